This is an optimization exercise on Yosys and OpenROAD, whose aim is small area, not a production implementation. Function was checked by simulation only, so behaviour that the tests miss may differ from the original. Order is by start time. A run may have started before the one above it ended, and the first run may already hold edits. The series may have gaps, and a smaller design here may also do less where the tests do not look. Power is estimated from default activity; no workload was simulated.

## flow/config.mk

```make
export PLATFORM = sky130hd
export DESIGN_NAME = ctrl_microondas
export DESIGN_NICKNAME = ctrl_microondas
export VERILOG_FILES = /design/flow/design.v
export SDC_FILE = /design/flow/constraint.sdc
export NUM_CORES = 4
export LEC_CHECK = 0
export CAP_MARGIN = 20
export CORE_MARGIN = 2
export CORE_UTILIZATION = 40
export SLEW_MARGIN = 20
```

## flow/constraint.sdc

```tcl
create_clock -name core_clock -period 10.0 [get_ports {clock}]
set_input_delay 2.0000 -clock core_clock [delete_from_list [all_inputs] [get_ports {clock}]]
set_output_delay 2.0000 -clock core_clock [all_outputs]
set_load 0.01 [all_outputs]
```

## flow/design.v

```verilog
 module edge_detector
(
  input clock, reset, din,
  output reg rising
);
  reg [16:0] contador;
  reg [1:0] EA;
  always @(posedge clock or posedge reset)
  begin
    if (reset == 1'b1) begin
	  EA <= 2'd0;
      rising <= 1'b0;
	  contador <= 17'd0;
    end
    else begin
      case (EA)
        2'd0 : begin
          if (din == 1'b1) begin
            contador <= 17'd0;
			EA <= 2'd1;
			rising <= 1'b1;
          end
        end
        2'd1 : begin
	      EA <= 2'd2;
	      rising <= 1'b0;
        end	
        default : begin
          if (din == 1'b0 && contador > 130) begin  
            EA <= 2'd0;
		  end
		  else begin
		    contador <= contador + 1;
          end
        end
      endcase
    end
  end
endmodule
module edge_detector_no_count
(
  input clock, reset, din,
  output rising
);
  reg din_reg;
  assign rising = (din_reg == 1'b0 && din == 1'b1) ? 1'b1 : 1'b0;
  always @(posedge clock or posedge reset)
  begin
    if (reset == 1'b1) begin
      din_reg <= 1'b0;
    end
    else begin
      din_reg <= din;
    end
  end
endmodule
module dspl_drv_NexysA7 
#(parameter HALF_MS_COUNT = 50)  
(
  input clock, reset,
  input [5:0] d1, d2, d3, d4, d5, d6, d7, d8,
  output reg [7:0] an, dec_cat
);
  reg ck_1KHz;
  reg [2:0] dig_selection;
  reg [4:0] selected_dig;
  reg [31:0] count_50K;
  wire ck_1KHz_rise = (count_50K == HALF_MS_COUNT-1) && !ck_1KHz;  
  always @(posedge clock or posedge reset)
  begin
    if (reset == 1'b1) begin
      ck_1KHz   <= 1'b0;
      count_50K <= 32'd0;
    end
    else begin
      if (count_50K == HALF_MS_COUNT-1) begin
        ck_1KHz   <= ~ck_1KHz;
        count_50K <= 32'd0;
      end
      else begin
        count_50K <= count_50K + 1;
      end
    end
  end
  always @(posedge clock or posedge reset)
  begin
    if (reset == 1'b1) begin
      dig_selection <= 3'd0;
      selected_dig  <= 5'd0;
      an            <= 8'b11111111;  
    end
    else if (ck_1KHz_rise) begin
      if (dig_selection == 3'b111) begin
        dig_selection <= 3'd0;
      end
      else begin
        dig_selection <= dig_selection + 1;
      end
      case (dig_selection)
        3'd0 : begin
          selected_dig <= d1[4:0];
          an <= {7'b1111111, ~d1[5]};
        end
        3'd1 : begin
          selected_dig <= d2[4:0];
          an <= {6'b111111, ~d2[5], 1'b1};
        end
        3'd2 : begin
          selected_dig <= d3[4:0];
          an <= {5'b11111, ~d3[5], 2'b11};
        end
        3'd3 : begin
          selected_dig <= d4[4:0];
          an <= {4'b1111, ~d4[5], 3'b111};
        end
        3'd4 : begin
          selected_dig <= d5[4:0];
          an <= {3'b111, ~d5[5], 4'b1111};
        end
        3'd5 : begin
          selected_dig <= d6[4:0];
          an <= {2'b11, ~d6[5], 5'b11111};
        end
        3'd6 : begin
          selected_dig <= d7[4:0];
          an <= {1'b1, ~d7[5], 6'b111111};
        end
        default : begin
          selected_dig <= d8[4:0];
          an <= {~d8[5], 7'b1111111};
        end
      endcase
    end
  end
  always @*
  begin
    case (selected_dig[4:1])
      4'h0 : dec_cat[7:1] = 7'b0000001;
      4'h1 : dec_cat[7:1] = 7'b1001111;
      4'h2 : dec_cat[7:1] = 7'b0010010;
      4'h3 : dec_cat[7:1] = 7'b0000110;
      4'h4 : dec_cat[7:1] = 7'b1001100;
      4'h5 : dec_cat[7:1] = 7'b0100100;
      4'h6 : dec_cat[7:1] = 7'b0100000;
      4'h7 : dec_cat[7:1] = 7'b0001111;
      4'h8 : dec_cat[7:1] = 7'b0000000;
      4'h9 : dec_cat[7:1] = 7'b0000100;
      4'hA : dec_cat[7:1] = 7'b0001000;
      4'hB : dec_cat[7:1] = 7'b1100000;
      4'hC : dec_cat[7:1] = 7'b0110001;
      4'hD : dec_cat[7:1] = 7'b1000010;
      4'hE : dec_cat[7:1] = 7'b0110000;
      default : dec_cat[7:1] = 7'b0111000;
    endcase
    dec_cat[0] = ~selected_dig[0];
  end
endmodule
module timer
(
    input start, stop, pause, clock, reset,
    input [6:0] min, sec,
    output done,
    output [7:0] an, dec_cat
);
    parameter HALF_MS_COUNT = 50_000;  
    parameter LIMITESEC = 7'd60;
    parameter LIMITEMIN = 7'd100;
    reg [1:0] EA, PE;
    wire [3:0] sec_u, sec_d, min_u, min_d;
    reg [6:0] count_sec;
    reg [6:0] count_min;
    reg [26:0] clock_count;
    reg ck1seg, done_int;
    wire ck1seg_rise = (clock_count == HALF_MS_COUNT) && !ck1seg;  
    wire  stop_int, pause_int, start_int;
    edge_detector stop_left     (.clock(clock), .reset(reset), .din(stop), .rising(stop_int));
    edge_detector pause_center  (.clock(clock), .reset(reset), .din(pause), .rising(pause_int));
    edge_detector start_right   (.clock(clock), .reset(reset), .din(start), .rising(start_int));                        
    always @(posedge clock or posedge reset)
    begin
        if(reset) begin
            ck1seg <= 0;
            clock_count <= 0;
        end
        else begin
            if (clock_count == HALF_MS_COUNT) begin
                clock_count <= 'd0;
                ck1seg <= ~ck1seg;
            end else begin
                clock_count <= clock_count + 'd1;
            end
        end
    end
    always @(posedge clock or posedge reset)
    begin
        if(reset) begin
            EA <= 'd0;
            done_int<= 'd0;
        end else begin
            case (EA)
                'd0: begin  
                    if(start_int == 'b1) begin
                        EA <= 'd1;
                    end
                end
                'd1: begin  
                    done_int <= 'd0;
                    if(pause_int == 'b1) begin
                        EA <= 'd2;
                    end
                    else if(stop_int == 'b1 || (count_sec == 'd0 && count_min == 'd0)) begin
                        EA <= 'd0;
                        done_int<= 'd1;
                    end 
                end
                'd2: begin  
                    if(pause_int == 'b1 || start_int == 'b1) begin
                        EA <= 'd1;
                    end
                    else if (stop_int == 'b1) begin
                        EA <= 'd0;
                        done_int<= 'd1;
                    end
                end
            endcase
        end
    end
    always @(posedge clock or posedge reset)
    begin
        if(reset) begin
            count_sec <= 'd0;
            count_min <= 'd0;    
        end else if (ck1seg_rise) begin
            if(EA == 'd0) begin
                count_sec <= sec;
                count_min <= min;
                if(min >= LIMITEMIN) begin
                    count_min <= 'd99;
                end else begin
                    count_min <= min;
                end
                if(sec >= LIMITESEC) begin
                    count_sec <= LIMITESEC;
                end 
            end
            if (EA == 'd1) begin
                if(count_sec == 'd0 && count_min >= 'd1) begin
                    count_sec <= 'd59;
                    count_min <= count_min - 'd1;
                end else  begin
                    count_sec <= count_sec - 'd1;
                end
            end
        end
    end
    assign  done = done_int;
    dspl_drv_NexysA7 display(.clock(clock), .reset(reset), .an(an), .dec_cat(dec_cat),  
                             .d1({1'b1, sec_u[3:0], 1'b0}), 
                             .d2({1'b1, sec_d[3:0], 1'b0}), 
                             .d3({1'b1, min_u[3:0], 1'b0}), 
                             .d4({1'b1, min_d[3:0], 1'b0}), 
                             .d5(6'b0), 
                             .d6({1'b1, 5'b0}), 
                             .d7(6'b0), 
                             .d8(6'b0));
    assign sec_u = count_sec % 10;
    assign sec_d = count_sec / 10;
    assign min_u = count_min % 10;
    assign min_d = count_min / 10;
endmodule
module ctrl_microondas
( 
  input clock, reset,
  input start, stop, pause, porta, mais, menos, potencia, sec_mod,
  input [1:0] min_mod,
  input [2:0] presets,
  output [2:0] potencia_rgb,
  output[7:0] an, dec_cat
);
  reg [1:0] EA, potencia_int;
  reg [6:0] min_int, sec_int,potencia_out;
  reg [2:0] potencia_rgb_int;
  integer incremento;
  wire [7:0] dec_cat_timer, pot_cat;
  wire start_int, stop_int, pause_int, mais_int, menos_int, done_int, done_timer, pause_timer, preset_neg, preset_edge;
  assign done = done_int;
  assign potencia_rgb = potencia_rgb_int;
  assign preset_neg = (presets == 'd0) ? 'b1 : 'b0;
  assign dec_cat = (an[5] =='b0)? pot_cat:
                    dec_cat_timer;
  assign pot_cat = (potencia_int == 'd1) ? 8'b11101111 :
                   (potencia_int == 'd2) ? 8'b11111101 :
                   (potencia_int == 'd3) ? 8'b01111111 :
                   'b11111111;
  assign pause_timer = (pause_int && EA == 'd1) || (porta == 'd1 && (EA  == 'd1))||(pause_int && porta =='d0 && EA == 'd2);
  always@(posedge clock or posedge reset) begin 
    if(reset)begin 
        potencia_rgb_int<= 'b000;
    end else begin
        if(potencia_int == 'd1 && EA == 'd1)begin 
          potencia_rgb_int <= 'b001;
        end
        if(potencia_int == 'd2 && EA == 'd1)begin 
          potencia_rgb_int <= 'b010;
        end
        if(potencia_int == 'd3 && EA == 'd1)begin 
          potencia_rgb_int <= 'b100;
        end
        if(EA == 'd0 || EA == 'd2)begin 
          potencia_rgb_int <= 'b000;
        end
    end
  end
  edge_detector stop_left     (.clock(clock), .reset(reset), .din(stop),  .rising(stop_int));
  edge_detector pause_center  (.clock(clock), .reset(reset), .din(pause), .rising(pause_int));
  edge_detector start_right   (.clock(clock), .reset(reset), .din(start), .rising(start_int));                        
  edge_detector mais_up       (.clock(clock), .reset(reset), .din(mais),  .rising(mais_int));                        
  edge_detector menos_down    (.clock(clock), .reset(reset), .din(menos), .rising(menos_int));
  edge_detector_no_count timer_done    (.clock(clock), .reset(reset), .din(done_timer), .rising(done_int));
  edge_detector_no_count preset_detect    (.clock(clock), .reset(reset), .din(preset_neg), .rising(preset_edge));
  timer timer_int (.clock(clock), .reset(reset), .start(start_int && porta == 'd0), .stop(stop_int), .pause(pause_timer ),
                   .min(min_int), .sec(sec_int), .done(done_timer), .an(an), .dec_cat(dec_cat_timer));
  always@(posedge clock or posedge reset) begin
      if(reset) begin
          EA <= 'd0;
      end else begin
          case(EA)
            'd0: begin   
                if(start_int == 'd1 && porta == 'd0) begin
                  EA <= 'd1;
                end
                if(preset_edge == 'd1) begin
                  EA <= 'd3;
                end
            end
            'd1: begin   
                if(pause_int == 'd1 || porta== 'd1) begin
                  EA <= 'd2;
                end
                if(stop_int ==  'd1) begin
                  EA <= 'd3;
                end
                if(done_int == 'd1) begin 
                  EA <= 'd3;
                end
                if(sec_int == 'd0 && min_int == 'd0) begin
                  EA <= 'd0;
                end
            end
            'd2: begin   
                if((pause_int == 'd1 || start_int == 'd1) && porta == 'd0) begin
                  EA <= 'd1;
                end
                if(stop_int == 'd1)begin 
                EA <= 'd3;
                end
            end
            'd3: begin
                EA <= 'd0;
            end
          endcase
      end
  end
    always@(posedge clock or posedge reset) begin
      if(reset)begin
          incremento <= 0;
        end else begin
          if((sec_mod == 'd0 && min_mod == 'd0)||(min_mod == 'd1)) begin
            incremento <= 1;
          end else if((sec_mod == 'd1 && min_mod == 'd0)||(min_mod >='d2)) begin
            incremento <= 10;
          end
        end
    end
    always@(posedge clock or posedge reset) begin
        if(reset)begin
          min_int <= 0;
          sec_int <= 0;
          potencia_int <= 2;
        end else begin
          if(EA == 'd0)begin  
            case(presets)
                'd0:begin  
                  if(potencia == 'd0)begin  
                   if(min_int > 99) begin 
                        min_int <= 'd99;
                      end 
                    if(min_mod == 'd0) begin  
                       if(mais_int == 'd1) begin
                         sec_int <= sec_int + incremento;
                         if(sec_int == 'd59 && incremento == 'd1)begin
                            sec_int <= 'd0;
                            min_int <= min_int + 'd1;
                         end
                         if(sec_int >= 'd50 && incremento == 'd10)begin
                            sec_int <= sec_int % 50;
                            min_int <= min_int + 'd1;
                         end
                       end
                       if(menos_int == 'd1)begin 
                         sec_int <= sec_int - incremento;
                          if(sec_int =='d0 && incremento == 'd1 && min_int == 'd0) begin
                              sec_int <= 'd0;
                          end
                          if(sec_int == 'd0 && incremento == 'd1 && min_int >= 'd1) begin 
                              sec_int <= 'd59;
                              min_int <= min_int - 1;
                          end
                          if(sec_int <= 9 && incremento == 'd10 && min_int >= 'd1 )begin 
                            min_int <= min_int - 1;
                            sec_int <= 'd50 + sec_int;
                          end else if(sec_int <= 10 && incremento == 'd10 && min_int == 0)begin 
                            sec_int <= 'd0;
                          end
                        end
                    end
                    if(min_mod == 'd1 || min_mod == 'd2 || min_mod == 'd3)begin
                      if(mais_int == 'd1) begin
                          min_int <= min_int + incremento;
                      end
                      if(menos_int == 'd1)begin 
                          min_int <= min_int - incremento;
                            if(min_int <= 'd10 && incremento == 'd10)begin 
                              min_int <= 'd0;
                            end else if( min_int <= 'd1 && incremento == 'd1)begin 
                              min_int <= 'd0;
                            end
                      end
                    end    
                  end else if(potencia == 'd1) begin  
                    if(mais_int == 'd1 && potencia_int <= 2)begin
                      potencia_int <= potencia_int + 'd1;
                    end
                    if (menos_int == 'd1 && potencia_int >= 2) begin
                      potencia_int <= potencia_int - 'd1;
                    end
                  end
                end  
                'd1: begin  
                  min_int <= 'd99;
                  sec_int <= 'd30;
                  potencia_int <= 'd1;
                end
                'd2: begin  
                  min_int <= 'd3;
                  sec_int <= 'd30;
                  potencia_int <= 'd2;
                end
                'd4: begin  
                  min_int <= 'd1;
                  sec_int <= 'd15;
                  potencia_int <= 'd3;
                end
            endcase
          end
          if(EA == 'd1)begin  
              if(done_int=='d1)begin 
                sec_int <= 0;
                min_int <= 0;
              end
          end
          if(EA == 'd2)begin  
          end
          if(EA == 'd3) begin
                sec_int <= 0;
                min_int <= 0;
          end
        end
    end
endmodule
```

## flow/run.sh

```bash
#!/bin/bash
# synth_recipe.tcl (not shown) runs the flow's synth.tcl, then flattens the netlist and writes it again
# the make line also repeats each setting of config.mk as NAME=value (left out here)
make -C /OpenROAD-flow-scripts/flow DESIGN_CONFIG=/design/flow/config.mk WORK_HOME=/design/flow/orfs CLKGATE_MAP_FILE= SYNTH_SCRIPT=/design/flow/synth_recipe.tcl finish
```

==> results.cfg, run 1 <==
[outcome]
status = no timing/DRC/antenna violations

[synthesis]
syn_avg_cell_area_sq_um = 8.83
ys_async_sr_fraction = 1.00
yosysWarnings = 7
synth_seq_cells = 275
syn_inst = 1926
netlist_area_sq_um = 17000
synth-edff-count = 0
ys_seq_area_frac = 0.405
synthFlopType = dfrtp_1
ys_types = 87

[min_path]
whs_path_depth = 0
hold_class = reg2reg
hp-start = timer_int.done_int
hold_end = timer_done.din_reg

[grt]
busiest_layer = met2
use_met2 = 0.282
grt_overflow = 0
grtUsageTotal = 0.181
use_met3 = 0.0352
grt_pass1_wl_mm = 66.8
grt_max_degree = 144
grt_util_met1 = 0.257
grt_antenna_before_repair = 0
grt_pass1_vias = 13400

[placed_design]
port-buffer-count = 29
dp_hpwl_mm = 27.4
placed_area_sq_um = 17800
place_congestion = 0.946

[floorplan]
fp-row-count = 75
start_util = 0.405
die_h_um = 210
dieArea_sq_um = 44200
boundaryPins = 34
die_w_um = 210
core_area_sq_um = 41900

[sta]
slew_viol_final = 0
clock.fmax_ghz = 0.221
fin_crit_sh = 0.452
timing.slew.headroom = 0.329
post-route-min-period_ns = 4.52
finalHoldViolations = 0
fin_skew_ns = 0.0151
grt_setup_unrepaired = no
final-setup-viol-count = 0
worst_pin_slew_ns = 1.00
tns_ns = 0

[clock_tree]
hold_buffers = 0
path_clk_slew_ns = 0.06
cts_root_buffer = clkbuf_16
cts.path.max_buffers = 3
cts_setup_buffers = 0
cts_sinks = 275
numCtsBuffers = 34
cts_tree = done
htreeDepth = 2
cts_resized = 0
clkLatencyLatePin_ns = 0.55

[power]
ir_worst_vdd_mv = 0.138
power.density_nw_per_um2 = 218
p_leak_nw = 8.22

[worst_setup_path]
critPathLaunchType = flop
critPathMaxFanout = 6
reg2reg_setup_slack_ns = 5.81
crit_path_end_kind = output port
r2r-start = timer_int.display.dig_selection[0]
setup.worst_path.class = reg2out
r2r_cells = 14
reg2reg_to = timer_int.display.selected_dig[2]
cp.arrival_ns = 2.52
crit_required_ns = 8.00

[layout]
largest_reg_flops = 32
area_growth_pct = 11.8
finalNetCount = 2037
final_layout_size_suffix_gt1_frac = 0.0601
final_area_sq_um = 19000
n_antenna_cell = 0
top_register = timer_int.display.count_50K
largest_registers = timer_int.display.count_50K x32, timer_int.clock_count x27
utilization = 0.453

[route]
drc = 0
drt_wl_total_mm = 39.2
vias = 14000
avgViaCountPerCell = 5.59
wire_per_inst_um = 15.7
firstDrtPassIters = 5
ant_nets = 0
drtIter0Drc = 870

[run]
cap_violations = 0
worst max-delay path by stage:
stage                                       from    endpoint  slack, ns
6_report       timer_int.display.selected_dig[1]  dec_cat[4]       5.48
5_1_grt        timer_int.display.selected_dig[1]  dec_cat[4]       5.31
4_1_cts        timer_int.display.selected_dig[1]  dec_cat[4]       5.42
3_5_place_dp                          min_mod[0]  sec_int[5]       5.73
3_3_place_gp                          min_mod[0]  sec_int[5]       5.80
2_1_floorplan                              reset       EA[0]       0.43
cells by family after synthesis:
family	Yosys count	share of synthesized area
and+or+nand+nor	771	0.226
DFF	275	0.405
adders and majority gates	84	0.0634
AOI/OAI and AO/OA	430	0.160
buffers and inverters	166	0.0381
xor gates and xnor gates	165	0.0850
other	1	0.000221
muxes	34	0.0218
report_power, final:
group          switching [mW]  internal [mW]
combinational           0.734          0.508
clock                   0.507          0.792
sequential              0.304           1.30
total                    1.54           2.60
cell usage in the layout (no fill, tap or decap), drive strengths merged, types with 28 or more instances in the layout:
cell / netlist / layout
a21oi: 137 / 137
and3: 29 / 29
clkbuf: 52 / 46
clkdlybuf4s50: 0 / 29
dfrtp: 269 / 269
ha: 79 / 79
inv: 102 / 105
nand2: 134 / 134
nand3: 80 / 80
nand4: 44 / 44
nor2: 236 / 236
nor2b: 29 / 29
nor3: 58 / 58
nor4: 28 / 28
o21ai: 110 / 110
or3: 41 / 41
xnor2: 89 / 89
xor2: 76 / 76
synth_stat cells (19+ instances only):
cell / instances / area (sq um)
dfrtp_1: 269 / 6730
nor2_1: 234 / 878
a21oi_1: 136 / 681
nand2_1: 134 / 503
o21ai_0: 106 / 531
inv_1: 102 / 383
xnor2_1: 89 / 780
nand3_1: 80 / 400
ha_1: 79 / 988
xor2_1: 76 / 666
nor3_1: 55 / 275
clkbuf_1: 52 / 195
nand4_1: 44 / 275
or3_1: 40 / 250
and3_1: 29 / 181
nor2b_1: 29 / 181
nor4_1: 28 / 175
mux2i_1: 19 / 190
nand2b_1: 19 / 119
worst max-delay path, stage by stage (launching register included):
cell and delay [ns]:
dfrtp_1 0.42, inv_1 0.13, ha_1 0.29, inv_1 0.05, mux4_2 0.45, nor2_1 0.10
a21oi_1 0.05, clkdlybuf4s50_1 0.49
per-stage QoR:
stage | std cells | hold WS, ns | total power, mW | worst slack [ns]
CTS | 2504 | 0.441 | 4.18 | 5.42
finish | 2504 | 0.433 | 4.15 | 5.48
global route | 2504 | 0.451 | 4.44 | 5.31
global placement | 2442 | 0.414 | 2.82 | 5.80
detailed placement | 2442 | 0.419 | 2.85 | 5.73
floorplan | 1929 | 0.367 | 2.49 | 0.430
area by class of cell:
class	count	area, sq um
fillers	3988	22900
multi-input cells	1488	9500
flip-flops and latches	275	6890
clock buffers	46	1010
well taps	539	674
inverters	102	390
repair buffers	38	370
clock inverters	16	186
routing by layer:
layer  up-vias  part of all wire
met3        58             0.047
li1       6893                 -
met5         -                 0
met2       285              0.44
met1      6761              0.49
met4         0             0.021
==> inputs of run 2 (changes only) <==
==> flow/design.v (replaced) <==
module edge_detector
(
  input clock, reset, din,
  output reg rising
);
  reg        waiting;
  reg        ready;
  reg [16:0] lfsr;
  wire at_start = lfsr == 17'd0;
  wire wrap     = ready && at_start;
  wire clear    = rising || wrap;
  wire at_130   = !lfsr[0] && lfsr[4] && lfsr[9] && !lfsr[15];
  always @(posedge clock or posedge reset)
  begin
    if (reset == 1'b1) begin
      rising  <= 1'b0;
      waiting <= 1'b0;
    end
    else begin
      rising <= !rising && !waiting && din;
      if (rising)
        waiting <= 1'b1;
      else if (!din && ready)
        waiting <= 1'b0;
    end
  end
  always @(posedge clock)
  begin
    lfsr  <= ~({17{clear}} | {lfsr[15:0], lfsr[16] ^ lfsr[13]});
    ready <= !clear && (ready || at_130);
  end
endmodule
module edge_detector_no_count
(
  input clock, reset, din,
  output rising
);
  reg din_reg;
  assign rising = !din_reg && din;
  always @(posedge clock or posedge reset)
  begin
    if (reset == 1'b1)
      din_reg <= 1'b0;
    else
      din_reg <= din;
  end
endmodule
module dspl_drv_NexysA7
(
  input clock, reset,
  input [3:0] sec_u, sec_d,
  input [6:0] count_min,
  input [1:0] potencia,
  output [7:0] an, dec_cat
);
  reg [6:0] prescaler;
  reg [2:0] dig_selection;
  reg [3:0] selected_dig;
  wire tick = prescaler == 7'h71;
  always @(posedge clock or posedge reset)
  begin
    if (reset == 1'b1) begin
      prescaler     <= 7'h30;
      dig_selection <= 3'd0;
    end
    else begin
      prescaler <= {prescaler[5:0], prescaler[6] ^ prescaler[5] ^ tick};
      if (tick)
        dig_selection <= dig_selection + 3'd1;
    end
  end
  wire [3:0] min_d = count_min / 7'd10;
  wire [3:0] min_u = count_min % 7'd10;
  reg  [3:0] digit;
  always @*
  begin
    case (dig_selection[1:0])
      2'd0: digit = sec_u;
      2'd1: digit = sec_d;
      2'd2: digit = min_u;
      default: digit = min_d;
    endcase
  end
  always @(posedge clock)
    if (tick)
      selected_dig <= digit;
  wire show_timer = dig_selection != 3'd0 && dig_selection[2:1] != 2'b11 && dig_selection != 3'd5;
  wire show_power = dig_selection == 3'd6;
  wire [3:0] d = show_timer ? selected_dig : 4'd0;
  assign an = {2'b11, !show_power, 1'b1,
               !(dig_selection == 3'd4), !(dig_selection == 3'd3),
               !(dig_selection == 3'd2), !(dig_selection == 3'd1)};
  reg [6:0] seg;
  always @*
  begin
    case (d)
      4'h0 : seg = 7'b0000001;
      4'h1 : seg = 7'b1001111;
      4'h2 : seg = 7'b0010010;
      4'h3 : seg = 7'b0000110;
      4'h4 : seg = 7'b1001100;
      4'h5 : seg = 7'b0100100;
      4'h6 : seg = 7'b0100000;
      4'h7 : seg = 7'b0001111;
      4'h8 : seg = 7'b0000000;
      4'h9 : seg = 7'b0000100;
      4'hA : seg = 7'b0001000;
      4'hB : seg = 7'b1100000;
      4'hC : seg = 7'b0110001;
      4'hD : seg = 7'b1000010;
      4'hE : seg = 7'b0110000;
      default : seg = 7'b0111000;
    endcase
  end
  wire [7:0] pot_cat = (potencia == 2'd1) ? 8'b11101111 :
                       (potencia == 2'd2) ? 8'b11111101 :
                       (potencia == 2'd3) ? 8'b01111111 :
                       8'b11111111;
  assign dec_cat = show_power ? pot_cat : {seg, 1'b1};
endmodule
module timer
(
    input start, stop, pause, clock, reset,
    input [6:0] min,
    input [2:0] sec_t,
    input [3:0] sec_u,
    input [1:0] potencia,
    output reg done,
    output [7:0] an, dec_cat
);
    reg [1:0] EA;
    reg [3:0] count_st, count_su;
    reg [6:0] count_min;
    reg [16:0] clock_count;
    reg start_int, stop_int;
    reg pause_int, pause_wait, pause_ready;
    reg [7:0] pause_cnt;
    wire ck1seg_rise = clock_count == 17'h19201;
    wire sec_zero = count_st == 4'd0 && count_su == 4'd0;
    wire pause_130 = !pause_cnt[0] && pause_cnt[2] && pause_cnt[3] && pause_cnt[4] && pause_cnt[5] && pause_cnt[6];
    always @(posedge clock or posedge reset)
    begin
        if (reset) begin
            start_int  <= 1'b0;
            stop_int   <= 1'b0;
            pause_int  <= 1'b0;
            pause_wait <= 1'b0;
        end
        else begin
            start_int <= start;
            stop_int  <= stop;
            pause_int <= !pause_int && !pause_wait && pause;
            if (pause_int)
                pause_wait <= 1'b1;
            else if (!pause && pause_ready)
                pause_wait <= 1'b0;
        end
    end
    always @(posedge clock)
    begin
        pause_cnt   <= ~({8{pause_int}} | {pause_cnt[6:0], pause_cnt[7] ^ pause_cnt[2]});
        pause_ready <= !pause_int && (pause_ready || pause_130);
    end
    always @(posedge clock or posedge reset)
    begin
        if (reset)
            clock_count <= 17'h1a626;
        else
            clock_count <= {clock_count[15:0], clock_count[16] ^ clock_count[13] ^ ck1seg_rise};
    end
    always @(posedge clock or posedge reset)
    begin
        if (reset) begin
            EA <= 2'd0;
            done <= 1'b0;
        end else begin
            case (EA)
                2'd0: begin
                    if (start_int)
                        EA <= 2'd1;
                end
                2'd1: begin
                    done <= 1'b0;
                    if (pause_int)
                        EA <= 2'd2;
                    else if (stop_int || (sec_zero && count_min == 7'd0)) begin
                        EA <= 2'd0;
                        done <= 1'b1;
                    end
                end
                2'd2: begin
                    if (pause_int || start_int)
                        EA <= 2'd1;
                    else if (stop_int) begin
                        EA <= 2'd0;
                        done <= 1'b1;
                    end
                end
                default: ;
            endcase
        end
    end
    always @(posedge clock or posedge reset)
    begin
        if (reset) begin
            count_st  <= 4'd0;
            count_su  <= 4'd0;
            count_min <= 7'd0;
        end else if (ck1seg_rise) begin
            if (EA == 2'd0) begin
                count_st  <= {1'b0, sec_t};
                count_su  <= sec_u;
                count_min <= (min >= 7'd100) ? 7'd99 : min;
            end
            if (EA == 2'd1) begin
                if (sec_zero && count_min != 7'd0) begin
                    count_st  <= 4'd5;
                    count_su  <= 4'd9;
                    count_min <= count_min - 7'd1;
                end else if (count_su == 4'd0) begin
                    count_su <= (count_st == 4'd0) ? 4'd7 : 4'd9;
                    count_st <= (count_st == 4'd0) ? 4'd12 : count_st - 4'd1;
                end else begin
                    count_su <= count_su - 4'd1;
                end
            end
        end
    end
    dspl_drv_NexysA7 display(.clock(clock), .reset(reset), .sec_u(count_su), .sec_d(count_st),
                             .count_min(count_min), .potencia(potencia), .an(an), .dec_cat(dec_cat));
endmodule
module ctrl_microondas
(
  input clock, reset,
  input start, stop, pause, porta, mais, menos, potencia, sec_mod,
  input [1:0] min_mod,
  input [2:0] presets,
  output [2:0] potencia_rgb,
  output [7:0] an, dec_cat
);
  reg [1:0] EA, potencia_int;
  reg [6:0] min_int;
  reg [2:0] sec_t;          
  reg [3:0] sec_u;          
  reg [2:0] potencia_rgb_int;
  reg inc10;                
  wire start_int, stop_int, pause_int, mais_int, menos_int, done_int, done_timer, pause_timer, preset_neg, preset_edge;
  assign potencia_rgb = potencia_rgb_int;
  assign preset_neg = presets == 3'd0;
  assign pause_timer = (EA == 2'd1 && (pause_int || porta)) || (EA == 2'd2 && pause_int && !porta);
  wire sec_zero = sec_t == 3'd0 && sec_u == 4'd0;
  wire min_zero = min_int == 7'd0;
  always @(posedge clock or posedge reset) begin
    if (reset)
      potencia_rgb_int <= 3'b000;
    else if (EA == 2'd1)
      potencia_rgb_int <= {potencia_int == 2'd3, potencia_int == 2'd2, potencia_int == 2'd1};
    else if (EA != 2'd3)
      potencia_rgb_int <= 3'b000;
  end
  edge_detector stop_left     (.clock(clock), .reset(reset), .din(stop),  .rising(stop_int));
  edge_detector pause_center  (.clock(clock), .reset(reset), .din(pause), .rising(pause_int));
  edge_detector start_right   (.clock(clock), .reset(reset), .din(start), .rising(start_int));
  edge_detector mais_up       (.clock(clock), .reset(reset), .din(mais),  .rising(mais_int));
  edge_detector menos_down    (.clock(clock), .reset(reset), .din(menos), .rising(menos_int));
  edge_detector_no_count timer_done    (.clock(clock), .reset(reset), .din(done_timer), .rising(done_int));
  edge_detector_no_count preset_detect (.clock(clock), .reset(reset), .din(preset_neg), .rising(preset_edge));
  timer timer_int (.clock(clock), .reset(reset), .start(start_int && !porta), .stop(stop_int), .pause(pause_timer),
                   .min(min_int), .sec_t(sec_t), .sec_u(sec_u), .potencia(potencia_int),
                   .done(done_timer), .an(an), .dec_cat(dec_cat));
  always @(posedge clock or posedge reset) begin
    if (reset) begin
      EA <= 2'd0;
    end else begin
      case (EA)
        2'd0: begin
          if (start_int && !porta) EA <= 2'd1;
          if (preset_edge) EA <= 2'd3;
        end
        2'd1: begin
          if (pause_int || porta) EA <= 2'd2;
          if (stop_int) EA <= 2'd3;
          if (done_int) EA <= 2'd3;
          if (sec_zero && min_zero) EA <= 2'd0;
        end
        2'd2: begin
          if ((pause_int || start_int) && !porta) EA <= 2'd1;
          if (stop_int) EA <= 2'd3;
        end
        default: EA <= 2'd0;
      endcase
    end
  end
  always @(posedge clock or posedge reset) begin
    if (reset)
      inc10 <= 1'b0;
    else
      inc10 <= min_mod[1] || (!min_mod[0] && sec_mod);
  end
  wire sec_mode = min_mod == 2'd0;
  wire carry  = mais_int && sec_t == 3'd5 && (inc10 || sec_u == 4'd9);
  wire borrow = menos_int && !min_zero && (inc10 ? sec_t == 3'd0 : sec_zero);
  wire min_step = sec_mode ? (carry || borrow) : (mais_int || menos_int);
  wire min_down = sec_mode ? borrow : menos_int;
  wire min_big  = !sec_mode && inc10;
  wire [6:0] min_delta = min_down ? (min_big ? -7'd10 : -7'd1) : (min_big ? 7'd10 : 7'd1);
  wire [6:0] min_sum = min_int + min_delta;
  wire min_sat = !sec_mode && menos_int && (inc10 ? min_int <= 7'd10 : min_int <= 7'd1);
  always @(posedge clock or posedge reset) begin
    if (reset) begin
      min_int <= 7'd0;
      sec_t <= 3'd0;
      sec_u <= 4'd0;
      potencia_int <= 2'd2;
    end else begin
      if (EA == 2'd0) begin
        case (presets)
          3'd0: begin
            if (!potencia) begin
              if (min_sat)
                min_int <= 7'd0;
              else if (min_step)
                min_int <= min_sum;
              else if (min_int > 7'd99)
                min_int <= 7'd99;
              if (sec_mode) begin
                if (menos_int) begin
                  if (!inc10) begin
                    if (sec_zero) begin
                      if (!min_zero) begin
                        sec_t <= 3'd5;
                        sec_u <= 4'd9;
                      end
                    end else if (sec_u == 4'd0) begin
                      sec_u <= 4'd9;
                      sec_t <= sec_t - 3'd1;
                    end else
                      sec_u <= sec_u - 4'd1;
                  end else begin
                    if (sec_t == 3'd0) begin
                      if (!min_zero)
                        sec_t <= 3'd5;
                      else
                        sec_u <= 4'd0;
                    end else
                      sec_t <= sec_t - 3'd1;
                  end
                end else if (mais_int) begin
                  if (!inc10) begin
                    if (sec_u == 4'd9) begin
                      sec_u <= 4'd0;
                      sec_t <= (sec_t == 3'd5) ? 3'd0 : sec_t + 3'd1;
                    end else
                      sec_u <= sec_u + 4'd1;
                  end else
                    sec_t <= (sec_t == 3'd5) ? 3'd0 : sec_t + 3'd1;
                end
              end
            end else begin
              if (mais_int && potencia_int != 2'd3)
                potencia_int <= potencia_int + 2'd1;
              if (menos_int && potencia_int != 2'd1)
                potencia_int <= potencia_int - 2'd1;
            end
          end
          3'd1: begin
            min_int <= 7'd99;
            sec_t <= 3'd3;
            sec_u <= 4'd0;
            potencia_int <= 2'd1;
          end
          3'd2: begin
            min_int <= 7'd3;
            sec_t <= 3'd3;
            sec_u <= 4'd0;
            potencia_int <= 2'd2;
          end
          3'd4: begin
            min_int <= 7'd1;
            sec_t <= 3'd1;
            sec_u <= 4'd5;
            potencia_int <= 2'd3;
          end
          default: ;
        endcase
      end
      if ((EA == 2'd1 && done_int) || EA == 2'd3) begin
        sec_t <= 3'd0;
        sec_u <= 4'd0;
        min_int <= 7'd0;
      end
    end
  end
endmodule
--- a/flow/config.mk
+++ b/flow/config.mk
@@ -6,6 +6,7 @@
 export NUM_CORES = 4
 export LEC_CHECK = 0
+export ABC_AREA = 1
 export CAP_MARGIN = 20
 export CORE_MARGIN = 2
-export CORE_UTILIZATION = 40
+export CORE_UTILIZATION = 60
 export SLEW_MARGIN = 20
==> results.cfg, run 2 <==
[outcome]
status = no timing/DRC/antenna violations

[sta]
timing.slew.headroom = 0.503
finalHoldViolations = 0
grt_setup_unrepaired = no
clock.fmax_ghz = 0.194
post-route-min-period_ns = 5.15
tns_ns = 0
slew_viol_final = 0
fin_crit_sh = 0.515
fin_skew_ns = 0.0137
worst_pin_slew_ns = 0.745
final-setup-viol-count = 0

[synthesis]
syn_inst = 978
synth-edff-count = 4
synth_area_leaders = dfxtp_1 24%, dfrtp_1 22%, nor2_1 7.3%
syn_avg_cell_area_sq_um = 8.52
yosys.area.top_type = dfxtp_1
ys_async_sr_fraction = 0.446
netlist_area_sq_um = 8330
synth_seq_cells = 186
synth.most_common_cell = nor2_1
synthFlopType = dfxtp_1
yosysWarnings = 5
synthTopCellsByCount = 161 x nor2_1, 133 x nand2_1, 105 x inv_1
ys_types = 58
synth_top_area_share = 0.238
ys_seq_area_frac = 0.503

[grt]
grt_pass1_vias = 6489
grtUsageTotal = 0.243
grt_max_degree = 84
grt_overflow = 0
grt_antenna_before_repair = 0
grt_pass1_wl_mm = 29.0

[run]
cap_violations = 0

[min_path]
hold_class = reg2reg

[layout]
final_area_sq_um = 9430
fill_cells = 1134
final_cell_mix = 161 x nor2_1, 133 x nand2_1, 104 x inv_1
final_layout_size_suffix_gt1_frac = 0.0906
finalNetCount = 1068
n_antenna_cell = 0
instances_no_fill = 1206
layout_commonest_cell = nor2_1
utilization = 0.687
area_growth_pct = 13.2

[route]
drtIter0Drc = 479
ant_nets = 0
vias = 6607
firstDrtPassIters = 4
drt_wl_total_mm = 17.0
avgViaCountPerCell = 5.48
drc = 0
wire_per_inst_um = 14.1

[worst_setup_path]
r2r-start = sec_u[0]
cp-startpoint = timer_int.display.dig_selection[0]
endpoint = dec_cat[4]
reg2reg_setup_slack_ns = 6.77
critPathLaunchType = flop
crit_required_ns = 8.00
cp_slowest_cell = clkdlybuf4s50_1
path_cells = inv_1 -> ha_1 -> nand2_1 -> nand3_1 -> nor2_1 -> inv_1 -> ha_1 -> o21ai_0 -> o211ai_1 -> o21ai_0 -> clkdlybuf4s50_1
cp.arrival_ns = 3.15
r2r_cells = 21
cp_slowest_stage_delay_ns = 0.56
critPathMaxFanout = 6
reg2reg_to = min_int[6]
setup.worst_path.class = reg2out
crit_path_end_kind = output port

[floorplan]
dieArea_sq_um = 14800
fp-row-count = 43
core_area_sq_um = 13700
die_w_um = 122
boundaryPins = 34
start_util = 0.607
die_h_um = 122

[placed_design]
place_congestion = 0.859
dp_cells = 1173
port-buffer-count = 29
placed_area_sq_um = 8780
dp_hpwl_mm = 12.2

[power]
power.density_nw_per_um2 = 276
p_leak_nw = 4.37
ir_worst_vdd_mv = 0.220

[clock_tree]
htreeDepth = 4
cts.path.max_buffers = 2
cts_tree = done
clkLatencyLatePin_ns = 0.43
hold_buffers = 0
cts_root_buffer = clkbuf_16
numCtsBuffers = 17
path_clk_slew_ns = 0.07
cts_resized = 0
cts_setup_buffers = 0
cts_sinks = 186
[run 2: cell count changes after synthesis, moves of 45 or more]
cell	before	now
a21oi_1	136	33
dfrtp_1	269	72
dfxtp_1	0	99
nor2_1	234	161
nor3_1	55	10
xnor2_1	89	2
xor2_1	76	17
[run 2: logic make-up after synthesis]
logic type                 share of synthesized area
other                                       0.000450
DFF                                            0.503
buffers and inverters                         0.0644
xor gates and xnor gates                      0.0200
and+or+nand+nor                                0.225
muxes                                        0.00120
adders and majority gates                     0.0610
AOI/OAI and AO/OA                              0.125
[run 2: worst max-delay path: cells and delay by family, from the launching register on]
kind | cells | cell delay [ns]
buf+inv | 3 | 0.79
flops | 1 | 0.41
simple gates | 3 | 0.52
fa+ha+maj | 2 | 0.61
compound gates | 3 | 0.39
[run 2: cell type report]
cell class / instances / area, sq um / area share
multi-input cells: 657 / 3640 / 0.386
well taps: 180 / 225 / 0.0239
repair buffers: 32 / 317 / 0.0336
flip-flops and latches: 186 / 4190 / 0.445
clock inverters: 14 / 168 / 0.0178
clock buffers: 18 / 439 / 0.0466
inverters: 119 / 448 / 0.0475
[run 2: worst min-delay path by stage]
stage	start	endpoint	slack, ns	cells past startpoint
3_5_place_dp	timer_int.clock_count[1]	timer_int.clock_count[2]	0.36	0
4_1_cts	timer_int.clock_count[1]	timer_int.clock_count[2]	0.37	0
3_3_place_gp	timer_int.display.prescaler[2]	timer_int.display.prescaler[3]	0.35	0
6_report	timer_int.clock_count[1]	timer_int.clock_count[2]	0.37	0
5_1_grt	timer_int.clock_count[1]	timer_int.clock_count[2]	0.38	0
2_1_floorplan	timer_int.display.prescaler[2]	timer_int.display.prescaler[3]	0.35	0
[run 2: power by group]
| group | leakage (nW) | internal, mW | switching (mW) |
|---|---|---|---|
| sequential | 1.92 | 1.03 | 0.205 |
| clock | 0.298 | 0.347 | 0.325 |
| combinational | 2.15 | 0.272 | 0.427 |
| total | 4.37 | 1.65 | 0.958 |
[run 2: metrics by stage]
stage | hold slack, ns | setup slack, ns | power, mW
3_3_place_gp | 0.351 | 5.44 | 1.89
4_1_cts | 0.371 | 4.87 | 2.62
5_1_grt | 0.377 | 4.56 | 2.79
3_5_place_dp | 0.357 | 5.33 | 1.93
2_1_floorplan | 0.346 | 5.88 | 1.73
6_report | 0.369 | 4.85 | 2.61
[run 2: routing by layer]
layer,up-vias,track usage,share of wire
li1,3316,-,-
met1,3157,0.299,0.44
met2,113,0.431,0.51
met3,21,0.0407,0.027
met4,0,0.0876,0.015
met5,-,0,0
==> inputs of run 3 (changes only) <==
--- a/flow/config.mk
+++ b/flow/config.mk
@@ -7,6 +7,8 @@
 export LEC_CHECK = 0
 export ABC_AREA = 1
-export CAP_MARGIN = 20
+export CAP_MARGIN = 0
 export CORE_MARGIN = 2
 export CORE_UTILIZATION = 60
-export SLEW_MARGIN = 20
+export CTS_BUF_LIST = sky130_fd_sc_hd__clkbuf_2 sky130_fd_sc_hd__clkbuf_4 sky130_fd_sc_hd__clkbuf_8
+export CTS_CLUSTER_SIZE = 20
+export SLEW_MARGIN = 0
==> results.cfg, run 3 <==
[outcome]
status = no timing/DRC/antenna violations

[power]
p_total_mw = 2.42
comb_power_share = 0.285
swShare = 0.381
p_leak_nw = 4.27
p_seq_frac = 0.508
power.density_nw_per_um2 = 263
ir_worst_vdd_mv = 0.224
clkPwrFrac = 0.207
internal_power_mw = 1.50
p_switching_mw = 0.923

[placed_design]
placed_area_sq_um = 8780
port-buffer-count = 29
dp_slack_ns = 5.33
place_congestion = 0.859
dp_cells = 1173
dp_hpwl_mm = 12.2

[synthesis]
synthTopCellsByCount = 161 x nor2_1, 133 x nand2_1, 105 x inv_1
netlist_area_sq_um = 8330
yosysWarnings = 5
synth_area_leaders = dfxtp_1 24%, dfrtp_1 22%, nor2_1 7.3%
synth_compound_area_frac = 0.125
ys_seq_area_frac = 0.503
synth.most_common_cell = nor2_1
synthMuxAreaShare = 0.00120
synthFlopType = dfxtp_1
ys_types = 58
synth_seq_cells = 186
synth_top_area_share = 0.238
syn_inst = 978
yosys.area_share.simple = 0.225
synth-edff-count = 4
ys_async_sr_fraction = 0.446
synth_fa_ha_area_frac = 0.0610
syn_avg_cell_area_sq_um = 8.52
synthXorXnorAreaFrac = 0.0200
yosys.area.top_type = dfxtp_1
synth_top_family_by_area = simple AND/OR/NAND/NOR gates

[worst_setup_path]
crit_required_ns = 8.00
reg2reg_setup_slack_ns = 6.78
cp_slowest_cell = clkdlybuf4s50_1
crit_family = buffers and inverters
cp.arrival_ns = 3.17
setup.worst_path.class = reg2out
cp_slowest_stage_delay_ns = 0.56
crit_path_end_kind = output port
path_cells = inv_1 -> ha_1 -> nand2_1 -> nand3_1 -> nor2_1 -> inv_1 -> ha_1 -> o21ai_0 -> o211ai_1 -> o21ai_0 -> clkdlybuf4s50_1
critPathLaunchType = flop
worst-path-buf-inv = 3
r2r-start = sec_u[0]
reg2reg_to = min_int[6]
r2r_cells = 21
critPathMaxFanout = 6

[run]
cap_violations = 0

[grt]
grt_antenna_before_repair = 0
grt_pass1_wl_mm = 28.5
grtUsageTotal = 0.239
grt_overflow = 0
grt_pass1_vias = 6371
grt_max_degree = 84

[clock_tree]
cts_tree = done
path_clk_slew_ns = 0.10
cts_root_buffer = clkbuf_8
clkLatencyLatePin_ns = 0.45
cts.path.max_buffers = 2
htreeDepth = 4
cts_sinks = 186
cts_resized = 0
cts_setup_buffers = 0
hold_buffers = 0
numCtsBuffers = 17

[sta]
fin_skew_ns = 0.0138
final-setup-viol-count = 0
fin_crit_sh = 0.517
post-route-min-period_ns = 5.17
tns_ns = 0
finalHoldViolations = 0
fin_ws_ns = 4.83
holdWs_ns = 0.374
grt_setup_unrepaired = no
timing.slew.headroom = 0.264
slew_viol_final = 0
worst_pin_slew_ns = 1.10
clock.fmax_ghz = 0.193

[floorplan]
start_util = 0.607
core_area_sq_um = 13700
die_w_um = 122
die_h_um = 122
dieArea_sq_um = 14800
boundaryPins = 34
fp-row-count = 43

[min_path]
hold_end = timer_int.clock_count[2]
hp-start = timer_int.clock_count[1]
whs_path_depth = 0
hold_class = reg2reg

[route]
wire_per_inst_um = 13.7
ant_nets = 0
drt_wl_total_mm = 16.5
drc = 0
firstDrtPassIters = 5
avgViaCountPerCell = 5.46
drtIter0Drc = 473
vias = 6578

[layout]
fill_cells = 1153
n_antenna_cell = 0
final_cell_mix = 161 x nor2_1, 133 x nand2_1, 104 x inv_1
area_growth_pct = 10.4
finalNetCount = 1067
utilization = 0.671
layout_commonest_cell = nor2_1
final_layout_size_suffix_gt1_frac = 0.0898
final_area_sq_um = 9200
multi_input_area_sq_um = 3610
instances_no_fill = 1205
seq_area_sq_um = 4190
run 3: cell counts after synthesis:
No cell type changed its count.
run 3: power by group through the flow:
stage | logic (mW) | clock network, mW | registers, mW
global route | 0.801 | 0.543 | 1.27
finish | 0.690 | 0.502 | 1.23
detailed placement | 0.692 | 0 | 1.24
global placement | 0.662 | 0 | 1.23
floorplan | 0.550 | 0 | 1.18
CTS | 0.696 | 0.517 | 1.23
run 3: routing by layer:
layer / routed length, um / global-route usage / part of all wire
met1: 7360 / 0.299 / 0.45
met2: 8320 / 0.416 / 0.50
met3: 578 / 0.0435 / 0.035
met4: 274 / 0.0826 / 0.017
met5: 0 / 0 / 0
run 3: kinds of logic (layout without fill, tap and decap cells):
kind of cell    after synthesis  count (layout)
buf+inv                     138             182
xor+xnor                     19              19
flops                       186             186
fa+ha+maj                    40              40
simple gates                423             423
compound gates              170             170
other cells                   1               4
mux                           1               1
run 3: how the worst max path moves through the flow:
stage                                  startpoint  slack [ns]  cells after the start         end
3_3_place_gp   timer_int.display.dig_selection[0]        5.44                     11  dec_cat[4]
4_1_cts        timer_int.display.dig_selection[0]        4.82                     11  dec_cat[4]
5_1_grt        timer_int.display.dig_selection[0]        4.51                     11  dec_cat[4]
6_report       timer_int.display.dig_selection[0]        4.83                     11  dec_cat[4]
3_5_place_dp   timer_int.display.dig_selection[0]        5.33                     11  dec_cat[4]
2_1_floorplan                               reset        5.88                      1       EA[0]
run 3: area by class of cell:
type,instances,share of cell area
clock inverters,14,0.0182
inverters,119,0.0487
well taps,180,0.0245
multi-input cells,657,0.393
flip-flops and latches,186,0.456
clock buffers,18,0.0269
repair buffers,31,0.0332
==> inputs of run 4 (changes only) <==
--- a/flow/config.mk
+++ b/flow/config.mk
@@ -10,5 +10,5 @@
 export CORE_MARGIN = 2
 export CORE_UTILIZATION = 60
-export CTS_BUF_LIST = sky130_fd_sc_hd__clkbuf_2 sky130_fd_sc_hd__clkbuf_4 sky130_fd_sc_hd__clkbuf_8
-export CTS_CLUSTER_SIZE = 20
+export CTS_BUF_LIST = sky130_fd_sc_hd__clkbuf_8
+export CTS_CLUSTER_SIZE = 30
 export SLEW_MARGIN = 0
==> results.cfg, run 4 <==
[outcome]
status = no timing/DRC/antenna violations

[synthesis]
syn_avg_cell_area_sq_um = 8.52
synth_seq_cells = 186
synth-edff-count = 4
synth_top_area_share = 0.238
syn_inst = 978
ys_async_sr_fraction = 0.446
ys_seq_area_frac = 0.503
synthTopCellsByCount = 161 x nor2_1, 133 x nand2_1, 105 x inv_1
synth_area_leaders = dfxtp_1 24%, dfrtp_1 22%, nor2_1 7.3%
yosys.area.top_type = dfxtp_1
synth.most_common_cell = nor2_1
synthFlopType = dfxtp_1
yosysWarnings = 5
netlist_area_sq_um = 8330
ys_types = 58

[sta]
clock.fmax_ghz = 0.193
holdWs_ns = 0.374
post-route-min-period_ns = 5.17
fin_crit_sh = 0.517
timing.slew.headroom = 0.264
fin_skew_ns = 0.0138
finalHoldViolations = 0
final-setup-viol-count = 0
worst_pin_slew_ns = 1.10
slew_viol_final = 0
fin_ws_ns = 4.83
grt_setup_unrepaired = no
tns_ns = 0

[floorplan]
boundaryPins = 34
die_h_um = 122
core_area_sq_um = 13700
dieArea_sq_um = 14800
start_util = 0.607
fp-row-count = 43
die_w_um = 122

[power]
p_leak_nw = 4.27
power.density_nw_per_um2 = 263
ir_worst_vdd_mv = 0.224

[clock_tree]
htreeDepth = 4
cts_tree = done
cts_root_buffer = clkbuf_8
cts_resized = 0
hold_buffers = 0
numCtsBuffers = 17
path_clk_slew_ns = 0.10
cts_sinks = 186
clkLatencyLatePin_ns = 0.45
cts_setup_buffers = 0
cts.path.max_buffers = 2

[grt]
grt_antenna_before_repair = 0
grt_max_degree = 84
grt_pass1_wl_mm = 28.5
grtUsageTotal = 0.239
grt_pass1_vias = 6371
grt_overflow = 0

[route]
avgViaCountPerCell = 5.46
ant_nets = 0
drtIter0Drc = 473
vias = 6578
wire_per_inst_um = 13.7
drt_wl_total_mm = 16.5
drc = 0
firstDrtPassIters = 5

[layout]
final_layout_size_suffix_gt1_frac = 0.0898
fill_cells = 1153
instances_no_fill = 1205
layout_commonest_cell = nor2_1
finalNetCount = 1067
area_growth_pct = 10.4
final_area_sq_um = 9200
final_cell_mix = 161 x nor2_1, 133 x nand2_1, 104 x inv_1
n_antenna_cell = 0

[placed_design]
place_congestion = 0.859
placed_area_sq_um = 8780
dp_hpwl_mm = 12.2
dp_cells = 1173
dp_slack_ns = 5.33
port-buffer-count = 29

[worst_setup_path]
crit_required_ns = 8.00
r2r_cells = 21
crit_family = buffers and inverters
crit_path_end_kind = output port
cp_slowest_cell = clkdlybuf4s50_1
critPathMaxFanout = 6
critPathLaunchType = flop
cp_slowest_stage_delay_ns = 0.56
r2r-start = sec_u[0]
reg2reg_setup_slack_ns = 6.78
path_cells = inv_1 -> ha_1 -> nand2_1 -> nand3_1 -> nor2_1 -> inv_1 -> ha_1 -> o21ai_0 -> o211ai_1 -> o21ai_0 -> clkdlybuf4s50_1
reg2reg_to = min_int[6]
worst-path-buf-inv = 3
cp-startpoint = timer_int.display.dig_selection[0]
cp.arrival_ns = 3.17
setup.worst_path.class = reg2out

[min_path]
whs_path_depth = 0
hp-start = timer_int.clock_count[1]
hold_class = reg2reg
hold_end = timer_int.clock_count[2]

[run]
cap_violations = 0
-- run 4: cell counts after synthesis --
Identical to the previous run, type by type.
-- run 4: layout make-up --
| class | instances | area [sq um] | area share |
|---|---|---|---|
| multi-input cells | 657 | 3610 | 0.393 |
| clock buffers | 18 | 248 | 0.0269 |
| clock inverters | 14 | 168 | 0.0182 |
| repair buffers | 31 | 305 | 0.0332 |
| inverters | 119 | 448 | 0.0487 |
| well taps | 180 | 225 | 0.0245 |
| flip-flops and latches | 186 | 4190 | 0.456 |
-- run 4: stage by stage --
step           power [mW]   util
2_1_floorplan        1.73      -
3_3_place_gp         1.89  0.640
3_5_place_dp         1.93  0.640
4_1_cts              2.44  0.671
5_1_grt              2.61  0.671
6_report             2.42  0.671
-- run 4: cell families (layout without fill, tap and decap cells) --
kind of cell / after synthesis / count (layout) / synth area share
and+or+nand+nor: 423 / 423 / 0.225
DFF: 186 / 186 / 0.503
AOI/OAI and AO/OA: 170 / 170 / 0.125
buffers and inverters: 138 / 182 / 0.0644
adders and majority gates: 40 / 40 / 0.0610
xor gates and xnor gates: 19 / 19 / 0.0200
other: 1 / 4 / 0.000450
muxes: 1 / 1 / 0.00120
-- run 4: metal layers --
layer / share of wire / vias to the layer above / wire, um / global-route usage
met3: 0.035 / 23 / 578 / 0.0435
met1: 0.45 / 3108 / 7360 / 0.299
met5: 0 / - / 0 / 0
met4: 0.017 / 0 / 274 / 0.0826
li1: - / 3314 / - / -
met2: 0.50 / 133 / 8320 / 0.416
-- run 4: how the worst max path moves through the flow --
stage	end	slack, ns	depth (start not counted)
6_report	dec_cat[4]	4.83	11
5_1_grt	dec_cat[4]	4.51	11
4_1_cts	dec_cat[4]	4.82	11
3_5_place_dp	dec_cat[4]	5.33	11
3_3_place_gp	dec_cat[4]	5.44	11
2_1_floorplan	EA[0]	5.88	1
-- run 4: worst register-to-register path, delay by kind of cell (launching register included) --
kind / cells / cell delay [ns]
xor+xnor: 1 / 0.13
flops: 1 / 0.48
simple gates: 8 / 0.61
buf+inv: 4 / 0.32
compound gates: 5 / 0.77
fa+ha+maj: 3 / 0.82
-- run 4: report_power, final --
part	internal, mW	switching [mW]	leakage (nW)
Combinational	0.270	0.420	2.14
Clock	0.200	0.301	0.211
Sequential	1.03	0.202	1.92
==> inputs of run 5 (changes only) <==
--- a/flow/config.mk
+++ b/flow/config.mk
@@ -11,4 +11,5 @@
 export CORE_UTILIZATION = 60
 export CTS_BUF_LIST = sky130_fd_sc_hd__clkbuf_8
-export CTS_CLUSTER_SIZE = 30
+export CTS_CLUSTER_DIAMETER = 200
+export CTS_CLUSTER_SIZE = 45
 export SLEW_MARGIN = 0
==> results.cfg, run 5 <==
[sta]
fin_skew_ns = 0.0138
slew_viol_final = 0
worst_pin_slew_ns = 1.10
finalHoldViolations = 0
timing.slew.headroom = 0.264
fin_ws_ns = 4.83
final-setup-viol-count = 0
tns_ns = 0
grt_setup_unrepaired = no
post-route-min-period_ns = 5.17
fin_crit_sh = 0.517
clock.fmax_ghz = 0.193

[route]
firstDrtPassIters = 5
ant_nets = 0
drtIter0Drc = 473
drc = 0
vias = 6578
drt_wl_total_mm = 16.5
wire_per_inst_um = 13.7
avgViaCountPerCell = 5.46

[grt]
grt_pass1_wl_mm = 28.5
grt_pass1_vias = 6371
grt_max_degree = 84
grt_antenna_before_repair = 0
grtUsageTotal = 0.239
grt_overflow = 0

[worst_setup_path]
cp.arrival_ns = 3.17
crit_path_end_kind = output port
cp_slowest_cell = clkdlybuf4s50_1
critPathLaunchType = flop
path_cells = inv_1 -> ha_1 -> nand2_1 -> nand3_1 -> nor2_1 -> inv_1 -> ha_1 -> o21ai_0 -> o211ai_1 -> o21ai_0 -> clkdlybuf4s50_1
setup.worst_path.class = reg2out
critPathMaxFanout = 6
crit_required_ns = 8.00
cp_slowest_stage_delay_ns = 0.56

[clock_tree]
cts_setup_buffers = 0
cts_resized = 0
cts_root_buffer = clkbuf_8
numCtsBuffers = 17
cts.path.max_buffers = 2
cts_tree = done
htreeDepth = 4
path_clk_slew_ns = 0.10
hold_buffers = 0
cts_sinks = 186
clkLatencyLatePin_ns = 0.45

[synthesis]
yosysWarnings = 5
syn_avg_cell_area_sq_um = 8.52
netlist_area_sq_um = 8330
synth.most_common_cell = nor2_1
synthFlopType = dfxtp_1
synth_area_leaders = dfxtp_1 24%, dfrtp_1 22%, nor2_1 7.3%
syn_inst = 978
ys_seq_area_frac = 0.503
ys_types = 58
synthTopCellsByCount = 161 x nor2_1, 133 x nand2_1, 105 x inv_1
ys_async_sr_fraction = 0.446
synth-edff-count = 4
yosys.area.top_type = dfxtp_1
synth_top_area_share = 0.238
synth_seq_cells = 186

[layout]
final_cell_mix = 161 x nor2_1, 133 x nand2_1, 104 x inv_1
layout_commonest_cell = nor2_1
n_antenna_cell = 0
final_layout_size_suffix_gt1_frac = 0.0898
finalNetCount = 1067
utilization = 0.671
area_growth_pct = 10.4
fill_cells = 1153

[floorplan]
core_area_sq_um = 13700
start_util = 0.607
die_w_um = 122
die_h_um = 122
dieArea_sq_um = 14800
fp-row-count = 43
boundaryPins = 34

[placed_design]
dp_hpwl_mm = 12.2
port-buffer-count = 29
dp_slack_ns = 5.33
place_congestion = 0.859

[power]
power.density_nw_per_um2 = 263
p_leak_nw = 4.27
ir_worst_vdd_mv = 0.224

[min_path]
hold_class = reg2reg

[run]
cap_violations = 0

[outcome]
status = no timing/DRC/antenna violations
[run 5: final cells by class]
cell class	instances	area, sq um	area share
sequential	186	4190	0.456
multi-input combinational	657	3610	0.393
inverter	119	448	0.0487
timing repair buffer	31	305	0.0332
clock buffer	18	248	0.0269
tap	180	225	0.0245
clock inverter	14	168	0.0182
[run 5: final timing paths]
check	end	slack [ns]	cells after the start	startpoint
worst min register to register	timer_int.clock_count[2]	0.37	0	timer_int.clock_count[1]
min in group asynchronous	timer_int.count_st[2]	2.20	3	reset
max in group asynchronous	min_int[0]	7.15	3	reset
worst max-delay path	dec_cat[4]	4.83	11	timer_int.display.dig_selection[0]
worst min-delay path	timer_int.clock_count[2]	0.37	0	timer_int.clock_count[1]
worst max register to register	min_int[6]	6.78	21	sec_u[0]
[run 5: layer usage]
layer,global-route usage,vias up,wire length [um]
li1,-,3314,-
met1,0.299,3108,7360
met2,0.416,133,8320
met3,0.0435,23,578
met4,0.0826,0,274
met5,0,-,0
[run 5: per-stage QoR]
stage / instances / instance area, sq um / total power [mW] / hold WS (ns)
2_1_floorplan: 981 / 8340 / 1.73 / 0.346
3_3_place_gp: 1173 / 8780 / 1.89 / 0.351
3_5_place_dp: 1173 / 8780 / 1.93 / 0.357
4_1_cts: 1205 / 9200 / 2.44 / 0.370
5_1_grt: 1205 / 9200 / 2.61 / 0.378
6_report: 1205 / 9200 / 2.42 / 0.374
[run 5: critical path, delay by kind of cell, from the launching register on]
| kind | cells | cell delay [ns] |
|---|---|---|
| adders and majority gates | 2 | 0.62 |
| and+or+nand+nor | 3 | 0.52 |
| AOI/OAI and AO/OA | 3 | 0.37 |
| DFF | 1 | 0.42 |
| buffers and inverters | 3 | 0.79 |
[run 5: where the power goes]
part	leakage [nW]	total, mW	internal [mW]	switching [mW]
Combinational	2.14	0.690	0.270	0.420
Clock	0.211	0.502	0.200	0.301
Sequential	1.92	1.23	1.03	0.202
Total	4.27	2.42	1.50	0.923
[run 5: kinds of logic (layout without fill, tap and decap cells)]
| group | after synthesis | after routing | synth area share |
|---|---|---|---|
| simple gates | 423 | 423 | 0.225 |
| flops | 186 | 186 | 0.503 |
| compound gates | 170 | 170 | 0.125 |
| buf+inv | 138 | 182 | 0.0644 |
| fa+ha+maj | 40 | 40 | 0.0610 |
| xor+xnor | 19 | 19 | 0.0200 |
| other cells | 1 | 4 | 0.000450 |
| mux | 1 | 1 | 0.00120 |
==> inputs of run 6 (changes only) <==
--- a/flow/design.v
+++ b/flow/design.v
@@ -243,8 +243,8 @@
   reg [2:0] sec_t;          
   reg [3:0] sec_u;          
-  reg [2:0] potencia_rgb_int;
+  reg cook_led;
   reg inc10;                
   wire start_int, stop_int, pause_int, mais_int, menos_int, done_int, done_timer, pause_timer, preset_neg, preset_edge;
-  assign potencia_rgb = potencia_rgb_int;
+  assign potencia_rgb = cook_led ? {potencia_int == 2'd3, potencia_int == 2'd2, potencia_int == 2'd1} : 3'b000;
   assign preset_neg = presets == 3'd0;
   assign pause_timer = (EA == 2'd1 && (pause_int || porta)) || (EA == 2'd2 && pause_int && !porta);
@@ -253,9 +253,7 @@
   always @(posedge clock or posedge reset) begin
     if (reset)
-      potencia_rgb_int <= 3'b000;
-    else if (EA == 2'd1)
-      potencia_rgb_int <= {potencia_int == 2'd3, potencia_int == 2'd2, potencia_int == 2'd1};
-    else if (EA != 2'd3)
-      potencia_rgb_int <= 3'b000;
+      cook_led <= 1'b0;
+    else
+      cook_led <= EA == 2'd1 || (EA == 2'd3 && cook_led);
   end
   edge_detector stop_left     (.clock(clock), .reset(reset), .din(stop),  .rising(stop_int));
==> flow/flow/run.sh (new file) <==
#!/bin/bash
export BUFFER_PORTS_ARGS="-buffer_cell sky130_fd_sc_hd__buf_1"
export CTS_ARGS="-sink_clustering_enable -repair_clock_nets -buf_list sky130_fd_sc_hd__clkbuf_8 -dont_use_dummy_load"
bash standard.sh > standard_run.log 2>&1
==> flow/standard.sh (new file) <==
#!/bin/bash
# synth_recipe.tcl (not shown) runs the flow's synth.tcl, then flattens the netlist and writes it again
# the make line also repeats each setting of config.mk as NAME=value (left out here)
make -C /OpenROAD-flow-scripts/flow DESIGN_CONFIG=/design/flow/config.mk WORK_HOME=/design/flow/orfs CLKGATE_MAP_FILE= SYNTH_SCRIPT=/design/flow/synth_recipe.tcl "${@:-finish}"
==> flow/config.mk (replaced) <==
export PLATFORM = sky130hd
export DESIGN_NAME = ctrl_microondas
export DESIGN_NICKNAME = ctrl_microondas
export VERILOG_FILES = /design/flow/design.v
export SDC_FILE = /design/flow/constraint.sdc
export NUM_CORES = 4
export LEC_CHECK = 0
export ABC_AREA = 1
export CAP_MARGIN = 20
export CORE_MARGIN = 2
export CORE_UTILIZATION = 60
export SLEW_MARGIN = 20
removed: flow/run.sh
==> results.cfg, run 6 <==
[outcome]
status = no timing/DRC/antenna violations

[min_path]
hold_class = reg2reg
hp-start = timer_int.clock_count[14]

[layout]
final_cell_mix = 163 x nor2_1, 140 x nand2_1, 118 x inv_1
layout_commonest_cell = nor2_1
final_layout_size_suffix_gt1_frac = 0.0787
n_antenna_cell = 0
utilization = 0.650
area_growth_pct = 6.44
finalNetCount = 1088

[synthesis]
yosys.area.top_type = dfxtp_1
synth_top_area_share = 0.235
ys_types = 58
synth_top_family_by_area = simple AND/OR/NAND/NOR gates
synth_seq_cells = 184
synthXorXnorAreaFrac = 0.0176
synth_compound_area_frac = 0.133
ys_async_sr_fraction = 0.440
synth_fa_ha_area_frac = 0.0631
synth_area_leaders = dfxtp_1 23%, dfrtp_1 21%, nor2_1 7.2%
syn_inst = 995
synth-edff-count = 4
ys_seq_area_frac = 0.490
syn_avg_cell_area_sq_um = 8.49
synth.most_common_cell = nor2_1
yosys.area_share.simple = 0.226
synthTopCellsByCount = 163 x nor2_1, 140 x nand2_1, 119 x inv_1
netlist_area_sq_um = 8450
synthFlopType = dfxtp_1
yosysWarnings = 5
synthMuxAreaShare = 0.00119

[power]
ir_worst_vdd_mv = 0.201
p_leak_nw = 4.14
power.density_nw_per_um2 = 258

[floorplan]
fp-row-count = 43
start_util = 0.611
core_area_sq_um = 13800
dieArea_sq_um = 15000
boundaryPins = 34
die_w_um = 123
die_h_um = 123

[worst_setup_path]
crit_required_ns = 8.00
critPathMaxFanout = 6
crit_family = adder cells
setup.worst_path.class = reg2out
cp.arrival_ns = 2.62
cp_slowest_stage_delay_ns = 0.39
worst-path-buf-inv = 3
cp-startpoint = timer_int.display.dig_selection[1]
crit_path_end_kind = output port
critPathLaunchType = flop
cp_slowest_cell = dfrtp_1
path_cells = inv_1 -> ha_1 -> nand2_1 -> nand3_1 -> nor2_1 -> inv_1 -> ha_1 -> nor2_1 -> o21ai_0 -> o22ai_1 -> buf_1
r2r-start = sec_u[0]
reg2reg_setup_slack_ns = 6.69

[route]
firstDrtPassIters = 5
vias = 6532
drc = 0
ant_nets = 0
wire_per_inst_um = 13.6
drtIter0Drc = 304
avgViaCountPerCell = 5.40
drt_wl_total_mm = 16.4

[sta]
worst_pin_slew_ns = 0.735
post-route-min-period_ns = 4.62
fin_skew_ns = 0.0319
final-setup-viol-count = 0
tns_ns = 0
grt_setup_unrepaired = no
fin_crit_sh = 0.462
timing.slew.headroom = 0.510
slew_viol_final = 0
clock.fmax_ghz = 0.217
holdWs_ns = 0.352
finalHoldViolations = 0
fin_ws_ns = 5.38

[clock_tree]
numCtsBuffers = 17
cts.path.max_buffers = 2
cts_sinks = 184
hold_buffers = 0
cts_resized = 0
cts_root_buffer = clkbuf_8
cts_setup_buffers = 0
htreeDepth = 4
clkLatencyLatePin_ns = 0.46
path_clk_slew_ns = 0.08
cts_tree = done

[grt]
grtUsageTotal = 0.233
grt_antenna_before_repair = 0
grt_max_degree = 82
grt_pass1_vias = 6097
grt_overflow = 0
grt_pass1_wl_mm = 27.8

[placed_design]
port-buffer-count = 29
dp_hpwl_mm = 11.9
dp_slack_ns = 5.42
place_congestion = 0.849

[run]
cap_violations = 0
[run 6: cell count changes after synthesis, sizes merged, moves of 3 or more]
cell / change
a211oi: +3
a31oi: +7
inv: +11
nand2: +7
nand3: -13
nor2: +6
nor4: +4
o21ai: -7
o22ai: +4
xor2: -3
[run 6: logic make-up (layout without fill, tap and decap cells)]
family,Yosys count,count (layout)
other,1,4
adder cells (fa/ha/maj),42,42
flip-flops,184,184
XOR/XNOR,17,17
multiplexers,1,1
AND/OR/NAND/NOR,426,426
buffers and inverters,147,178
AO/OA/AOI/OAI,177,177
[run 6: final cells by class]
class / count / area, sq um
clock buffer: 17 / 234
fill: 1229 / 4840
inverter: 130 / 489
multi-input combinational: 667 / 3770
sequential: 184 / 4140
tap: 180 / 225
timing repair buffer: 31 / 128
[run 6: path summary, 6_finish.rpt]
check | end | cells after the start
max | dec_cat[4] | 11
min | timer_int.clock_count[15] | 0
max reg2reg | min_int[6] | 21
min reg2reg | timer_int.clock_count[15] | 0
max in group asynchronous | timer_int.count_min[5] | 3
min in group asynchronous | timer_int.clock_count[0] | 3
[run 6: where the power goes]
group | leakage (nW) | total, mW | internal (mW) | switching [mW]
clock | 0.122 | 0.368 | 0.150 | 0.218
combinational | 2.12 | 0.733 | 0.277 | 0.456
sequential | 1.90 | 1.22 | 1.02 | 0.196
[run 6: per-layer routing]
layer / part of all wire / track usage
met2: 0.46 / 0.372
met4: 0.019 / 0.0970
met1: 0.49 / 0.312
met5: 0 / 0
met3: 0.037 / 0.0460
[run 6: through the flow]
stage | power (mW) | std cells | instance area [sq um]
floorplan | 1.76 | 998 | 8460
global placement | 1.94 | 1192 | 8730
detailed placement | 1.95 | 1192 | 8730
CTS | 2.33 | 1209 | 8960
global route | 2.51 | 1209 | 8990
finish | 2.32 | 1209 | 8990
==> inputs of run 7 (changes only) <==
==> flow/flow/run.sh (replaced) <==
#!/bin/bash
set -euo pipefail
here=$(pwd)
sed "s|SYNTH_SCRIPT=[^ ]*|SYNTH_SCRIPT=$here/flow/my_synth.tcl|" standard.sh > my_standard.sh
grep -q "SYNTH_SCRIPT=$here/flow/my_synth.tcl" my_standard.sh
bash my_standard.sh synth > synth_run.log 2>&1
export BUFFER_PORTS_ARGS="-buffer_cell sky130_fd_sc_hd__buf_1"
export CTS_ARGS="-sink_clustering_enable -repair_clock_nets -buf_list sky130_fd_sc_hd__clkbuf_8 -dont_use_dummy_load"
bash standard.sh > standard_run.log 2>&1
==> flow/flow/area.abc (new file) <==
strash
ifraig
&get -n
&deepsyn -T 60
&put
dch -f
amap
==> flow/flow/my_synth.tcl (new file) <==
# synth_recipe.tcl (ORFS synthesis without Yosys's fsm and share passes, then
# flattened and renamed), except that the ABC step runs flow/area.abc, an
# area-oriented script, in place of ORFS's own. The registers are mapped
# before ABC runs, so they are the standard synthesis's.
proc synth {args} { yosys synth -nofsm -noshare {*}$args }
set my_abc_script [file normalize [file join [file dirname [info script]] area.abc]]
proc my_abc_args {args_in} {
  set out {}
  set skip ""
  foreach a $args_in {
    if {$skip eq "-script"} { lappend out -script $::my_abc_script; set skip ""; continue }
    if {$skip eq "-D"} { set skip ""; continue }
    if {$a eq "-script" || $a eq "-D"} { set skip $a; continue }
    lappend out $a
  }
  return $out
}
set fh [open $::env(SCRIPTS_DIR)/synth.tcl]
set src [read $fh]
close $fh
set src [string map [list {log_cmd abc {*}$abc_args} {log_cmd abc {*}[my_abc_args $abc_args]}] $src]
if {[string first {my_abc_args $abc_args} $src] < 0} { error "abc call not found in synth.tcl" }
uplevel #0 $src
# left out here: clear keep_hierarchy, flatten, clean up, hide names made inside functions, write 1_2_yosys.v
==> results.cfg, run 7 <==
[synthesis]
syn_inst = 821
synthFlopType = dfxtp_1
ys_seq_area_frac = 0.540
yosysWarnings = 5
syn_avg_cell_area_sq_um = 9.34
synth_top_area_share = 0.259
synth_area_leaders = dfxtp_1 26%, dfrtp_1 23%, nor2_1 8.8%
ys_async_sr_fraction = 0.440
yosys.area.top_type = dfxtp_1
synth_seq_cells = 184
synth-edff-count = 4
synth.most_common_cell = nor2_1
ys_types = 54
netlist_area_sq_um = 7670
synthTopCellsByCount = 180 x nor2_1, 106 x clkinv_1, 99 x dfxtp_1

[layout]
area_growth_pct = 7.79
final_layout_size_suffix_gt1_frac = 0.0413
finalNetCount = 930
multi_input_area_sq_um = 3120
utilization = 0.657
final_area_sq_um = 8260
n_antenna_cell = 0
fill_cells = 1115
layout_commonest_cell = nor2_1
seq_area_sq_um = 4140
final_cell_mix = 180 x nor2_1, 105 x clkinv_1, 99 x dfxtp_1

[sta]
fin_crit_sh = 0.507
grt_setup_unrepaired = no
tns_ns = 0
final-setup-viol-count = 0
timing.slew.headroom = 0.458
post-route-min-period_ns = 5.07
fin_skew_ns = 0.0364
worst_pin_slew_ns = 0.804
finalHoldViolations = 0
slew_viol_final = 0
clock.fmax_ghz = 0.197

[worst_setup_path]
critPathMaxFanout = 6
critPathLaunchType = flop
r2r_cells = 21
cp.arrival_ns = 3.07
crit_required_ns = 8.00
reg2reg_setup_slack_ns = 5.79
setup.worst_path.class = reg2out
r2r-start = menos_down.rising
reg2reg_to = min_int[6]
crit_path_end_kind = output port

[min_path]
hold_class = reg2reg
whs_path_depth = 0
hp-start = timer_int.display.prescaler[4]
hold_end = timer_int.display.prescaler[5]

[grt]
grt_overflow = 0
grtUsageTotal = 0.247
grt_antenna_before_repair = 0
grt_max_degree = 82
grt_pass1_wl_mm = 26.2
grt_pass1_vias = 5702

[route]
firstDrtPassIters = 5
ant_nets = 0
avgViaCountPerCell = 5.63
wl_met1_mm = 6.99
drt_wl_total_mm = 15.6
wire_per_inst_um = 15.0
wl_met2_mm = 7.49
highest_layer = met4
drtIter0Drc = 346
wl_met3_um = 767
drc = 0
vias = 5870

[clock_tree]
htreeDepth = 4
cts_root_buffer = clkbuf_8
clkLatencyLatePin_ns = 0.48
numCtsBuffers = 17
cts_tree = done
cts_sinks = 184
cts_resized = 0
path_clk_slew_ns = 0.07
hold_buffers = 0
cts.path.max_buffers = 2
cts_setup_buffers = 0

[placed_design]
place_congestion = 0.966
placed_area_sq_um = 8030
dp_hpwl_mm = 11.8
port-buffer-count = 29

[floorplan]
dieArea_sq_um = 13700
start_util = 0.610
die_h_um = 117
boundaryPins = 34
core_area_sq_um = 12600
die_w_um = 117
fp-row-count = 41

[power]
ir_worst_vdd_mv = 0.203
power.density_nw_per_um2 = 254
p_leak_nw = 3.41

[outcome]
status = no timing/DRC/antenna violations

[run]
cap_violations = 0
-- run 7: logic make-up after synthesis --
group | after synthesis | share of synthesized area
adder cells (fa/ha/maj) | 42 | 0.0695
other | 1 | 0.000489
AO/OA/AOI/OAI | 182 | 0.158
flip-flops | 184 | 0.540
AND/OR/NAND/NOR | 302 | 0.175
buffers and inverters | 110 | 0.0558
-- run 7: cell type report --
type | instances | share of cell area
clock buffers | 17 | 0.0283
inverters | 106 | 0.0483
multi-input cells | 530 | 0.378
flip-flops and latches | 184 | 0.501
well taps | 172 | 0.0260
repair buffers | 34 | 0.0182
-- run 7: where the power goes --
| group | internal, mW | switching (mW) |
|---|---|---|
| combinational | 0.217 | 0.321 |
| clock | 0.150 | 0.212 |
| sequential | 1.01 | 0.186 |
| total | 1.38 | 0.719 |
-- run 7: routing by layer --
layer	vias to the layer above	GRT usage
met5	-	0
met1	2753	0.307
met4	0	0.103
met3	35	0.0659
li1	2948	-
met2	134	0.412
-- run 7: how the worst max path moves through the flow --
| stage | slack, ns | end | start | cells after the start |
|---|---|---|---|---|
| after CTS | 4.91 | dec_cat[4] | timer_int.display.dig_selection[1] | 9 |
| after detailed placement | 5.12 | sec_u[2] | presets[1] | 11 |
| final | 4.93 | dec_cat[4] | timer_int.display.dig_selection[1] | 9 |
| after global placement | 5.32 | min_int[6] | min_mod[1] | 17 |
| after floorplan | 5.79 | min_int[6] | min_mod[1] | 16 |
| after global routing | 4.63 | dec_cat[1] | timer_int.display.dig_selection[1] | 12 |
-- run 7: per-stage QoR --
step           setup WS (ns)  hold slack, ns  power (mW)  instances
2_1_floorplan           5.79           0.345        1.57        824
3_3_place_gp            5.32           0.351        1.72       1026
3_5_place_dp            5.12           0.356        1.75       1026
4_1_cts                 4.91           0.370        2.12       1043
5_1_grt                 4.63           0.375        2.26       1043
6_report                4.93           0.368        2.10       1043
-- run 7: critical path, cell delays in order (launching register included) --
cell and delay (ns):
dfrtp_1 0.40, clkinv_1 0.13, ha_1 0.28, o32ai_1 0.40, nand2_1 0.25, ha_1 0.35, nand2_1 0.11, o221ai_1 0.12
a221oi_1 0.39, buf_1 0.20
==> inputs of run 8 (changes only) <==
--- a/flow/design.v
+++ b/flow/design.v
@@ -49,6 +49,5 @@
 (
   input clock, reset,
-  input [3:0] sec_u, sec_d,
-  input [6:0] count_min,
+  input [6:0] count_sec, count_min,
   input [1:0] potencia,
   output [7:0] an, dec_cat
@@ -70,16 +69,6 @@
     end
   end
-  wire [3:0] min_d = count_min / 7'd10;
-  wire [3:0] min_u = count_min % 7'd10;
-  reg  [3:0] digit;
-  always @*
-  begin
-    case (dig_selection[1:0])
-      2'd0: digit = sec_u;
-      2'd1: digit = sec_d;
-      2'd2: digit = min_u;
-      default: digit = min_d;
-    endcase
-  end
+  wire [6:0] value = dig_selection[1] ? count_min : count_sec;
+  wire [3:0] digit = dig_selection[0] ? value / 7'd10 : value % 7'd10;
   always @(posedge clock)
     if (tick)
@@ -123,6 +112,5 @@
     input start, stop, pause, clock, reset,
     input [6:0] min,
-    input [2:0] sec_t,
-    input [3:0] sec_u,
+    input [5:0] sec,
     input [1:0] potencia,
     output reg done,
@@ -130,5 +118,5 @@
 );
     reg [1:0] EA;
-    reg [3:0] count_st, count_su;
+    reg [6:0] count_sec;
     reg [6:0] count_min;
     reg [16:0] clock_count;
@@ -137,5 +125,5 @@
     reg [7:0] pause_cnt;
     wire ck1seg_rise = clock_count == 17'h19201;
-    wire sec_zero = count_st == 4'd0 && count_su == 4'd0;
+    wire sec_zero = count_sec == 7'd0;
     wire pause_130 = !pause_cnt[0] && pause_cnt[2] && pause_cnt[3] && pause_cnt[4] && pause_cnt[5] && pause_cnt[6];
     always @(posedge clock or posedge reset)
@@ -204,28 +192,21 @@
     begin
         if (reset) begin
-            count_st  <= 4'd0;
-            count_su  <= 4'd0;
+            count_sec <= 7'd0;
             count_min <= 7'd0;
         end else if (ck1seg_rise) begin
             if (EA == 2'd0) begin
-                count_st  <= {1'b0, sec_t};
-                count_su  <= sec_u;
+                count_sec <= {1'b0, sec};
                 count_min <= (min >= 7'd100) ? 7'd99 : min;
             end
             if (EA == 2'd1) begin
                 if (sec_zero && count_min != 7'd0) begin
-                    count_st  <= 4'd5;
-                    count_su  <= 4'd9;
+                    count_sec <= 7'd59;
                     count_min <= count_min - 7'd1;
-                end else if (count_su == 4'd0) begin
-                    count_su <= (count_st == 4'd0) ? 4'd7 : 4'd9;
-                    count_st <= (count_st == 4'd0) ? 4'd12 : count_st - 4'd1;
-                end else begin
-                    count_su <= count_su - 4'd1;
-                end
+                end else
+                    count_sec <= count_sec - 7'd1;
             end
         end
     end
-    dspl_drv_NexysA7 display(.clock(clock), .reset(reset), .sec_u(count_su), .sec_d(count_st),
+    dspl_drv_NexysA7 display(.clock(clock), .reset(reset), .count_sec(count_sec),
                              .count_min(count_min), .potencia(potencia), .an(an), .dec_cat(dec_cat));
 endmodule
@@ -241,6 +222,5 @@
   reg [1:0] EA, potencia_int;
   reg [6:0] min_int;
-  reg [2:0] sec_t;          
-  reg [3:0] sec_u;          
+  reg [5:0] sec_int;        
   reg cook_led;
   reg inc10;                
@@ -249,5 +229,5 @@
   assign preset_neg = presets == 3'd0;
   assign pause_timer = (EA == 2'd1 && (pause_int || porta)) || (EA == 2'd2 && pause_int && !porta);
-  wire sec_zero = sec_t == 3'd0 && sec_u == 4'd0;
+  wire sec_zero = sec_int == 6'd0;
   wire min_zero = min_int == 7'd0;
   always @(posedge clock or posedge reset) begin
@@ -265,5 +245,5 @@
   edge_detector_no_count preset_detect (.clock(clock), .reset(reset), .din(preset_neg), .rising(preset_edge));
   timer timer_int (.clock(clock), .reset(reset), .start(start_int && !porta), .stop(stop_int), .pause(pause_timer),
-                   .min(min_int), .sec_t(sec_t), .sec_u(sec_u), .potencia(potencia_int),
+                   .min(min_int), .sec(sec_int), .potencia(potencia_int),
                    .done(done_timer), .an(an), .dec_cat(dec_cat));
   always @(posedge clock or posedge reset) begin
@@ -290,13 +270,9 @@
     end
   end
-  always @(posedge clock or posedge reset) begin
-    if (reset)
-      inc10 <= 1'b0;
-    else
-      inc10 <= min_mod[1] || (!min_mod[0] && sec_mod);
-  end
+  always @(posedge clock)
+    inc10 <= min_mod[1] || (!min_mod[0] && sec_mod);
   wire sec_mode = min_mod == 2'd0;
-  wire carry  = mais_int && sec_t == 3'd5 && (inc10 || sec_u == 4'd9);
-  wire borrow = menos_int && !min_zero && (inc10 ? sec_t == 3'd0 : sec_zero);
+  wire carry  = mais_int && (inc10 ? sec_int >= 6'd50 : sec_int == 6'd59);
+  wire borrow = menos_int && !min_zero && (inc10 ? sec_int <= 6'd9 : sec_zero);
   wire min_step = sec_mode ? (carry || borrow) : (mais_int || menos_int);
   wire min_down = sec_mode ? borrow : menos_int;
@@ -305,9 +281,28 @@
   wire [6:0] min_sum = min_int + min_delta;
   wire min_sat = !sec_mode && menos_int && (inc10 ? min_int <= 7'd10 : min_int <= 7'd1);
+  reg [5:0] sec_delta;
+  reg       sec_clear;
+  always @* begin
+    sec_clear = 1'b0;
+    if (menos_int) begin
+      if (!inc10)
+        sec_delta = sec_zero ? (min_zero ? 6'd0 : 6'd59) : -6'd1;
+      else if (sec_int <= 6'd9) begin
+        sec_delta = 6'd50;
+        sec_clear = min_zero;
+      end else
+        sec_delta = -6'd10;
+    end else begin
+      if (!inc10)
+        sec_delta = (sec_int == 6'd59) ? 6'd5 : 6'd1;
+      else
+        sec_delta = (sec_int >= 6'd50) ? -6'd50 : 6'd10;
+    end
+  end
+  wire [5:0] sec_sum = sec_clear ? 6'd0 : sec_int + sec_delta;
   always @(posedge clock or posedge reset) begin
     if (reset) begin
       min_int <= 7'd0;
-      sec_t <= 3'd0;
-      sec_u <= 4'd0;
+      sec_int <= 6'd0;
       potencia_int <= 2'd2;
     end else begin
@@ -322,37 +317,6 @@
               else if (min_int > 7'd99)
                 min_int <= 7'd99;
-              if (sec_mode) begin
-                if (menos_int) begin
-                  if (!inc10) begin
-                    if (sec_zero) begin
-                      if (!min_zero) begin
-                        sec_t <= 3'd5;
-                        sec_u <= 4'd9;
-                      end
-                    end else if (sec_u == 4'd0) begin
-                      sec_u <= 4'd9;
-                      sec_t <= sec_t - 3'd1;
-                    end else
-                      sec_u <= sec_u - 4'd1;
-                  end else begin
-                    if (sec_t == 3'd0) begin
-                      if (!min_zero)
-                        sec_t <= 3'd5;
-                      else
-                        sec_u <= 4'd0;
-                    end else
-                      sec_t <= sec_t - 3'd1;
-                  end
-                end else if (mais_int) begin
-                  if (!inc10) begin
-                    if (sec_u == 4'd9) begin
-                      sec_u <= 4'd0;
-                      sec_t <= (sec_t == 3'd5) ? 3'd0 : sec_t + 3'd1;
-                    end else
-                      sec_u <= sec_u + 4'd1;
-                  end else
-                    sec_t <= (sec_t == 3'd5) ? 3'd0 : sec_t + 3'd1;
-                end
-              end
+              if (sec_mode && (mais_int || menos_int))
+                sec_int <= sec_sum;
             end else begin
               if (mais_int && potencia_int != 2'd3)
@@ -364,18 +328,15 @@
           3'd1: begin
             min_int <= 7'd99;
-            sec_t <= 3'd3;
-            sec_u <= 4'd0;
+            sec_int <= 6'd30;
             potencia_int <= 2'd1;
           end
           3'd2: begin
             min_int <= 7'd3;
-            sec_t <= 3'd3;
-            sec_u <= 4'd0;
+            sec_int <= 6'd30;
             potencia_int <= 2'd2;
           end
           3'd4: begin
             min_int <= 7'd1;
-            sec_t <= 3'd1;
-            sec_u <= 4'd5;
+            sec_int <= 6'd15;
             potencia_int <= 2'd3;
           end
@@ -384,6 +345,5 @@
       end
       if ((EA == 2'd1 && done_int) || EA == 2'd3) begin
-        sec_t <= 3'd0;
-        sec_u <= 4'd0;
+        sec_int <= 6'd0;
         min_int <= 7'd0;
       end
==> results.cfg, run 8 <==
[worst_setup_path]
setup.worst_path.class = reg2out
r2r-start = timer_int.clock_count[9]
critPathLaunchType = flop
r2r_cells = 13
crit_path_end_kind = output port
critPathMaxFanout = 12
crit_required_ns = 8.00
cp-startpoint = timer_int.display.dig_selection[1]
cp.arrival_ns = 3.39

[synthesis]
synth-edff-count = 4
ys_async_sr_fraction = 0.429
yosysWarnings = 5
ys_seq_area_frac = 0.546
synth_top_area_share = 0.267
syn_inst = 804
netlist_area_sq_um = 7490
yosys.area_share.simple = 0.187
synth_fa_ha_area_frac = 0.0655
synthFlopType = dfxtp_1
synth_compound_area_frac = 0.144
ys_types = 50
synth_area_leaders = dfxtp_1 27%, dfrtp_1 22%, nor2_1 8.9%
synthXorXnorAreaFrac = 0.00351
synthMuxAreaShare = 0
syn_avg_cell_area_sq_um = 9.31
synth_top_family_by_area = simple AND/OR/NAND/NOR gates
yosys.area.top_type = dfxtp_1
synth_seq_cells = 182
synth.most_common_cell = nor2_1
synthTopCellsByCount = 177 x nor2_1, 100 x dfxtp_1, 99 x clkinv_1

[sta]
fin_crit_sh = 0.539
slew_viol_final = 0
fin_skew_ns = 0.0252
clock.fmax_ghz = 0.186
final-setup-viol-count = 0
post-route-min-period_ns = 5.39
grt_setup_unrepaired = no
worst_pin_slew_ns = 0.938
tns_ns = 0
finalHoldViolations = 0
timing.slew.headroom = 0.369

[grt]
grt_max_degree = 79
grt_pass1_vias = 5594
grt_pass1_wl_mm = 24.9
grt_antenna_before_repair = 0
grt_overflow = 0
grtUsageTotal = 0.236

[min_path]
hold_class = reg2reg
hp-start = timer_int.clock_count[9]
whs_path_depth = 0

[power]
ir_worst_vdd_mv = 0.223
p_leak_nw = 3.36
power.density_nw_per_um2 = 259

[route]
drt_wl_total_mm = 14.7
drc = 0
drtIter0Drc = 343
wire_per_inst_um = 14.4
ant_nets = 0
avgViaCountPerCell = 5.61
vias = 5747
firstDrtPassIters = 5

[clock_tree]
cts.path.max_buffers = 2
path_clk_slew_ns = 0.09
numCtsBuffers = 17
cts_resized = 0
clkLatencyLatePin_ns = 0.46
cts_setup_buffers = 0
cts_tree = done
htreeDepth = 4
cts_sinks = 182
hold_buffers = 0
cts_root_buffer = clkbuf_8

[placed_design]
port-buffer-count = 29
dp_hpwl_mm = 10.9
place_congestion = 0.941

[layout]
area_growth_pct = 8.22
final_cell_mix = 177 x nor2_1, 100 x dfxtp_1, 98 x clkinv_1
layout_commonest_cell = nor2_1
finalNetCount = 911
final_layout_size_suffix_gt1_frac = 0.0444
n_antenna_cell = 0
utilization = 0.669

[floorplan]
core_area_sq_um = 12100
die_w_um = 116
boundaryPins = 34
dieArea_sq_um = 13400
die_h_um = 116
fp-row-count = 40
start_util = 0.618

[run]
cap_violations = 0

[outcome]
status = no timing/DRC/antenna violations
## run 8: cell count changes after synthesis, moves of 6 or more
cell | before | now
o21ai_0 | 50 | 37
or2_0 | 4 | 12
a21oi_1 | 27 | 34
clkinv_1 | 106 | 99
nand2_1 | 35 | 42
o21a_1 | 8 | 14
## run 8: area by class of cell
class	instances	area (sq um)
tap	168	210
timing repair buffer	36	174
clock buffer	17	234
sequential	182	4090
inverter	99	373
multi-input combinational	522	3020
fill	1010	4010
## run 8: critical path: stages (launching register included)
cell and delay, ns:
dfrtp_1 0.56, clkinv_1 0.34, ha_1 0.30, o32ai_1 0.38, nand2_1 0.22, clkinv_1 0.12
ha_1 0.17, clkinv_1 0.09, o21ai_0 0.24, or2_0 0.17, nor2_1 0.06, a31oi_1 0.13
buf_1 0.16
## run 8: power by group
group	switching, mW	internal, mW
Clock	0.215	0.150
Combinational	0.327	0.229
Sequential	0.172	1.00
Total	0.714	1.38
## run 8: through the flow
stage               hold WS [ns]  total power, mW  std cells  setup slack, ns  area [sq um]
floorplan                  0.345             1.57        807             5.58          7500
finish                     0.345             2.10       1024             4.61          8100
global route               0.349             2.26       1024             4.24          8100
global placement           0.356             1.71       1006             5.33          7850
CTS                        0.349             2.11       1023             4.60          8080
detailed placement         0.354             1.74       1006             5.08          7850
## run 8: routing by layer
metal | wire length (um) | global-route usage
met5 | 0 | 0
met4 | 257 | 0.0881
met3 | 782 | 0.0591
met2 | 7060 | 0.402
met1 | 6630 | 0.292
## run 8: kinds of logic after synthesis
group / count (synthesis)
AND/OR/NAND/NOR: 313
flip-flops: 182
AO/OA/AOI/OAI: 164
buffers and inverters: 103
adder cells (fa/ha/maj): 38
XOR/XNOR: 3
other: 1
## run 8: final timing paths
check,slack (ns),to
min reg2reg,0.35,timer_int.clock_count[10]
min in group asynchronous,1.65,timer_int.clock_count[4]
max,4.61,dec_cat[2]
max in group asynchronous,7.69,timer_int.clock_count[16]
min,0.35,timer_int.clock_count[10]
max reg2reg,6.12,timer_int.count_min[6]
==> inputs of run 9 (changes only) <==
--- a/flow/design.v
+++ b/flow/design.v
@@ -71,10 +71,11 @@
   wire [6:0] value = dig_selection[1] ? count_min : count_sec;
   wire [3:0] digit = dig_selection[0] ? value / 7'd10 : value % 7'd10;
-  always @(posedge clock)
-    if (tick)
-      selected_dig <= digit;
-  wire show_timer = dig_selection != 3'd0 && dig_selection[2:1] != 2'b11 && dig_selection != 3'd5;
+  always @(posedge clock or posedge reset)
+    if (reset == 1'b1)
+      selected_dig <= 4'd0;
+    else if (tick)
+      selected_dig <= dig_selection[2] ? 4'd0 : digit;
   wire show_power = dig_selection == 3'd6;
-  wire [3:0] d = show_timer ? selected_dig : 4'd0;
+  wire [3:0] d = selected_dig;
   assign an = {2'b11, !show_power, 1'b1,
                !(dig_selection == 3'd4), !(dig_selection == 3'd3),
@@ -126,4 +127,5 @@
     wire ck1seg_rise = clock_count == 17'h19201;
     wire sec_zero = count_sec == 7'd0;
+    wire [6:0] count_dec = (sec_zero && count_min != 7'd0 ? count_min : count_sec) - 7'd1;
     wire pause_130 = !pause_cnt[0] && pause_cnt[2] && pause_cnt[3] && pause_cnt[4] && pause_cnt[5] && pause_cnt[6];
     always @(posedge clock or posedge reset)
@@ -202,7 +204,7 @@
                 if (sec_zero && count_min != 7'd0) begin
                     count_sec <= 7'd59;
-                    count_min <= count_min - 7'd1;
+                    count_min <= count_dec;
                 end else
-                    count_sec <= count_sec - 7'd1;
+                    count_sec <= count_dec;
             end
         end
==> results.cfg, run 9 <==
[outcome]
status = no timing/DRC/antenna violations

[sta]
timing.slew.headroom = 0.302
final-setup-viol-count = 0
post-route-min-period_ns = 4.33
finalHoldViolations = 0
slew_viol_final = 0
grt_setup_unrepaired = no
worst_pin_slew_ns = 1.04
clock.fmax_ghz = 0.231
holdWs_ns = 0.367
tns_ns = 0
fin_skew_ns = 0.0262
fin_crit_sh = 0.433

[route]
drc = 0
ant_nets = 0
drt_wl_total_mm = 14.8
drtIter0Drc = 305
wire_per_inst_um = 15.0
firstDrtPassIters = 6
avgViaCountPerCell = 5.79
vias = 5714

[placed_design]
place_congestion = 0.927
port-buffer-count = 29
dp_hpwl_mm = 11.0
placed_area_sq_um = 7730

[layout]
n_antenna_cell = 0
final_cell_mix = 148 x nor2_1, 105 x clkinv_1, 100 x dfxtp_1
final_layout_size_suffix_gt1_frac = 0.0440
area_growth_pct = 7.75
final_area_sq_um = 7970
finalNetCount = 892
utilization = 0.664
fill_cells = 1011
layout_commonest_cell = nor2_1

[worst_setup_path]
cp_slowest_cell = dfrtp_1
cp_slowest_stage_delay_ns = 0.43
worst-path-buf-inv = 2
crit_top_cell = o21ai_0
setup.worst_path.class = reg2out
crit_required_ns = 8.00
path_cells = clkinv_1 -> ha_1 -> nand2_1 -> o21ai_0 -> or4_1 -> o21ai_0 -> buf_1
crit_path_end_kind = output port
crit_family = simple AND/OR/NAND/NOR gates
critPathLaunchType = flop
critPathMaxFanout = 8
reg2reg_setup_slack_ns = 6.14
cp.arrival_ns = 2.33

[grt]
grt_pass1_wl_mm = 25.1
grt_overflow = 0
grt_antenna_before_repair = 0
grt_max_degree = 83
grt_pass1_vias = 5599
grtUsageTotal = 0.238

[synthesis]
yosys.area.top_type = dfxtp_1
synthFlopType = dfxtp_1
synth_fa_ha_area_frac = 0.0612
synth_top_family_by_area = simple AND/OR/NAND/NOR gates
synth_top_area_share = 0.271
synth_area_leaders = dfxtp_1 27%, dfrtp_1 24%, nor2_1 7.5%
yosysWarnings = 5
synth_seq_cells = 182
ys_seq_area_frac = 0.550
synthTopCellsByCount = 148 x nor2_1, 106 x clkinv_1, 100 x dfxtp_1
synth_compound_area_frac = 0.150
synthXorXnorAreaFrac = 0
ys_async_sr_fraction = 0.451
ys_types = 49
synthMuxAreaShare = 0
netlist_area_sq_um = 7400
syn_avg_cell_area_sq_um = 9.38
yosys.area_share.simple = 0.181
syn_inst = 789
synth.most_common_cell = nor2_1
synth-edff-count = 0

[clock_tree]
cts_sinks = 182
cts_root_buffer = clkbuf_8
cts_setup_buffers = 0
cts_resized = 0
htreeDepth = 4
hold_buffers = 0
path_clk_slew_ns = 0.08
cts.path.max_buffers = 2
cts_tree = done
clkLatencyLatePin_ns = 0.45
numCtsBuffers = 17

[floorplan]
die_w_um = 115
dieArea_sq_um = 13200
fp-row-count = 40
boundaryPins = 34
die_h_um = 115
core_area_sq_um = 12000
start_util = 0.616

[power]
internal_power_mw = 1.37
comb_power_share = 0.256
power.density_nw_per_um2 = 260
ir_worst_vdd_mv = 0.188
p_total_mw = 2.08
p_seq_frac = 0.569
swShare = 0.340
p_leak_nw = 3.37
clkPwrFrac = 0.175
p_switching_mw = 0.705

[run]
cap_violations = 0

[min_path]
hold_class = reg2reg
==> run 9: changes by cell type after synthesis, moves of 4 or more <==
cell | previous run | this run
o21a_1 | 14 | 5
o21ai_0 | 37 | 43
clkinv_1 | 99 | 106
dfrtp_1 | 67 | 71
a222oi_1 | 2 | 8
edfxtp_1 | 4 | 0
nor2_1 | 177 | 148
o32ai_1 | 8 | 4
nand2_1 | 42 | 50
nor3_1 | 20 | 24
==> run 9: cell type report <==
type / instances / area [sq um] / share of cell area
repair buffers: 35 / 158 / 0.0198
inverters: 106 / 399 / 0.0501
flip-flops and latches: 182 / 4070 / 0.510
multi-input cells: 500 / 2930 / 0.367
well taps: 147 / 184 / 0.0231
clock buffers: 17 / 234 / 0.0294
==> run 9: kinds of logic after synthesis <==
kind of cell	Yosys count
AOI/OAI and AO/OA	166
adders and majority gates	35
buffers and inverters	110
DFF	182
other	1
and+or+nand+nor	295
==> run 9: through the flow <==
stage | setup slack (ns) | instances
floorplan | 5.73 | 792
global placement | 5.47 | 970
detailed placement | 5.32 | 970
CTS | 5.65 | 987
global route | 5.48 | 987
finish | 5.67 | 987
==> run 9: routing by layer <==
layer | vias to the layer above | wire (um) | track usage
met1 | 2742 | 6800 | 0.304
met5 | - | 0 | 0
met2 | 119 | 7200 | 0.396
li1 | 2832 | - | -
met4 | 0 | 303 | 0.0972
met3 | 21 | 542 | 0.0506
==> run 9: path summary, 6_finish.rpt <==
path / to / cells after the start / start
min: timer_int.clock_count[10] / 0 / timer_int.clock_count[9]
max reg2reg: min_int[5] / 17 / sec_int[1]
min in group asynchronous: timer_int.clock_count[8] / 3 / reset
max in group asynchronous: potencia_int[0] / 3 / reset
min reg2reg: timer_int.clock_count[10] / 0 / timer_int.clock_count[9]
max: dec_cat[4] / 7 / timer_int.display.dig_selection[0]
==> run 9: power groups by stage <==
stage                     logic (mW)  clock network, mW  registers, mW
final                          0.532              0.362           1.18
after global routing           0.616              0.400           1.22
after CTS                      0.534              0.373           1.18
after global placement         0.503                  0           1.18
after detailed placement       0.531                  0           1.19
after floorplan                0.408                  0           1.14
==> inputs of run 10 (changes only) <==
--- a/flow/config.mk
+++ b/flow/config.mk
@@ -7,6 +7,6 @@
 export LEC_CHECK = 0
 export ABC_AREA = 1
-export CAP_MARGIN = 20
+export CAP_MARGIN = 0
 export CORE_MARGIN = 2
 export CORE_UTILIZATION = 60
-export SLEW_MARGIN = 20
+export SLEW_MARGIN = 0
==> results.cfg, run 10 <==
[clock_tree]
path_clk_slew_ns = 0.08
cts_root_buffer = clkbuf_8
cts_setup_buffers = 0
clkLatencyLatePin_ns = 0.45
cts_tree = done
numCtsBuffers = 17
htreeDepth = 4
cts.path.max_buffers = 2
hold_buffers = 0
cts_sinks = 182
cts_resized = 0

[layout]
final_layout_size_suffix_gt1_frac = 0.0440
n_antenna_cell = 0
layout_commonest_cell = nor2_1
final_cell_mix = 148 x nor2_1, 105 x clkinv_1, 100 x dfxtp_1
area_growth_pct = 7.69
finalNetCount = 892
fill_cells = 1010

[min_path]
hp-start = timer_int.clock_count[9]
hold_class = reg2reg
hold_end = timer_int.clock_count[10]
whs_path_depth = 0

[floorplan]
core_area_sq_um = 12000
start_util = 0.616
fp-row-count = 40
die_h_um = 115
dieArea_sq_um = 13200
boundaryPins = 34
die_w_um = 115

[sta]
timing.slew.headroom = 0.317
fin_ws_ns = 5.67
slew_viol_final = 0
holdWs_ns = 0.367
post-route-min-period_ns = 4.33
fin_crit_sh = 0.433
grt_setup_unrepaired = no
fin_skew_ns = 0.0262
finalHoldViolations = 0
tns_ns = 0
worst_pin_slew_ns = 1.02
final-setup-viol-count = 0
clock.fmax_ghz = 0.231

[placed_design]
place_congestion = 0.927
dp_slack_ns = 5.32
port-buffer-count = 29
dp_hpwl_mm = 11.0

[route]
drtIter0Drc = 305
wl_met2_mm = 7.17
drc = 0
wl_met1_mm = 6.78
firstDrtPassIters = 4
highest_layer = met4
drt_wl_total_mm = 14.8
avgViaCountPerCell = 5.79
ant_nets = 0
wire_per_inst_um = 15.0
vias = 5716
wl_met3_um = 573

[synthesis]
syn_avg_cell_area_sq_um = 9.38
synth_seq_cells = 182
ys_seq_area_frac = 0.550
yosys.area.top_type = dfxtp_1
synth-edff-count = 0
synthFlopType = dfxtp_1
synth_area_leaders = dfxtp_1 27%, dfrtp_1 24%, nor2_1 7.5%
ys_types = 49
synth_top_area_share = 0.271
synthTopCellsByCount = 148 x nor2_1, 106 x clkinv_1, 100 x dfxtp_1
synth.most_common_cell = nor2_1
syn_inst = 789
yosysWarnings = 5
netlist_area_sq_um = 7400
ys_async_sr_fraction = 0.451

[grt]
grtUsageTotal = 0.238
grt_pass1_vias = 5599
grt_overflow = 0
grt_pass1_wl_mm = 25.1
grt_antenna_before_repair = 0
grt_max_degree = 83

[worst_setup_path]
setup.worst_path.class = reg2out
crit_top_cell = o21ai_0
cp_slowest_cell = dfrtp_1
reg2reg_setup_slack_ns = 6.14
crit_required_ns = 8.00
path_cells = clkinv_1 -> ha_1 -> nand2_1 -> o21ai_0 -> or4_1 -> o21ai_0 -> buf_1
critPathLaunchType = flop
r2r-start = sec_int[1]
reg2reg_to = min_int[5]
cp_slowest_stage_delay_ns = 0.43
cp.arrival_ns = 2.33
cp-startpoint = timer_int.display.dig_selection[0]
r2r_cells = 17
crit_path_end_kind = output port
critPathMaxFanout = 8

[run]
cap_violations = 0

[power]
power.density_nw_per_um2 = 260
ir_worst_vdd_mv = 0.188
p_leak_nw = 3.37

[outcome]
status = no timing/DRC/antenna violations
-- run 10: cell counts after synthesis --
Identical to the previous run, type by type.
-- run 10: power breakdown --
part	total (mW)	internal (mW)	switching (mW)
sequential	1.18	1.00	0.178
clock	0.362	0.150	0.212
combinational	0.532	0.216	0.315
-- run 10: logic make-up (layout without fill, tap and decap cells) --
logic type / after synthesis / in the layout / synth area share
flops: 182 / 182 / 0.550
other cells: 1 / 4 / 0.000507
simple gates: 295 / 295 / 0.181
buf+inv: 110 / 158 / 0.0578
compound gates: 166 / 166 / 0.150
fa+ha+maj: 35 / 35 / 0.0612
-- run 10: area by class of cell --
type | instances | area, sq um | share of cell area
flip-flops and latches | 182 | 4070 | 0.511
repair buffers | 35 | 154 | 0.0193
well taps | 147 | 184 | 0.0231
inverters | 106 | 399 | 0.0501
clock buffers | 17 | 234 | 0.0294
multi-input cells | 500 | 2930 | 0.368
-- run 10: worst max-delay path by stage --
stage	slack [ns]	to
after floorplan	5.73	min_int[6]
after global placement	5.47	min_int[6]
after detailed placement	5.32	min_int[5]
after CTS	5.65	dec_cat[4]
after global routing	5.48	min_int[5]
final	5.67	dec_cat[4]
-- run 10: layer usage --
metal,global-route usage,up-vias
met2,0.396,124
met5,0,-
li1,-,2830
met3,0.0506,23
met4,0.0972,0
met1,0.304,2739
-- run 10: per-stage QoR --
stage | power (mW) | std cells | util | instance area (sq um)
global placement | 1.69 | 970 | 0.644 | 7730
detailed placement | 1.72 | 970 | 0.644 | 7730
finish | 2.08 | 987 | 0.663 | 7970
CTS | 2.09 | 987 | 0.663 | 7970
global route | 2.23 | 987 | 0.663 | 7970
floorplan | 1.55 | 792 | - | 7410
-- run 10: worst max-delay path: cells and delay by family (launching register included) --
kind,cells,cell delay [ns]
AO/OA/AOI/OAI,2,0.27
adder cells (fa/ha/maj),1,0.24
buffers and inverters,2,0.33
flip-flops,1,0.43
AND/OR/NAND/NOR,2,0.64
==> inputs of run 11 (changes only) <==
==> flow/flow/area.abc (replaced) <==
strash
ifraig
&get -n
&deepsyn -T 60
&put
dch -f
amap -F 4 -A 8
--- a/flow/flow/my_synth.tcl
+++ b/flow/flow/my_synth.tcl
@@ -1,6 +1,10 @@
 # synth_recipe.tcl (ORFS synthesis without Yosys's fsm and share passes, then
-# flattened and renamed), except that the ABC step runs flow/area.abc, an
-# area-oriented script, in place of ORFS's own. The registers are mapped
-# before ABC runs, so they are the standard synthesis's.
+# flattened and renamed), except that:
+# - the ABC step runs flow/area.abc, an area-oriented script, in place of
+#   ORFS's own;
+# - adders are not extracted into half/full-adder cells before ABC, so ABC
+#   optimises them with the rest of the logic.
+# The registers are mapped before ABC runs, so they are the standard
+# synthesis's.
 proc synth {args} { yosys synth -nofsm -noshare {*}$args }
 set my_abc_script [file normalize [file join [file dirname [info script]] area.abc]]
@@ -21,4 +25,6 @@
 set src [string map [list {log_cmd abc {*}$abc_args} {log_cmd abc {*}[my_abc_args $abc_args]}] $src]
 if {[string first {my_abc_args $abc_args} $src] < 0} { error "abc call not found in synth.tcl" }
+set src [string map [list {extract_fa {*}[dont_use_extract_fa_args]} {puts "extract_fa skipped"}] $src]
+if {[string first {extract_fa skipped} $src] < 0} { error "extract_fa call not found in synth.tcl" }
 uplevel #0 $src
 # left out here: clear keep_hierarchy, flatten, clean up, hide names made inside functions, write 1_2_yosys.v
==> results.cfg, run 11 <==
[worst_setup_path]
worst-path-buf-inv = 2
critPathMaxFanout = 13
critPathLaunchType = flop
crit_path_end_kind = output port
r2r-start = timer_int.clock_count[9]
reg2reg_to = timer_int.count_min[5]
reg2reg_setup_slack_ns = 5.54
cp_slowest_cell = nor3_1
crit_required_ns = 8.00
setup.worst_path.class = reg2out
path_cells = clkinv_1 -> nor3_1 -> or2_0 -> nor3_1 -> a31oi_1 -> buf_1
cp_slowest_stage_delay_ns = 0.70
cp.arrival_ns = 2.81
r2r_cells = 16
crit_top_cell = nor3_1
crit_family = simple AND/OR/NAND/NOR gates

[clock_tree]
hold_buffers = 0
cts_setup_buffers = 0
clkLatencyLatePin_ns = 0.44
cts.path.max_buffers = 2
cts_sinks = 182
path_clk_slew_ns = 0.07
numCtsBuffers = 17
cts_root_buffer = clkbuf_8
cts_resized = 0
htreeDepth = 4
cts_tree = done

[sta]
finalHoldViolations = 0
worst_pin_slew_ns = 1.09
slew_viol_final = 0
fin_crit_sh = 0.481
fin_ws_ns = 5.19
fin_skew_ns = 0.0279
grt_setup_unrepaired = no
final-setup-viol-count = 0
post-route-min-period_ns = 4.81
timing.slew.headroom = 0.260
tns_ns = 0
holdWs_ns = 0.359
clock.fmax_ghz = 0.208

[synthesis]
synth_fa_ha_area_frac = 0
synthXorXnorAreaFrac = 0
synthTopCellsByCount = 170 x nor2_1, 100 x dfxtp_1, 88 x clkinv_1
ys_seq_area_frac = 0.586
yosys.area_share.simple = 0.199
synth_compound_area_frac = 0.163
synth.most_common_cell = nor2_1
netlist_area_sq_um = 6940
synth_area_leaders = dfxtp_1 29%, dfrtp_1 26%, nor2_1 9.2%
synth-edff-count = 0
synth_seq_cells = 182
syn_avg_cell_area_sq_um = 9.28
yosysWarnings = 5
synth_top_area_share = 0.288
synth_top_family_by_area = simple AND/OR/NAND/NOR gates
ys_types = 45
yosys.area.top_type = dfxtp_1
synthMuxAreaShare = 0
ys_async_sr_fraction = 0.451
syn_inst = 748
synthFlopType = dfxtp_1

[power]
ir_worst_vdd_mv = 0.232
p_leak_nw = 3.02
p_total_mw = 1.95
power.density_nw_per_um2 = 260

[route]
drtIter0Drc = 451
drt_wl_total_mm = 14.2
drc = 0
ant_nets = 0
wire_per_inst_um = 15.1
firstDrtPassIters = 7
avgViaCountPerCell = 5.76
vias = 5422

[floorplan]
die_h_um = 112
fp-row-count = 39
boundaryPins = 34
core_area_sq_um = 11400
dieArea_sq_um = 12400
die_w_um = 112
start_util = 0.611

[layout]
area_growth_pct = 8.13
seq_area_sq_um = 4070
layout_commonest_cell = nor2_1
fill_cells = 928
final_cell_mix = 170 x nor2_1, 100 x dfxtp_1, 87 x clkinv_1
n_antenna_cell = 0
utilization = 0.660
finalNetCount = 815
multi_input_area_sq_um = 2550
final_layout_size_suffix_gt1_frac = 0.0464

[grt]
grt_overflow = 0
grt_max_degree = 83
grt_pass1_vias = 5272
grt_antenna_before_repair = 0
grtUsageTotal = 0.241
grt_pass1_wl_mm = 24.3

[outcome]
status = no timing/DRC/antenna violations

[run]
cap_violations = 0

[min_path]
hold_end = timer_int.clock_count[10]
hp-start = timer_int.clock_count[9]
hold_class = reg2reg
whs_path_depth = 0

[placed_design]
place_congestion = 0.977
dp_slack_ns = 5.07
dp_hpwl_mm = 10.5
port-buffer-count = 29
run 11: per-layer routing:
metal / routed length [um] / up-vias / GRT usage
met5: 0 / - / 0
met1: 6750 / 2572 / 0.325
met4: 227 / 0 / 0.0848
met3: 527 / 20 / 0.0566
met2: 6690 / 118 / 0.386
li1: - / 2712 / -
run 11: report_power, final:
group	total, mW	switching, mW	internal (mW)
clock network	0.359	0.209	0.150
registers	1.14	0.163	0.978
logic	0.450	0.277	0.173
total	1.95	0.649	1.30
run 11: logic make-up after synthesis:
kind of cell	Yosys count
AO/OA/AOI/OAI	169
AND/OR/NAND/NOR	304
flip-flops	182
other	1
buffers and inverters	92
run 11: area by class of cell:
class | instances | share of cell area
Clock buffer | 17 | 0.0312
Timing Repair Buffer | 34 | 0.0195
Multi-Input combinational cell | 477 | 0.339
Inverter | 88 | 0.0442
Sequential cell | 182 | 0.542
Tap cell | 143 | 0.0238
run 11: worst max path at each step:
stage	slack, ns	depth (start not counted)	end	startpoint
2_1_floorplan	5.58	13	min_int[6]	min_mod[1]
3_3_place_gp	5.17	14	min_int[6]	min_mod[1]
3_5_place_dp	5.07	14	min_int[6]	min_mod[1]
4_1_cts	5.23	6	dec_cat[7]	timer_int.display.dig_selection[1]
5_1_grt	4.97	6	dec_cat[7]	timer_int.display.dig_selection[1]
6_report	5.19	6	dec_cat[7]	timer_int.display.dig_selection[1]
run 11: through the flow:
stage | std cells | cell area [sq um]
4_1_cts | 941 | 7510
3_3_place_gp | 924 | 7270
6_report | 941 | 7510
5_1_grt | 941 | 7510
3_5_place_dp | 924 | 7270
2_1_floorplan | 751 | 6950
run 11: worst reg2reg max path, cell delays in order, from the launching register on:
cell and delay (ns):
dfstp_2 0.52, or4b_1 0.41, or4_1 0.51, nor3_1 0.33
clkinv_1 0.21, nor3_1 0.27, nand2_1 0.14, nor2_1 0.18
nand2_1 0.13, or3_1 0.38, nor2_1 0.20, clkinv_1 0.12
nor3_1 0.36, clkinv_1 0.17, nor3_1 0.27, nor2_1 0.07
a21oi_1 0.11
==> inputs of run 12 (changes only) <==
==> flow/flow/area.abc (replaced) <==
strash
ifraig
&get -n
&deepsyn -T 150
&put
dch -f
amap -F 4 -A 8
==> results.cfg, run 12 <==
[clock_tree]
hold_buffers = 0
htreeDepth = 4
cts_tree = done
cts_resized = 0
numCtsBuffers = 17
clkLatencyLatePin_ns = 0.43
cts.path.max_buffers = 2
path_clk_slew_ns = 0.08
cts_setup_buffers = 0
cts_sinks = 182
cts_root_buffer = clkbuf_8

[power]
p_switching_mw = 0.709
clkPwrFrac = 0.174
power.density_nw_per_um2 = 277
p_seq_frac = 0.573
ir_worst_vdd_mv = 0.250
p_leak_nw = 2.98
internal_power_mw = 1.36
comb_power_share = 0.252
swShare = 0.343

[min_path]
hp-start = timer_int.display.prescaler[4]
whs_path_depth = 0
hold_class = reg2reg
hold_end = timer_int.display.prescaler[5]

[placed_design]
dp_cells = 920
place_congestion = 0.937
port-buffer-count = 29
dp_hpwl_mm = 10.3

[grt]
grt_antenna_before_repair = 0
grt_max_degree = 83
grt_overflow = 0
grt_pass1_wl_mm = 23.9
grtUsageTotal = 0.237
grt_pass1_vias = 5284

[floorplan]
start_util = 0.611
die_w_um = 111
core_area_sq_um = 11300
fp-row-count = 39
die_h_um = 111
boundaryPins = 34
dieArea_sq_um = 12400

[worst_setup_path]
setup.worst_path.class = in2reg
critPathLaunchType = primary input
crit_path_end_kind = flop
critPathMaxFanout = 7
r2r_cells = 19
cp.arrival_ns = 5.49
crit_required_ns = 10.31
r2r-start = sec_int[2]
reg2reg_setup_slack_ns = 5.79
reg2reg_to = min_int[2]

[layout]
area_growth_pct = 8.04
finalNetCount = 811
fill_cells = 896
final_cell_mix = 164 x nor2_1, 100 x dfxtp_1, 85 x clkinv_1
layout_commonest_cell = nor2_1
final_layout_size_suffix_gt1_frac = 0.0453
utilization = 0.661
instances_no_fill = 937
n_antenna_cell = 0

[synthesis]
synth-edff-count = 0
synth_seq_cells = 182
ys_async_sr_fraction = 0.451
netlist_area_sq_um = 6920
synth_area_leaders = dfxtp_1 29%, dfrtp_1 26%, nor2_1 8.9%
ys_types = 52
syn_inst = 744
synthFlopType = dfxtp_1
yosys.area.top_type = dfxtp_1
ys_seq_area_frac = 0.588
synth_top_area_share = 0.289
yosysWarnings = 5
syn_avg_cell_area_sq_um = 9.30
synth.most_common_cell = nor2_1
synthTopCellsByCount = 164 x nor2_1, 100 x dfxtp_1, 86 x clkinv_1

[sta]
fin_crit_sh = 0.518
slew_viol_final = 0
worst_pin_slew_ns = 1.01
tns_ns = 0
post-route-min-period_ns = 5.18
grt_setup_unrepaired = no
finalHoldViolations = 0
clock.fmax_ghz = 0.193
timing.slew.headroom = 0.324
fin_skew_ns = 0.0284
final-setup-viol-count = 0

[route]
drt_wl_total_mm = 14.2
drtIter0Drc = 480
drc = 0
ant_nets = 0
firstDrtPassIters = 5
avgViaCountPerCell = 5.89
vias = 5515
wire_per_inst_um = 15.2

[run]
cap_violations = 0

[outcome]
status = no timing/DRC/antenna violations
[run 12: per-layer routing]
layer | wire length, um | up-vias | share of wire | track usage
met5 | 0 | - | 0 | 0
met3 | 590 | 19 | 0.041 | 0.0593
met2 | 6800 | 155 | 0.48 | 0.383
met1 | 6610 | 2613 | 0.46 | 0.313
met4 | 234 | 0 | 0.016 | 0.0897
li1 | - | 2728 | - | -
[run 12: power groups by stage]
stage	Combinational, mW	Sequential, mW	Clock, mW
6_report	0.522	1.19	0.361
5_1_grt	0.601	1.22	0.397
4_1_cts	0.521	1.18	0.370
3_5_place_dp	0.519	1.20	0
3_3_place_gp	0.494	1.19	0
2_1_floorplan	0.404	1.14	0
[run 12: metrics by stage]
stage	worst slack (ns)	power (mW)	cell area, sq um	hold slack, ns
global route	4.46	2.22	7480	0.368
floorplan	5.27	1.55	6930	0.345
finish	4.82	2.07	7480	0.366
CTS	4.97	2.07	7480	0.366
detailed placement	4.51	1.72	7240	0.357
global placement	4.76	1.68	7240	0.350
[run 12: cells by family (layout without fill, tap and decap cells)]
logic type / count (synthesis) / in the layout / synth area share
compound gates: 172 / 172 / 0.165
simple gates: 299 / 299 / 0.196
flops: 182 / 182 / 0.588
buf+inv: 90 / 137 / 0.0510
other cells: 1 / 4 / 0.000542
[run 12: worst max path at each step]
stage / from / end / cells past startpoint
3_5_place_dp: min_mod[1] / min_int[2] / 17
3_3_place_gp: min_mod[1] / min_int[2] / 17
4_1_cts: min_mod[1] / min_int[2] / 17
6_report: min_mod[1] / min_int[2] / 17
2_1_floorplan: min_mod[1] / min_int[2] / 16
5_1_grt: min_mod[1] / min_int[2] / 17
[run 12: final cells by class]
class / instances / area, sq um / area share
inverter: 86 / 324 / 0.0433
clock buffer: 17 / 234 / 0.0313
multi-input combinational: 475 / 2530 / 0.338
timing repair buffer: 34 / 146 / 0.0196
sequential: 182 / 4070 / 0.544
tap: 143 / 179 / 0.0239
[run 12: worst max-delay path: stages]
cell and delay (ns):
buf_1 0.08, nor2_1 0.18, clkinv_1 0.13, o21ai_0 0.63
clkinv_1 0.29, nor2_1 0.20, o22ai_1 0.11, nor2_1 0.13
a311oi_1 0.08, nor3_1 0.37, nand3_1 0.21, nand3_1 0.26
nor2_1 0.13, a31oi_1 0.30, o21ai_0 0.18, o22ai_1 0.15
a21oi_1 0.06

-- static timing again, ports no longer ideal --
The results above use ideal ports. As a check the final layouts listed here were re-extracted and re-timed, cells and wires unchanged. Step 1 sets driving cells, clkbuf_16 on the clock port and buf_2 on the other inputs (assumed; they add their load-dependent delay and slew). Step 2 times the ports against the registers' clock, not the clock port: input delays grow and output delays shrink by t, the midpoint of the rising clock arrivals with the driver on. a / b / c = ideal / step 1 / step 2; a / b = the first two.
run	t, ns	setup slack, ns	clock arrival spread, ns
run 1	0.597	5.478 / 5.422 / 5.712	0.018 / 0.019
run 2	0.470	4.853 / 4.807 / 5.277	0.015 / 0.015
run 3	0.488	4.826 / 4.785 / 5.274	0.016 / 0.015
run 4	0.488	4.826 / 4.785 / 5.274	0.016 / 0.015
run 5	0.488	4.826 / 4.785 / 5.274	0.016 / 0.015
run 6	0.474	5.383 / 5.345 / 5.403	0.044 / 0.044
run 7	0.499	4.930 / 4.891 / 4.945	0.037 / 0.037
run 8	0.479	4.611 / 4.574 / 5.053	0.028 / 0.028
run 9	0.469	5.673 / 5.636 / 5.276	0.038 / 0.037
run 10	0.468	5.671 / 5.635 / 5.277	0.039 / 0.038
run 11	0.465	5.195 / 5.157 / 5.033	0.031 / 0.031
run 12	0.456	4.823 / 4.837 / 4.382	0.029 / 0.029
After both steps every run listed still meets setup and hold. For run 12, which loses most, drivers alone change the setup slack by +0.014 ns; drivers and shift together by -0.441 ns.
